Background: an optimization exercise with open tools, aiming at small area, a short achievable clock period and few clock cycles per item. Do not read the settings as production practice.
Only simulation tests tie the RTL to the original design; equivalence was not proved.
Order is by start time. A run may have started before the one above it ended, and the first run may already hold edits.
Some runs may be left out. An edit can pass the tests and still lose a function that they never use.

--- flow/config.mk ---
export PLATFORM = sky130hd
export DESIGN_NAME = cipher
export DESIGN_NICKNAME = cipher
export VERILOG_FILES = /design/flow/design.v
export SDC_FILE = /design/flow/constraint.sdc
export NUM_CORES = 4
export LEC_CHECK = 0
export CAP_MARGIN = 30
export CORE_MARGIN = 2
export CORE_UTILIZATION = 40
export SLEW_MARGIN = 40
--- flow/constraint.sdc ---
create_clock -name core_clock -period 7.0 [get_ports {clk_in}]
set_input_delay 1.4000 -clock core_clock [delete_from_list [all_inputs] [get_ports {clk_in}]]
set_output_delay 1.4000 -clock core_clock [all_outputs]
set_load 0.01 [all_outputs]
--- flow/design.v ---
`timescale 1ns / 1ps
`default_nettype none
module aes_sbox(
    input wire [7:0] a,
    output wire [7:0] y
);
    wire x0 = a[7], x1 = a[6], x2 = a[5], x3 = a[4], x4 = a[3], x5 = a[2], x6 = a[1], x7 = a[0];
    wire y14;
    wire y13;
    wire y9;
    wire y8;
    wire t0;
    wire y1;
    wire y4;
    wire y12;
    wire y2;
    wire y5;
    wire y3;
    wire t1;
    wire y15;
    wire y20;
    wire y6;
    wire y10;
    wire y11;
    wire y7;
    wire y17;
    wire y19;
    wire y16;
    wire y21;
    wire y18;
    wire t2;
    wire t3;
    wire t4;
    wire t5;
    wire t6;
    wire t7;
    wire t8;
    wire t9;
    wire t10;
    wire t11;
    wire t12;
    wire t13;
    wire t14;
    wire t15;
    wire t16;
    wire t17;
    wire t18;
    wire t19;
    wire t20;
    wire t21;
    wire t22;
    wire t23;
    wire t24;
    wire t25;
    wire t26;
    wire t27;
    wire t28;
    wire t29;
    wire t30;
    wire t31;
    wire t32;
    wire t33;
    wire t34;
    wire t35;
    wire t36;
    wire t37;
    wire t38;
    wire t39;
    wire t40;
    wire t41;
    wire t42;
    wire t43;
    wire t44;
    wire t45;
    wire z0;
    wire z1;
    wire z2;
    wire z3;
    wire z4;
    wire z5;
    wire z6;
    wire z7;
    wire z8;
    wire z9;
    wire z10;
    wire z11;
    wire z12;
    wire z13;
    wire z14;
    wire z15;
    wire z16;
    wire z17;
    wire t46;
    wire t47;
    wire t48;
    wire t49;
    wire t50;
    wire t51;
    wire t52;
    wire t53;
    wire t54;
    wire t55;
    wire t56;
    wire t57;
    wire t58;
    wire t59;
    wire t60;
    wire t61;
    wire t62;
    wire t63;
    wire t64;
    wire t65;
    wire t66;
    wire s0;
    wire s6;
    wire s7;
    wire t67;
    wire s3;
    wire s4;
    wire s5;
    wire s1;
    wire s2;
    assign y14 = x3 ^ x5;
    assign y13 = x0 ^ x6;
    assign y9 = x0 ^ x3;
    assign y8 = x0 ^ x5;
    assign t0 = x1 ^ x2;
    assign y1 = t0 ^ x7;
    assign y4 = y1 ^ x3;
    assign y12 = y13 ^ y14;
    assign y2 = y1 ^ x0;
    assign y5 = y1 ^ x6;
    assign y3 = y5 ^ y8;
    assign t1 = x4 ^ y12;
    assign y15 = t1 ^ x5;
    assign y20 = t1 ^ x1;
    assign y6 = y15 ^ x7;
    assign y10 = y15 ^ t0;
    assign y11 = y20 ^ y9;
    assign y7 = x7 ^ y11;
    assign y17 = y10 ^ y11;
    assign y19 = y10 ^ y8;
    assign y16 = t0 ^ y11;
    assign y21 = y13 ^ y16;
    assign y18 = x0 ^ y16;
    assign t2 = y12 & y15;
    assign t3 = y3 & y6;
    assign t4 = t3 ^ t2;
    assign t5 = y4 & x7;
    assign t6 = t5 ^ t2;
    assign t7 = y13 & y16;
    assign t8 = y5 & y1;
    assign t9 = t8 ^ t7;
    assign t10 = y2 & y7;
    assign t11 = t10 ^ t7;
    assign t12 = y9 & y11;
    assign t13 = y14 & y17;
    assign t14 = t13 ^ t12;
    assign t15 = y8 & y10;
    assign t16 = t15 ^ t12;
    assign t17 = t4 ^ t14;
    assign t18 = t6 ^ t16;
    assign t19 = t9 ^ t14;
    assign t20 = t11 ^ t16;
    assign t21 = t17 ^ y20;
    assign t22 = t18 ^ y19;
    assign t23 = t19 ^ y21;
    assign t24 = t20 ^ y18;
    assign t25 = t21 ^ t22;
    assign t26 = t21 & t23;
    assign t27 = t24 ^ t26;
    assign t28 = t25 & t27;
    assign t29 = t28 ^ t22;
    assign t30 = t23 ^ t24;
    assign t31 = t22 ^ t26;
    assign t32 = t31 & t30;
    assign t33 = t32 ^ t24;
    assign t34 = t23 ^ t33;
    assign t35 = t27 ^ t33;
    assign t36 = t24 & t35;
    assign t37 = t36 ^ t34;
    assign t38 = t27 ^ t36;
    assign t39 = t29 & t38;
    assign t40 = t25 ^ t39;
    assign t41 = t40 ^ t37;
    assign t42 = t29 ^ t33;
    assign t43 = t29 ^ t40;
    assign t44 = t33 ^ t37;
    assign t45 = t42 ^ t41;
    assign z0 = t44 & y15;
    assign z1 = t37 & y6;
    assign z2 = t33 & x7;
    assign z3 = t43 & y16;
    assign z4 = t40 & y1;
    assign z5 = t29 & y7;
    assign z6 = t42 & y11;
    assign z7 = t45 & y17;
    assign z8 = t41 & y10;
    assign z9 = t44 & y12;
    assign z10 = t37 & y3;
    assign z11 = t33 & y4;
    assign z12 = t43 & y13;
    assign z13 = t40 & y5;
    assign z14 = t29 & y2;
    assign z15 = t42 & y9;
    assign z16 = t45 & y14;
    assign z17 = t41 & y8;
    assign t46 = z15 ^ z16;
    assign t47 = z10 ^ z11;
    assign t48 = z5 ^ z13;
    assign t49 = z9 ^ z10;
    assign t50 = z2 ^ z12;
    assign t51 = z2 ^ z5;
    assign t52 = z7 ^ z8;
    assign t53 = z0 ^ z3;
    assign t54 = z6 ^ z7;
    assign t55 = z16 ^ z17;
    assign t56 = z12 ^ t48;
    assign t57 = t50 ^ t53;
    assign t58 = z4 ^ t46;
    assign t59 = z3 ^ t54;
    assign t60 = t46 ^ t57;
    assign t61 = z14 ^ t57;
    assign t62 = t52 ^ t58;
    assign t63 = t49 ^ t58;
    assign t64 = z4 ^ t59;
    assign t65 = t61 ^ t62;
    assign t66 = z1 ^ t63;
    assign s0 = t59 ^ t63;
    assign s6 = t56 ^ ~t62;
    assign s7 = t48 ^ ~t60;
    assign t67 = t64 ^ t65;
    assign s3 = t53 ^ t66;
    assign s4 = t51 ^ t66;
    assign s5 = t47 ^ t65;
    assign s1 = t64 ^ ~s3;
    assign s2 = t55 ^ ~t67;
    assign y = {s0, s1, s2, s3, s4, s5, s6, s7};
endmodule
`default_nettype wire
`timescale 1ns / 1ps
`default_nettype none
module cipher(
    input wire clk_in,
    input wire rst_in,
    input wire start,
    input wire [127:0] block_in,
    input wire [127:0] key_in,
    output logic [127:0] result_out,
    output logic valid_out
);
    logic [127:0] state;
    logic [127:0] round_key;
    logic [3:0] round;   
    assign result_out = state;
    function automatic [7:0] byte_at(input [127:0] x, input integer r, input integer c);
        byte_at = x[127 - 8 * (4 * r + c) -: 8];
    endfunction
    function automatic [7:0] xtime(input [7:0] a);
        xtime = {a[6:0], 1'b0} ^ (a[7] ? 8'h1b : 8'h00);
    endfunction
    logic [7:0] rcon;
    always_comb begin
        case (round)
            4'd1: rcon = 8'h01;
            4'd2: rcon = 8'h02;
            4'd3: rcon = 8'h04;
            4'd4: rcon = 8'h08;
            4'd5: rcon = 8'h10;
            4'd6: rcon = 8'h20;
            4'd7: rcon = 8'h40;
            4'd8: rcon = 8'h80;
            4'd9: rcon = 8'h1b;
            default: rcon = 8'h36;
        endcase
    end
    wire last = (round == 4'd10);
    logic [127:0] next_key;
    genvar r, c;
    generate
        for (r = 0; r < 4; r = r + 1) begin : g_key
            wire [7:0] sub;
            aes_sbox ks(.a(byte_at(round_key, (r + 1) % 4, 3)), .y(sub));
            wire [7:0] t = (r == 0) ? (sub ^ rcon) : sub;
            wire [7:0] k0 = byte_at(round_key, r, 0);
            wire [7:0] k1 = byte_at(round_key, r, 1);
            wire [7:0] k2 = byte_at(round_key, r, 2);
            wire [7:0] k3 = byte_at(round_key, r, 3);
            assign next_key[127 - 8 * (4 * r + 0) -: 8] = k0 ^ t;
            assign next_key[127 - 8 * (4 * r + 1) -: 8] = (k0 ^ k1) ^ t;
            assign next_key[127 - 8 * (4 * r + 2) -: 8] = (k0 ^ k1 ^ k2) ^ t;
            assign next_key[127 - 8 * (4 * r + 3) -: 8] = (k0 ^ k1 ^ k2 ^ k3) ^ t;
        end
        logic [127:0] shifted;
        for (r = 0; r < 4; r = r + 1) begin : g_row
            for (c = 0; c < 4; c = c + 1) begin : g_col
                aes_sbox sb(.a(byte_at(state, r, (c + r) % 4)),
                            .y(shifted[127 - 8 * (4 * r + c) -: 8]));
            end
        end
        logic [127:0] next_state;
        for (c = 0; c < 4; c = c + 1) begin : g_mix
            wire [7:0] a0 = byte_at(shifted, 0, c);
            wire [7:0] a1 = byte_at(shifted, 1, c);
            wire [7:0] a2 = byte_at(shifted, 2, c);
            wire [7:0] a3 = byte_at(shifted, 3, c);
            wire [7:0] tot = a0 ^ a1 ^ a2 ^ a3;
            wire [7:0] m0 = tot ^ xtime(a0 ^ a1);
            wire [7:0] m1 = tot ^ xtime(a1 ^ a2);
            wire [7:0] m2 = tot ^ xtime(a2 ^ a3);
            wire [7:0] m3 = tot ^ xtime(a3 ^ a0);
            assign next_state[127 - 8 * (4 * 0 + c) -: 8] = a0 ^ byte_at(next_key, 0, c) ^ (last ? 8'h00 : m0);
            assign next_state[127 - 8 * (4 * 1 + c) -: 8] = a1 ^ byte_at(next_key, 1, c) ^ (last ? 8'h00 : m1);
            assign next_state[127 - 8 * (4 * 2 + c) -: 8] = a2 ^ byte_at(next_key, 2, c) ^ (last ? 8'h00 : m2);
            assign next_state[127 - 8 * (4 * 3 + c) -: 8] = a3 ^ byte_at(next_key, 3, c) ^ (last ? 8'h00 : m3);
        end
    endgenerate
    always_ff @(posedge clk_in) begin
        if (start) begin
            state <= block_in ^ key_in;
            round_key <= key_in;
        end else begin
            state <= next_state;
            round_key <= next_key;
        end
    end
    always_ff @(posedge clk_in) begin
        if (rst_in) begin
            round <= 4'd0;
            valid_out <= 1'b0;
        end else begin
            valid_out <= last;
            if (start) round <= 4'd1;
            else if (last) round <= 4'd0;
            else if (round != 4'd0) round <= round + 4'd1;
        end
    end
endmodule
`default_nettype wire
--- flow/run.sh ---
#!/bin/bash
# synth_recipe.tcl (not shown) runs the flow's synth.tcl, then flattens the netlist and writes it again
# the make line also repeats each setting of config.mk as NAME=value (left out here)
make -C /OpenROAD-flow-scripts/flow DESIGN_CONFIG=/design/flow/config.mk WORK_HOME=/design/flow/orfs CLKGATE_MAP_FILE= SYNTH_SCRIPT=/design/flow/synth_recipe.tcl finish
==> results.toml, run 1 <==
[worst_setup_path]
cp.required_ns = 7.44
crit_path_top_delay_cell = "sky130_fd_sc_hd__or4b_4"
cp_cell_sequence = "xor3_2 -> xnor2_2 -> xnor2_2 -> inv_1 -> ha_1 -> xnor3_1 -> and3_1 -> nor3_2 -> nor3_1 -> mux4_2 -> or4b_4 -> xnor2_4 -> xor2_2 -> xnor3_2 -> xor2_2 -> xnor3_1 -> buf_4 -> xnor2_1 -> nor2_1 -> xnor2_2 -> o21ai_1"
cp_max_fo = 6
critical_path.most_common_cell = "sky130_fd_sc_hd__xnor2_2"
worstSetupEndpointType = "register"
setup.worst_path.class = "reg2reg"
critPathArrivalTime_ns = 7.26
start_kind = "register"
critical_path.max_stage_delay_ns = 0.57

[cts]
cts_root_buffer = "sky130_fd_sc_hd__clkbuf_16"
cts-htree-levels = 2
path_clk_slew_ns = 0.06
cts_num_sinks = 261
clk-insertion-delay-late_ns = 0.62
max-clock-path-buffers = 3
total_cts_buffers = 38
cts_tree = "built"

[routing]
detail_route.wirelength_mm = 239
routed-wl-met2_mm = 103
dr.max_layer_used = "met5"
routed-via-count = 55200
detail_route.vias_per_cell = 5.91
drt-pass1-iter-count = 5
ant_nets = 0
detail_route.wirelength.met1_mm = 102
route.met3.wl_mm = 21.4
first_iter_violations = 6634
routedWlPerCell_um = 25.5
detail_route.drc_violations = 0

[placed_design]
place_worst_setup_slack_ns = -0.384
dp.final_hpwl_mm = 196
finalWeightedCongestion = 1.04
numPortBuffers = 387

[timing]
layout_min_cycle_time_ns = 6.82
worst_clock_skew_ns = 0.0314
maxClockFrequency_mhz = 147
timing.max_slew.rel_slack_pct = 34.6
worst_setup_slack_final_ns = 0.177
worstMarginPinSlew_ns = 0.973
grt_setup_unrepaired = "yes"
final_setup_violating_endpoints = 0
drv_slew = 0
final.period_utilization_pct = 97.5
timing_hold_violations_final = 0

[floorplan]
core-area_um2 = 135000
initial_utilization_pct = 40.1
num_rows = 135
die-width_um = 372
die_area_um2 = 138000
design.portCount = 388
dieHeight_um = 372

[synthesis]
synth_async_sr_flop_share_pct = 0
synthesis.instances = 6575
flop_and_latch_count_out_of_synthesis = 261
synth_sequential_area_ratio_pct = 9.65
postSynthAreaPerCell_um2 = 8.24
ys_top_cells_by_area = "sky130_fd_sc_hd__xnor2_1, sky130_fd_sc_hd__xnor3_1, sky130_fd_sc_hd__dfxtp_1"
post_syn_nets = 6920
synth.largest_area_cell = "sky130_fd_sc_hd__xnor2_1"
synth-edff-count = 0
syn-cell-area_um2 = 54100
synth.lib_cells_used.distinct = 129
ys_warn_count = 1
ys_dominant_reg_cell = "sky130_fd_sc_hd__dfxtp_1"
synth_top_cell_area_share_pct = 18.7

[hold_path]
holdCritPathClass = "reg2reg"

[global_routing]
grt_pass1_vias = 51400
largest_net_degree_at_the_start_of_global_routing = 135
grt_antenna_before_repair = 12
grt_pass1_wl_mm = 343
globalRoute.totalOverflow = 0
grtUsageTotal_pct = 33.0

[outcome]
outcome = "complete, no violations"

[run]
cap_viol_max_count = 0

[final_layout]
drive_gt1_share_pct = 18.6
final_net_count = 7873
syn2layout_area_growth_pct = 25.2
## cells in the final DEF, fill, tap and decap left out, types with 48 or more instances in the layout
cell type | Yosys | routed
sky130_fd_sc_hd__o22ai_1 | 61 | 61
sky130_fd_sc_hd__xor3_1 | 66 | 65
sky130_fd_sc_hd__nand2_1 | 548 | 547
sky130_fd_sc_hd__mux2i_1 | 166 | 163
sky130_fd_sc_hd__o211ai_1 | 72 | 72
sky130_fd_sc_hd__xnor3_1 | 255 | 245
sky130_fd_sc_hd__and3_1 | 48 | 48
sky130_fd_sc_hd__and2_1 | 49 | 48
sky130_fd_sc_hd__o21ai_0 | 367 | 362
sky130_fd_sc_hd__a21oi_1 | 324 | 322
sky130_fd_sc_hd__clkdlybuf4s50_1 | 0 | 386
sky130_fd_sc_hd__buf_4 | 22 | 925
sky130_fd_sc_hd__nand3_1 | 166 | 165
sky130_fd_sc_hd__nand4_1 | 48 | 48
sky130_fd_sc_hd__ha_1 | 86 | 85
sky130_fd_sc_hd__xnor2_2 | 41 | 92
sky130_fd_sc_hd__a31oi_1 | 83 | 82
sky130_fd_sc_hd__o221ai_1 | 52 | 52
sky130_fd_sc_hd__inv_1 | 140 | 140
sky130_fd_sc_hd__nor2_1 | 449 | 445
sky130_fd_sc_hd__xor2_1 | 557 | 545
sky130_fd_sc_hd__xnor2_1 | 1159 | 1099
sky130_fd_sc_hd__nor3_1 | 173 | 168
sky130_fd_sc_hd__dfxtp_1 | 261 | 252
sky130_fd_sc_hd__mux2_2 | 89 | 89
## cell type report
cell class / count / area [um2]
flip-flops and latches: 261 / 5240
clock buffers: 45 / 1040
diodes: 2 / 5.00
multi-input cells: 5764 / 47500
inverters: 145 / 544
repair buffers: 1318 / 10900
well taps: 1781 / 2230
clock inverters: 24 / 310
fillers: 13000 / 67200
## logic make-up (layout without fill, tap and decap cells)
logic type	count (synthesis)	count (layout)	share of synthesized area [%]
xor+xnor	2132	2132	44.7
simple gates	1738	1738	15.1
compound gates	1543	1543	19.3
buf+inv	550	1532	4.15
flops	261	261	9.65
mux	259	259	5.04
fa+ha+maj	92	92	2.10
other cells	0	2	0
## worst max-delay path, delay by kind of cell, from the launching register on
| family | cells | cell delay [ns] |
|---|---|---|
| DFF | 1 | 0.44 |
| AOI/OAI and AO/OA | 1 | 0.20 |
| and+or+nand+nor | 5 | 1.36 |
| xor gates and xnor gates | 11 | 3.61 |
| muxes | 1 | 0.51 |
| buffers and inverters | 2 | 0.28 |
| adders and majority gates | 1 | 0.23 |
## routing by layer
| metal | global-route usage, % | vias up |
|---|---|---|
| met2 | 51.0 | 2680 |
| met1 | 44.9 | 26700 |
| met4 | 14.0 | 10 |
| met5 | 0 | - |
| met3 | 5.89 | 473 |
| li1 | - | 25300 |
## stage by stage
stage | hold WS (ns) | setup TNS (ns) | utilization [%] | instances | area (um2)
floorplan | 0.553 | 0 | - | 6575 | 54100
global placement | 0.611 | -0.260 | 48.6 | 9263 | 65600
detailed placement | 0.607 | -0.490 | 48.6 | 9263 | 65600
CTS | 0.627 | 0 | 49.7 | 9332 | 67000
global route | 0.676 | -0.492 | 50.2 | 9339 | 67800
finish | 0.621 | 0 | 50.2 | 9340 | 67800
## synth_stat cells, types with 49 or more instances
cell type and instances:
sky130_fd_sc_hd__nand3_1 166, sky130_fd_sc_hd__xnor2_1 1159, sky130_fd_sc_hd__dfxtp_1 261, sky130_fd_sc_hd__buf_2 71, sky130_fd_sc_hd__nor2_1 449, sky130_fd_sc_hd__o211ai_1 72, sky130_fd_sc_hd__mux2i_1 166, sky130_fd_sc_hd__o221ai_1 52
sky130_fd_sc_hd__a31oi_1 83, sky130_fd_sc_hd__xor2_1 557, sky130_fd_sc_hd__clkbuf_1 287, sky130_fd_sc_hd__xnor3_1 255, sky130_fd_sc_hd__o21ai_0 367, sky130_fd_sc_hd__nor3_1 173, sky130_fd_sc_hd__o22ai_1 61, sky130_fd_sc_hd__nand2_1 548
sky130_fd_sc_hd__inv_1 140, sky130_fd_sc_hd__mux2_2 89, sky130_fd_sc_hd__ha_1 86, sky130_fd_sc_hd__and2_1 49, sky130_fd_sc_hd__xor3_1 66, sky130_fd_sc_hd__a21oi_1 324
## path summary, 6_finish.rpt
| path | slack (ns) | start | cells past startpoint | endpoint |
|---|---|---|---|---|
| worst min register to register | 0.62 | round_key[20]$_DFF_P_ | 2 | round_key[20]$_DFF_P_ |
| worst max-delay path | 0.18 | state[9]$_DFF_P_ | 21 | state[1]$_DFF_P_ |
| worst max register to register | 0.18 | state[9]$_DFF_P_ | 21 | state[1]$_DFF_P_ |
| worst min-delay path | 0.62 | round_key[20]$_DFF_P_ | 2 | round_key[20]$_DFF_P_ |
## what timing repair did
action                     4_1_cts  5_1_grt
setup buffers                    0        6
pin swaps                        1        7
gates resized for setup          9      120
hold buffers                     0        0
setup endpoints to repair        4      107
## flip-flops by register name, indices dropped and copies added (netlist names)
| register | cells |
|---|---|
| round | 4 |
| round_key | 128 |
| state | 128 |
| valid_out | 1 |
Testbench counts, summed over its fixed seeds: cycles 3,072, blocks 256.
Power of run 1 is left out: the tool's default activity adds up to more than one toggle a clock period on the data nets, which glitch-free logic cannot reach.
==> inputs of run 2 (changes only) <==
--- a/flow/design.v
+++ b/flow/design.v
@@ -298,7 +298,7 @@
                             .y(shifted[127 - 8 * (4 * r + c) -: 8]));
             end
         end
-        logic [127:0] next_state;
+        logic [127:0] mixed;
         for (c = 0; c < 4; c = c + 1) begin : g_mix
             wire [7:0] a0 = byte_at(shifted, 0, c);
             wire [7:0] a1 = byte_at(shifted, 1, c);
@@ -309,20 +309,17 @@
             wire [7:0] m1 = tot ^ xtime(a1 ^ a2);
             wire [7:0] m2 = tot ^ xtime(a2 ^ a3);
             wire [7:0] m3 = tot ^ xtime(a3 ^ a0);
-            assign next_state[127 - 8 * (4 * 0 + c) -: 8] = a0 ^ byte_at(next_key, 0, c) ^ (last ? 8'h00 : m0);
-            assign next_state[127 - 8 * (4 * 1 + c) -: 8] = a1 ^ byte_at(next_key, 1, c) ^ (last ? 8'h00 : m1);
-            assign next_state[127 - 8 * (4 * 2 + c) -: 8] = a2 ^ byte_at(next_key, 2, c) ^ (last ? 8'h00 : m2);
-            assign next_state[127 - 8 * (4 * 3 + c) -: 8] = a3 ^ byte_at(next_key, 3, c) ^ (last ? 8'h00 : m3);
+            assign mixed[127 - 8 * (4 * 0 + c) -: 8] = a0 ^ (last ? 8'h00 : m0);
+            assign mixed[127 - 8 * (4 * 1 + c) -: 8] = a1 ^ (last ? 8'h00 : m1);
+            assign mixed[127 - 8 * (4 * 2 + c) -: 8] = a2 ^ (last ? 8'h00 : m2);
+            assign mixed[127 - 8 * (4 * 3 + c) -: 8] = a3 ^ (last ? 8'h00 : m3);
         end
     endgenerate
+    wire [127:0] key_sel = start ? key_in : next_key;
+    wire [127:0] data_sel = start ? block_in : mixed;
     always_ff @(posedge clk_in) begin
-        if (start) begin
-            state <= block_in ^ key_in;
-            round_key <= key_in;
-        end else begin
-            state <= next_state;
-            round_key <= next_key;
-        end
+        state <= data_sel ^ key_sel;
+        round_key <= key_sel;
     end
     always_ff @(posedge clk_in) begin
         if (rst_in) begin
==> run 2 against run 1 <==
  * Clock skew rose by 0.0063 ns
  * Sequential cell count did not move
  * Non-clock buffer count rose by 122
  * Synthesized area fell by 2.0%
  * Maximum frequency barely moved
  * Cell count rose by 3.5%
  * Setup slack got worse by 0.0035 ns
==> results.toml, run 2 <==
[routing]
first_iter_violations = 6766
detail_route.vias_per_cell = 5.93
routedWlPerCell_um = 25.8
drt-pass1-iter-count = 6
ant_nets = 0
detail_route.drc_violations = 0
routed-via-count = 57300
detail_route.wirelength_mm = 249

[final_layout]
largest_registers = "round_key x128, state x128, round x4"
most-common-layout-cells = "sky130_fd_sc_hd__xnor2_1, sky130_fd_sc_hd__buf_4, sky130_fd_sc_hd__nand2_1"
mostFrequentLayoutCell = "sky130_fd_sc_hd__xnor2_1"
drive_gt1_share_pct = 19.1
syn2layout_area_growth_pct = 28.9
number_of_filler_cells_placed_in_the_layout = 12800
final_net_count = 8214
final_area_um2 = 68400

[synthesis]
post_syn_nets = 7131
syn-cell-area_um2 = 53100
synth_most_common_cell = "sky130_fd_sc_hd__xnor2_1"
flop_and_latch_count_out_of_synthesis = 261
synth_common_cells = "sky130_fd_sc_hd__xnor2_1, sky130_fd_sc_hd__nand2_1, sky130_fd_sc_hd__xor2_1, sky130_fd_sc_hd__nor2_1, sky130_fd_sc_hd__o21ai_0"
synth_top_cell_area_share_pct = 19.0
synth.lib_cells_used.distinct = 107
synth-edff-count = 0
ys_top_cells_by_area = "sky130_fd_sc_hd__xnor2_1, sky130_fd_sc_hd__dfxtp_1, sky130_fd_sc_hd__xor2_1"
ys_dominant_reg_cell = "sky130_fd_sc_hd__dfxtp_1"
synthesis.instances = 6786
postSynthAreaPerCell_um2 = 7.82
ys_warn_count = 1
synth.largest_area_cell = "sky130_fd_sc_hd__xnor2_1"
synth_async_sr_flop_share_pct = 0
synth_sequential_area_ratio_pct = 9.85

[global_routing]
grt_pass1_wl_mm = 362
gr-usage-met3_pct = 6.03
grtUsageMet1_pct = 47.9
grt_pass1_vias = 53900
groute.layer.met2.usage_pct = 55.7
grtUsageTotal_pct = 35.2
busiest_layer = "met2"
largest_net_degree_at_the_start_of_global_routing = 170
grt_antenna_before_repair = 46
globalRoute.totalOverflow = 0

[timing]
timing_hold_violations_final = 0
timing.max_slew.rel_slack_pct = 34.5
layout_min_cycle_time_ns = 6.83
worst_clock_skew_ns = 0.0377
grt_setup_unrepaired = "yes"
final.period_utilization_pct = 97.5
worst_setup_slack_final_ns = 0.173
maxClockFrequency_mhz = 146
final_setup_violating_endpoints = 0
drv_slew = 0
worstMarginPinSlew_ns = 0.972

[placed_design]
dp.final_hpwl_mm = 205
place_worst_setup_slack_ns = -0.643
finalWeightedCongestion = 1.03
detailed_place.area_um2 = 65500
numPortBuffers = 387

[hold_path]
holdCritPathClass = "reg2reg"
hold_path_cells = 3

[floorplan]
dieHeight_um = 368
initial_utilization_pct = 40.3
die-width_um = 368
design.portCount = 388
core-area_um2 = 132000
die_area_um2 = 136000
num_rows = 133

[cts]
clk-insertion-delay-late_ns = 0.60
cts_hold_buffers = 0
max-clock-path-buffers = 3
cts_root_buffer = "sky130_fd_sc_hd__clkbuf_16"
cts_num_sinks = 261
total_cts_buffers = 38
path_clk_slew_ns = 0.07
cts-htree-levels = 2
cts_tree = "built"

[worst_setup_path]
cpLargestDelayFamily = "XOR/XNOR gates"
critical_path.endpoint = "state[11]$_DFF_P_"
worst_r2r_startpoint = "state[57]$_DFF_P_"
critical_path.most_common_cell = "sky130_fd_sc_hd__xnor2_1"
cp_max_fo = 7
critical_path.max_stage_delay_ns = 0.56
setup.worst_path.class = "reg2reg"
worst_r2r_endpoint = "state[11]$_DFF_P_"
setup.worst_path.start = "state[57]$_DFF_P_"
critPathArrivalTime_ns = 7.37
crit_path_top_delay_cell = "sky130_fd_sc_hd__dfxtp_1"
worstSetupEndpointType = "register"
cp_num_cells = 28
r2r_cells = 28
reg2reg_slack_ns = 0.17
crit_buf_inv = 6
start_kind = "register"
cp.required_ns = 7.55

[outcome]
outcome = "complete, no violations"

[run]
cap_viol_max_count = 0
==> run 2: changes by cell type after synthesis, moves of 22 or more <==
cell | before | now
sky130_fd_sc_hd__clkbuf_1 | 287 | 316
sky130_fd_sc_hd__nor2_1 | 449 | 485
sky130_fd_sc_hd__a211oi_1 | 43 | 91
sky130_fd_sc_hd__buf_2 | 71 | 48
sky130_fd_sc_hd__o22ai_1 | 61 | 98
sky130_fd_sc_hd__nand2_1 | 548 | 697
sky130_fd_sc_hd__o21ai_0 | 367 | 485
sky130_fd_sc_hd__mux2_2 | 89 | 55
sky130_fd_sc_hd__a21oi_1 | 324 | 346
sky130_fd_sc_hd__xnor3_1 | 255 | 212
==> run 2: worst min path at each step <==
stage | to | from
after global routing | round_key[15]$_DFF_P_ | round_key[15]$_DFF_P_
after CTS | round_key[15]$_DFF_P_ | round_key[15]$_DFF_P_
after global placement | round_key[15]$_DFF_P_ | round_key[15]$_DFF_P_
after detailed placement | round_key[15]$_DFF_P_ | round_key[15]$_DFF_P_
final | round_key[15]$_DFF_P_ | round_key[15]$_DFF_P_
after floorplan | round[1]$_SDFFE_PP0P_ | round[1]$_SDFFE_PP0P_
==> run 2: worst min-delay path, cell delays in order, from the launching register on <==
cell                      delay [ns]
sky130_fd_sc_hd__dfxtp_1        0.32
sky130_fd_sc_hd__xor2_1         0.09
sky130_fd_sc_hd__nand2_1        0.07
sky130_fd_sc_hd__nand2_1        0.07
==> run 2: timing repair <==
| action | 4_1_cts | 5_1_grt |
|---|---|---|
| pin swaps | 1 | 35 |
| resized for setup | 37 | 202 |
| endpoints found under the setup margin | 42 | 118 |
| setup buffers | 0 | 27 |
==> run 2: per-stage QoR <==
| step | cells | setup TNS, ns | hold slack, ns | utilization [%] |
|---|---|---|---|---|
| floorplan | 6786 | -0.0116 | 0.555 | - |
| global placement | 9557 | -5.09 | 0.591 | 49.8 |
| detailed placement | 9557 | -3.67 | 0.600 | 49.8 |
| CTS | 9624 | -0.0824 | 0.611 | 50.9 |
| global route | 9657 | -0.258 | 0.656 | 52.0 |
| finish | 9663 | 0 | 0.608 | 52.0 |
==> run 2: per-layer routing <==
metal,routed length (um),vias to the layer above
met2,111000,2789
met3,22200,444
met5,229,-
met4,10400,38
li1,-,26400
met1,106000,27700
==> run 2: cells by family after synthesis <==
family                   share of synthesized area [%]
XOR/XNOR                                          42.2
adder cells (fa/ha/maj)                           2.12
flip-flops                                        9.85
AND/OR/NAND/NOR                                   16.4
AO/OA/AOI/OAI                                     21.3
buffers and inverters                             3.94
multiplexers                                      4.17
==> run 2: area by class of cell <==
type,count,area (um2),area share (%)
multi-input cells,5990,47100,68.8
diodes,12,30.0,0.0439
flip-flops and latches,261,5250,7.68
well taps,1755,2200,3.21
repair buffers,1440,12000,17.5
inverters,138,523,0.765
clock buffers,50,1110,1.62
clock inverters,17,210,0.307
Testbench counts for the RTL of run 2, summed over its fixed seeds: cycles 3,072, blocks 256.
Power of run 2 is left out for the same reason.
==> inputs of run 3 (changes only) <==
==> flow/design.v (replaced) <==
`timescale 1ns / 1ps
`default_nettype none
module aes_sbox(
    input wire [7:0] a,
    output wire [7:0] y
);
    localparam [255:0] T0 = 256'h4f1ead396f247a0410bdb210c006eab568ab4bfa8acb7a13b14ede67096c6eed;
    localparam [255:0] T1 = 256'hc870974094ead8a96a450b2ef33486b4e61a4c5e97816f7a7bae007d4c53fc7d;
    localparam [255:0] T2 = 256'hac39b6c0d6ce2efc577d64e03b0c3ffb23a869a2a428c424a16387fb3b48b4c6;
    localparam [255:0] T3 = 256'h4e9ddb76c892fb1be9da849cf6ac6c1b2568ea2effa8527d109020a2193d586a;
    localparam [255:0] T4 = 256'hf210a3aece472e532624b286bc48ecb4f7f17a494ce30f58c2b0f97752b8b11e;
    localparam [255:0] T5 = 256'h54b248130b4f256f7d8dcc4706319e086bc2aa4e0d787aa4f8045f7b6d98dd7f;
    localparam [255:0] T6 = 256'h21e0b833255917823f6bcb91b30db559e4851b3bf3ab2560980a3cc2c2fdb4ff;
    localparam [255:0] T7 = 256'h52379de7b844e3e14cb3770196ca0329e7bac28f866aac825caa2ec7bf977090;
    assign y[0] = T0[a];
    assign y[1] = T1[a];
    assign y[2] = T2[a];
    assign y[3] = T3[a];
    assign y[4] = T4[a];
    assign y[5] = T5[a];
    assign y[6] = T6[a];
    assign y[7] = T7[a];
endmodule
`default_nettype wire
`timescale 1ns / 1ps
`default_nettype none
module cipher(
    input wire clk_in,
    input wire rst_in,
    input wire start,
    input wire [127:0] block_in,
    input wire [127:0] key_in,
    output logic [127:0] result_out,
    output logic valid_out
);
    logic [127:0] state;
    logic [127:0] round_key;
    logic [3:0] round;   
    assign result_out = state;
    function automatic [7:0] byte_at(input [127:0] x, input integer r, input integer c);
        byte_at = x[127 - 8 * (4 * r + c) -: 8];
    endfunction
    function automatic [7:0] xtime(input [7:0] a);
        xtime = {a[6:0], 1'b0} ^ (a[7] ? 8'h1b : 8'h00);
    endfunction
    logic [7:0] rcon;
    always_comb begin
        case (round)
            4'd1: rcon = 8'h01;
            4'd2: rcon = 8'h02;
            4'd3: rcon = 8'h04;
            4'd4: rcon = 8'h08;
            4'd5: rcon = 8'h10;
            4'd6: rcon = 8'h20;
            4'd7: rcon = 8'h40;
            4'd8: rcon = 8'h80;
            4'd9: rcon = 8'h1b;
            default: rcon = 8'h36;
        endcase
    end
    wire last = (round == 4'd10);
    logic [127:0] next_key;
    genvar r, c;
    generate
        for (r = 0; r < 4; r = r + 1) begin : g_key
            wire [7:0] sub;
            aes_sbox ks(.a(byte_at(round_key, (r + 1) % 4, 3)), .y(sub));
            wire [7:0] t = (r == 0) ? (sub ^ rcon) : sub;
            wire [7:0] k0 = byte_at(round_key, r, 0);
            wire [7:0] k1 = byte_at(round_key, r, 1);
            wire [7:0] k2 = byte_at(round_key, r, 2);
            wire [7:0] k3 = byte_at(round_key, r, 3);
            assign next_key[127 - 8 * (4 * r + 0) -: 8] = k0 ^ t;
            assign next_key[127 - 8 * (4 * r + 1) -: 8] = (k0 ^ k1) ^ t;
            assign next_key[127 - 8 * (4 * r + 2) -: 8] = (k0 ^ k1 ^ k2) ^ t;
            assign next_key[127 - 8 * (4 * r + 3) -: 8] = (k0 ^ k1 ^ k2 ^ k3) ^ t;
        end
        logic [127:0] shifted;
        for (r = 0; r < 4; r = r + 1) begin : g_row
            for (c = 0; c < 4; c = c + 1) begin : g_col
                aes_sbox sb(.a(byte_at(state, r, (c + r) % 4)),
                            .y(shifted[127 - 8 * (4 * r + c) -: 8]));
            end
        end
        logic [127:0] mixed;
        for (c = 0; c < 4; c = c + 1) begin : g_mix
            wire [7:0] a0 = byte_at(shifted, 0, c);
            wire [7:0] a1 = byte_at(shifted, 1, c);
            wire [7:0] a2 = byte_at(shifted, 2, c);
            wire [7:0] a3 = byte_at(shifted, 3, c);
            wire [7:0] tot = a0 ^ a1 ^ a2 ^ a3;
            wire [7:0] m0 = tot ^ xtime(a0 ^ a1);
            wire [7:0] m1 = tot ^ xtime(a1 ^ a2);
            wire [7:0] m2 = tot ^ xtime(a2 ^ a3);
            wire [7:0] m3 = tot ^ xtime(a3 ^ a0);
            assign mixed[127 - 8 * (4 * 0 + c) -: 8] = a0 ^ (last ? 8'h00 : m0);
            assign mixed[127 - 8 * (4 * 1 + c) -: 8] = a1 ^ (last ? 8'h00 : m1);
            assign mixed[127 - 8 * (4 * 2 + c) -: 8] = a2 ^ (last ? 8'h00 : m2);
            assign mixed[127 - 8 * (4 * 3 + c) -: 8] = a3 ^ (last ? 8'h00 : m3);
        end
    endgenerate
    wire [127:0] key_sel = start ? key_in : next_key;
    wire [127:0] data_sel = start ? block_in : mixed;
    always_ff @(posedge clk_in) begin
        state <= data_sel ^ key_sel;
        round_key <= key_sel;
    end
    always_ff @(posedge clk_in) begin
        if (rst_in) begin
            round <= 4'd0;
            valid_out <= 1'b0;
        end else begin
            valid_out <= last;
            if (start) round <= 4'd1;
            else if (last) round <= 4'd0;
            else if (round != 4'd0) round <= round + 4'd1;
        end
    end
endmodule
`default_nettype wire
--- a/flow/config.mk
+++ b/flow/config.mk
@@ -5,6 +5,7 @@
 export SDC_FILE = /design/flow/constraint.sdc
 export NUM_CORES = 4
 export LEC_CHECK = 0
+export ABC_AREA = 1
 export CAP_MARGIN = 30
 export CORE_MARGIN = 2
 export CORE_UTILIZATION = 40
==> run 3 against run 2 <==
  * Still clean on timing, DRC and antenna
  * Count of clock-buffer cells in the layout is 3 higher
  * Synthesized area up 55%
  * Sequential cell count did not move
  * Via count is 110% higher
  * Cell count grew 95%
  * Register-to-register slack gained 1.6 ns
  * Largest cell class unchanged
  * Highest routed layer unchanged
==> results.toml, run 3 <==
[worst_setup_path]
critical_path.max_stage_delay_ns = 0.83
r2r_cells = 19
cp_cell_sequence = "inv_1 -> ha_1 -> nand2_1 -> nand3_1 -> nand3_1 -> nand3_1 -> nand3_1 -> nand3_1 -> nand2_1 -> inv_1 -> nand2_1 -> nand2_1 -> nand2_1 -> nand3_1 -> nand3_1 -> nand2_1 -> nand3_1 -> nand3_1 -> nand2_1"
critical_path.most_common_cell = "sky130_fd_sc_hd__nand3_1"
crit_path_top_delay_cell = "sky130_fd_sc_hd__dfxtp_1"
reg2reg_slack_ns = 1.76
worstSetupEndpointType = "register"
critPathArrivalTime_ns = 5.81
crit_buf_inv = 2
worst_r2r_endpoint = "state[106]$_DFF_P_"
worst_r2r_startpoint = "state[105]$_DFF_P_"
cp.required_ns = 7.57
setup.worst_path.class = "reg2reg"
cpLargestDelayFamily = "simple AND/OR/NAND/NOR gates"
start_kind = "register"
cp_max_fo = 16

[cts]
cts_root_buffer = "sky130_fd_sc_hd__clkbuf_16"
cts_num_sinks = 261
cts_hold_buffers = 0
path_clk_slew_ns = 0.07
clk-insertion-delay-late_ns = 0.71
total_cts_buffers = 45
max-clock-path-buffers = 3
cts-htree-levels = 2
cts_tree = "built"
cts-resized-gates = 0
postCtsSetupRepairBufs = 0

[synthesis]
post_synth_and_or_nand_nor_area_fraction_pct = 64.4
synth.largest_area_cell = "sky130_fd_sc_hd__nand3_1"
ys_top_cells_by_area = "sky130_fd_sc_hd__nand3_1, sky130_fd_sc_hd__nand2_1, sky130_fd_sc_hd__dfxtp_1"
post_synth_xor_area_fraction_pct = 2.21
synth_top_cell_area_share_pct = 28.2
combinational_family_with_the_most_area_after_synthesis = "simple AND/OR/NAND/NOR gates"
yosys.area_share.adder_pct = 4.76
synth.lib_cells_used.distinct = 57
flop_and_latch_count_out_of_synthesis = 261
muxShareOfSynthArea_pct = 0.0122
ys_warn_count = 1
syn-cell-area_um2 = 82000
synthesis.instances = 16500
synth_async_sr_flop_share_pct = 0
synth_most_common_cell = "sky130_fd_sc_hd__nand2_1"
synth-edff-count = 0
ys_dominant_reg_cell = "sky130_fd_sc_hd__dfxtp_1"
synth_common_cells = "sky130_fd_sc_hd__nand2_1, sky130_fd_sc_hd__nand3_1, sky130_fd_sc_hd__nor2_1, sky130_fd_sc_hd__inv_1, sky130_fd_sc_hd__o21ai_0"
synth_sequential_area_ratio_pct = 6.37
post_syn_nets = 17000
postSynthAreaPerCell_um2 = 4.98
synth_compound_gate_area_share_pct = 11.3

[placed_design]
detailed_place.area_um2 = 85900
place_worst_setup_slack_ns = 1.86
numPortBuffers = 387
finalWeightedCongestion = 1.09
dp.final_hpwl_mm = 397

[global_routing]
globalRoute.totalOverflow = 0
largest_net_degree_at_the_start_of_global_routing = 185
grt_antenna_before_repair = 84
grt_pass1_vias = 108000
grt_pass1_wl_mm = 754
grtUsageTotal_pct = 47.5

[floorplan]
design.portCount = 388
die_area_um2 = 209000
initial_utilization_pct = 40.2
core-area_um2 = 204000
dieHeight_um = 457
die-width_um = 457
num_rows = 166

[final_layout]
mostFrequentLayoutCell = "sky130_fd_sc_hd__nand2_1"
largest_registers = "round_key x128, state x128, round x4"
final_net_count = 16700
number_of_filler_cells_placed_in_the_layout = 23700
final_area_um2 = 87700
most-common-layout-cells = "sky130_fd_sc_hd__nand2_1, sky130_fd_sc_hd__nand3_1, sky130_fd_sc_hd__nor2_1"
syn2layout_area_growth_pct = 6.91
drive_gt1_share_pct = 5.35

[routing]
ant_nets = 0
drt-pass1-iter-count = 8
routedWlPerCell_um = 28.0
detail_route.vias_per_cell = 6.48
routed-via-count = 122000
first_iter_violations = 23600
detail_route.drc_violations = 0
detail_route.wirelength_mm = 528

[timing]
final.setup.tns_ns = 0
worst_clock_skew_ns = 0.0644
worst_setup_slack_final_ns = 1.76
final_setup_violating_endpoints = 0
maxClockFrequency_mhz = 191
drv_slew = 0
worstMarginPinSlew_ns = 0.934
layout_min_cycle_time_ns = 5.24
timing.max_slew.rel_slack_pct = 37.1
grt_setup_unrepaired = "no"
finalHoldWorstSlack_ns = 0.569
final.period_utilization_pct = 74.9
timing_hold_violations_final = 0

[hold_path]
holdCritPathClass = "reg2reg"
hold_path_cells = 2
terminating_pin_of_the_worst_hold_path = "round[1]$_SDFFE_PP0P_"
timing.hold.worst.start = "round[1]$_SDFFE_PP0P_"

[run]
cap_viol_max_count = 0

[outcome]
outcome = "complete, no violations"
run 3: cell count changes after synthesis, moves of 212 or more:
cell,previous run,this run
sky130_fd_sc_hd__xor2_1,569,109
sky130_fd_sc_hd__xnor3_1,212,0
sky130_fd_sc_hd__xnor2_1,1150,96
sky130_fd_sc_hd__nor2_1,485,893
sky130_fd_sc_hd__nand2_1,697,5874
sky130_fd_sc_hd__nand3_1,162,4615
sky130_fd_sc_hd__buf_2,48,410
sky130_fd_sc_hd__inv_1,136,850
sky130_fd_sc_hd__ha_1,86,312
run 3: worst max path at each step:
stage | from | endpoint | slack [ns] | depth (start not counted)
global route | state[105]$_DFF_P_ | state[42]$_DFF_P_ | 1.54 | 19
CTS | state[97]$_DFF_P_ | state[64]$_DFF_P_ | 1.91 | 21
global placement | state[65]$_DFF_P_ | state[106]$_DFF_P_ | 1.13 | 20
detailed placement | state[97]$_DFF_P_ | state[64]$_DFF_P_ | 1.86 | 21
finish | state[105]$_DFF_P_ | state[106]$_DFF_P_ | 1.76 | 19
floorplan | state[73]$_DFF_P_ | state[18]$_DFF_P_ | 3.95 | 21
run 3: worst min-delay path, stage by stage (launching register included):
cell                      delay [ns]
sky130_fd_sc_hd__dfxtp_1        0.37
sky130_fd_sc_hd__nand2_1        0.09
sky130_fd_sc_hd__a21oi_1        0.06
run 3: area by class of cell:
type | count | area, um2 | share of cell area, %
Clock inverter | 29 | 335 | 0.383
Antenna cell | 49 | 123 | 0.140
Tap cell | 2688 | 3360 | 3.84
Timing Repair Buffer | 622 | 5730 | 6.54
Clock buffer | 53 | 1220 | 1.39
Sequential cell | 261 | 5290 | 6.03
Inverter | 974 | 3700 | 4.23
Multi-Input combinational cell | 14200 | 67900 | 77.5
run 3: logic make-up (layout without fill, tap and decap cells):
family          count (synthesis)  after routing
buf+inv                      2010           1678
compound gates               1632           1632
fa+ha+maj                     312            312
flops                         261            261
xor+xnor                      206            206
mux                             1              1
simple gates                12100          12100
other cells                     0             49
run 3: per-layer routing:
layer	GRT usage [%]	routed length [um]	part of all wire, %
met5	0	371	0.070
met4	37.8	52100	9.9
met3	12.8	69100	13
met1	58.6	192000	36
met2	69.4	214000	41
run 3: metrics by stage:
step	util [%]	cells
floorplan	-	16500
global placement	42.0	18700
detailed placement	42.1	18800
CTS	42.9	18800
global route	42.9	18900
finish	42.9	18900
Testbench counts for the RTL of run 3, summed over its fixed seeds: cycles 3,072, blocks 256.
Power of run 3 is left out for the same reason.
==> inputs of run 4 (changes only) <==
==> flow/design.v (replaced) <==
`timescale 1ns / 1ps
`default_nettype none
module aes_sbox(
    input wire [7:0] a,
    output wire [7:0] y
);
    localparam [255:0] T0 = 256'h4f1ead396f247a0410bdb210c006eab568ab4bfa8acb7a13b14ede67096c6eed;
    localparam [255:0] T1 = 256'hc870974094ead8a96a450b2ef33486b4e61a4c5e97816f7a7bae007d4c53fc7d;
    localparam [255:0] T2 = 256'hac39b6c0d6ce2efc577d64e03b0c3ffb23a869a2a428c424a16387fb3b48b4c6;
    localparam [255:0] T3 = 256'h4e9ddb76c892fb1be9da849cf6ac6c1b2568ea2effa8527d109020a2193d586a;
    localparam [255:0] T4 = 256'hf210a3aece472e532624b286bc48ecb4f7f17a494ce30f58c2b0f97752b8b11e;
    localparam [255:0] T5 = 256'h54b248130b4f256f7d8dcc4706319e086bc2aa4e0d787aa4f8045f7b6d98dd7f;
    localparam [255:0] T6 = 256'h21e0b833255917823f6bcb91b30db559e4851b3bf3ab2560980a3cc2c2fdb4ff;
    localparam [255:0] T7 = 256'h52379de7b844e3e14cb3770196ca0329e7bac28f866aac825caa2ec7bf977090;
    assign y[0] = T0[a];
    assign y[1] = T1[a];
    assign y[2] = T2[a];
    assign y[3] = T3[a];
    assign y[4] = T4[a];
    assign y[5] = T5[a];
    assign y[6] = T6[a];
    assign y[7] = T7[a];
endmodule
`default_nettype wire
`timescale 1ns / 1ps
`default_nettype none
module cipher(
    input wire clk_in,
    input wire rst_in,
    input wire start,
    input wire [127:0] block_in,
    input wire [127:0] key_in,
    output logic [127:0] result_out,
    output logic valid_out
);
    logic [127:0] state;
    logic [127:0] round_key;
    logic [3:0] count;
    function automatic [7:0] byte_at(input [127:0] x, input integer r, input integer c);
        byte_at = x[127 - 8 * (4 * r + c) -: 8];
    endfunction
    function automatic [7:0] xtime(input [7:0] a);
        xtime = {a[6:0], 1'b0} ^ (a[7] ? 8'h1b : 8'h00);
    endfunction
    logic [7:0] rcon;
    always_comb begin
        case (count)
            4'd1: rcon = 8'h02;
            4'd2: rcon = 8'h04;
            4'd3: rcon = 8'h08;
            4'd4: rcon = 8'h10;
            4'd5: rcon = 8'h20;
            4'd6: rcon = 8'h40;
            4'd7: rcon = 8'h80;
            4'd8: rcon = 8'h1b;
            4'd9: rcon = 8'h36;
            default: rcon = 8'h01;
        endcase
    end
    logic load;
    logic [127:0] shifted;
    wire [127:0] key_sel = load ? key_in : round_key;
    logic [127:0] next_key;
    logic [127:0] mixed;
    logic [127:0] sbox_in;
    logic [127:0] next_state;
    genvar r, c;
    generate
        for (r = 0; r < 4; r = r + 1) begin : g_shift
            for (c = 0; c < 4; c = c + 1) begin : g_col
                assign shifted[127 - 8 * (4 * r + c) -: 8] = byte_at(state, r, (c + r) % 4);
            end
        end
        for (r = 0; r < 4; r = r + 1) begin : g_key
            wire [7:0] sub;
            aes_sbox ks(.a(byte_at(key_sel, (r + 1) % 4, 3)), .y(sub));
            wire [7:0] t = (r == 0) ? (sub ^ rcon) : sub;
            wire [7:0] k0 = byte_at(key_sel, r, 0);
            wire [7:0] k1 = byte_at(key_sel, r, 1);
            wire [7:0] k2 = byte_at(key_sel, r, 2);
            wire [7:0] k3 = byte_at(key_sel, r, 3);
            assign next_key[127 - 8 * (4 * r + 0) -: 8] = k0 ^ t;
            assign next_key[127 - 8 * (4 * r + 1) -: 8] = (k0 ^ k1) ^ t;
            assign next_key[127 - 8 * (4 * r + 2) -: 8] = (k0 ^ k1 ^ k2) ^ t;
            assign next_key[127 - 8 * (4 * r + 3) -: 8] = (k0 ^ k1 ^ k2 ^ k3) ^ t;
        end
        for (c = 0; c < 4; c = c + 1) begin : g_mix
            wire [7:0] a0 = byte_at(shifted, 0, c);
            wire [7:0] a1 = byte_at(shifted, 1, c);
            wire [7:0] a2 = byte_at(shifted, 2, c);
            wire [7:0] a3 = byte_at(shifted, 3, c);
            wire [7:0] tot = a0 ^ a1 ^ a2 ^ a3;
            assign mixed[127 - 8 * (4 * 0 + c) -: 8] = a0 ^ tot ^ xtime(a0 ^ a1);
            assign mixed[127 - 8 * (4 * 1 + c) -: 8] = a1 ^ tot ^ xtime(a1 ^ a2);
            assign mixed[127 - 8 * (4 * 2 + c) -: 8] = a2 ^ tot ^ xtime(a2 ^ a3);
            assign mixed[127 - 8 * (4 * 3 + c) -: 8] = a3 ^ tot ^ xtime(a3 ^ a0);
        end
        for (r = 0; r < 16; r = r + 1) begin : g_sub
            aes_sbox sb(.a(sbox_in[8 * r + 7 -: 8]), .y(next_state[8 * r + 7 -: 8]));
        end
    endgenerate
    assign sbox_in = (load ? block_in : mixed) ^ key_sel;
    assign result_out = shifted ^ round_key;
    always_ff @(posedge clk_in) begin
        state <= next_state;
        round_key <= next_key;
    end
    always_ff @(posedge clk_in) begin
        if (rst_in) begin
            count <= 4'd0;
            load <= 1'b1;
            valid_out <= 1'b0;
        end else begin
            if (count == 4'd0) count <= start ? 4'd1 : 4'd0;
            else if (count == 4'd10) count <= 4'd0;
            else count <= count + 4'd1;
            load <= !((count == 4'd0 && start) || (count != 4'd0 && count < 4'd9));
            valid_out <= (count == 4'd9);
        end
    end
endmodule
`default_nettype wire
==> flow/flow/run.sh (new file) <==
#!/bin/bash
# The standard layout (standard.sh), except that synthesis does not extract half and full
# adders (ADDER_MAP_FILE left empty): the design has no arithmetic, and the extracted
# ha/fa cells are larger and slower than the XOR/NAND logic ABC maps otherwise.
set -euo pipefail
cd "$(dirname "$0")/.."
W=$PWD
sed -e 's#^\(make .*\) "\${@:-finish}"$#\1 ADDER_MAP_FILE= "${@:-finish}"#' standard.sh > standard_noadders.sh
grep -q 'ADDER_MAP_FILE= ' standard_noadders.sh
bash standard_noadders.sh finish > "$W/flow_make.log" 2>&1
test -s out/final.def
==> flow/standard.sh (new file) <==
#!/bin/bash
# synth_recipe.tcl (not shown) runs the flow's synth.tcl, then flattens the netlist and writes it again
# the make line also repeats each setting of config.mk as NAME=value (left out here)
make -C /OpenROAD-flow-scripts/flow DESIGN_CONFIG=/design/flow/config.mk WORK_HOME=/design/flow/orfs CLKGATE_MAP_FILE= SYNTH_SCRIPT=/design/flow/synth_recipe.tcl "${@:-finish}"
--- a/flow/config.mk
+++ b/flow/config.mk
@@ -8,5 +8,6 @@
 export ABC_AREA = 1
 export CAP_MARGIN = 30
 export CORE_MARGIN = 2
-export CORE_UTILIZATION = 40
+export CORE_UTILIZATION = 65
+export SETUP_SLACK_MARGIN = 3.5
 export SLEW_MARGIN = 40
removed: flow/run.sh
==> run 4 against run 3 <==
  * The flow now stops in global routing
  * Synthesized cell count fell by 10%
  * Synthesized area down 11%
==> results.toml, run 4 <==
[synthesis]
synth_common_cells = "sky130_fd_sc_hd__nand2_1, sky130_fd_sc_hd__nand3_1, sky130_fd_sc_hd__nor2_1, sky130_fd_sc_hd__inv_1, sky130_fd_sc_hd__o21ai_0"
synth-edff-count = 0
ys_warn_count = 1
synth_most_common_cell = "sky130_fd_sc_hd__nand2_1"
synth.largest_area_cell = "sky130_fd_sc_hd__nand2_1"
synth_sequential_area_ratio_pct = 7.22
postSynthAreaPerCell_um2 = 4.90
syn-cell-area_um2 = 72600
ys_dominant_reg_cell = "sky130_fd_sc_hd__dfxtp_1"
ys_top_cells_by_area = "sky130_fd_sc_hd__nand2_1, sky130_fd_sc_hd__nand3_1, sky130_fd_sc_hd__dfxtp_1"
synth_top_cell_area_share_pct = 29.8
synth_async_sr_flop_share_pct = 0
flop_and_latch_count_out_of_synthesis = 262
post_syn_nets = 15100
synthesis.instances = 14800
synth.lib_cells_used.distinct = 64

[placed_design]
dp.final_hpwl_mm = 289
numPortBuffers = 387
finalWeightedCongestion = 1.46
placed_cells = 16000

[cts]
cts_root_buffer = "sky130_fd_sc_hd__clkbuf_16"
total_cts_buffers = 41
cts_hold_buffers = 0
cts-htree-levels = 2
cts_num_sinks = 262
max-clock-path-buffers = 3

[floorplan]
dieHeight_um = 338
design.portCount = 388
num_rows = 122
die-width_um = 338
initial_utilization_pct = 65.6

[timing]
worstEndpointGrtRepair = "round_key[71]$_DFF_P_/D"
timing.repair.worst_endpoint_type = "register data pin"

[outcome]
error = "[ERROR GRT-0232] Routing congestion too high. Check the congestion heatmap in the GUI."
outcome = "stopped before the end"
stop_stage = "global routing"

[global_routing]
largest_net_degree_at_the_start_of_global_routing = 82
grtUsageTotal_pct = 82.5
globalRoute.totalOverflow = 452
run 4: cell count changes after synthesis, moves of 49 or more:
cell,before,now
sky130_fd_sc_hd__xor2_1,109,424
sky130_fd_sc_hd__buf_4,124,35
sky130_fd_sc_hd__xnor2_1,96,145
sky130_fd_sc_hd__buf_2,410,494
sky130_fd_sc_hd__ha_1,312,0
sky130_fd_sc_hd__buf_1,155,65
sky130_fd_sc_hd__nand3_1,4615,3328
sky130_fd_sc_hd__nand4_1,225,85
sky130_fd_sc_hd__nand2_1,5874,5768
run 4: worst max-delay path by stage:
| stage | start | end | slack [ns] | cells past startpoint |
|---|---|---|---|---|
| after CTS | key_in[11] | state[9]$_DFF_P_ | 3.42 | 15 |
| after global placement | key_in[61] | state[61]$_DFF_P_ | 1.79 | 16 |
| after floorplan | key_in[56] | state[56]$_DFF_P_ | 3.74 | 14 |
| after detailed placement | key_in[100] | state[98]$_DFF_P_ | 1.82 | 15 |
run 4: logic make-up after synthesis:
| family | synth area share [%] |
|---|---|
| AO/OA/AOI/OAI | 13.3 |
| AND/OR/NAND/NOR | 61.9 |
| XOR/XNOR | 7.04 |
| flip-flops | 7.22 |
| multiplexers | 0.143 |
| buffers and inverters | 10.4 |
run 4: routing by layer:
layer	overflow	global-route usage (%)
met4	180	77.8
met5	12	52.3
met3	78	75.7
met2	148	92.4
met1	34	83.0
run 4: per-stage QoR:
step	setup slack [ns]	cell area, um2	util, %
2_1_floorplan	3.74	72600	-
3_3_place_gp	1.79	75400	68.1
3_5_place_dp	1.82	75600	68.3
4_1_cts	3.42	80600	72.9
run 4: what timing repair did:
| action | CTS |
|---|---|
| cloned | 15 |
| gates resized for setup | 759 |
| setup buffers | 72 |
| setup endpoints to repair | 343 |
| pin swaps | 31 |
Testbench counts for the RTL of run 4, summed over its fixed seeds: cycles 2,816, blocks 256.
==> inputs of run 5 (changes only) <==
==> flow/flow/run.sh (replaced) <==
#!/bin/bash
# The standard layout (standard.sh) with two changes to how it is made:
#  - synthesis does not extract half and full adders (ADDER_MAP_FILE left empty): the
#    design has no arithmetic, and the extracted ha/fa cells are larger and slower than
#    the XOR/NAND logic ABC maps otherwise;
#  - the port buffers that placement inserts on every input and output are buf_2 cells
#    instead of the slow delay buffers buffer_ports picks by default.
set -euo pipefail
cd "$(dirname "$0")/.."
W=$PWD
sed -e 's#^\(make .*\) "\${@:-finish}"$#\1 ADDER_MAP_FILE= "BUFFER_PORTS_ARGS=-buffer_cell sky130_fd_sc_hd__buf_2" "${@:-finish}"#' standard.sh > standard_custom.sh
grep -q 'ADDER_MAP_FILE= "BUFFER_PORTS_ARGS' standard_custom.sh
bash standard_custom.sh finish > "$W/flow_make.log" 2>&1
test -s out/final.def
--- a/flow/config.mk
+++ b/flow/config.mk
@@ -8,6 +8,6 @@
 export ABC_AREA = 1
 export CAP_MARGIN = 30
 export CORE_MARGIN = 2
-export CORE_UTILIZATION = 65
-export SETUP_SLACK_MARGIN = 3.5
+export CORE_UTILIZATION = 45
+export SETUP_SLACK_MARGIN = 3.6
 export SLEW_MARGIN = 40
==> run 5 against run 4 <==
  * Now clean on timing, DRC and antenna
  * Synthesized area unchanged
  * Synthesized cell count unchanged
==> results.toml, run 5 <==
[global_routing]
grt_antenna_before_repair = 46
grtUsageTotal_pct = 55.0
grt_pass1_wl_mm = 682
globalRoute.totalOverflow = 0
grt_pass1_vias = 101000
largest_net_degree_at_the_start_of_global_routing = 70

[synthesis]
post_syn_nets = 15100
synth_common_cells = "sky130_fd_sc_hd__nand2_1, sky130_fd_sc_hd__nand3_1, sky130_fd_sc_hd__nor2_1, sky130_fd_sc_hd__inv_1, sky130_fd_sc_hd__o21ai_0"
synth_most_common_cell = "sky130_fd_sc_hd__nand2_1"
flop_and_latch_count_out_of_synthesis = 262
ys_dominant_reg_cell = "sky130_fd_sc_hd__dfxtp_1"
synth.largest_area_cell = "sky130_fd_sc_hd__nand2_1"
postSynthAreaPerCell_um2 = 4.90
synth_async_sr_flop_share_pct = 0
syn-cell-area_um2 = 72600
synth_top_cell_area_share_pct = 29.8
ys_warn_count = 1
synth-edff-count = 0
ys_top_cells_by_area = "sky130_fd_sc_hd__nand2_1, sky130_fd_sc_hd__nand3_1, sky130_fd_sc_hd__dfxtp_1"
synthesis.instances = 14800
synth.lib_cells_used.distinct = 64
synth_sequential_area_ratio_pct = 7.22

[final_layout]
number_of_filler_cells_placed_in_the_layout = 17600
mostFrequentLayoutCell = "sky130_fd_sc_hd__nand2_1"
largest_registers = "round_key x128, state x128, count x4"
syn2layout_area_growth_pct = 19.1
layout.core_utilization_pct = 53.9
final_net_count = 15200
most-common-layout-cells = "sky130_fd_sc_hd__nand2_1, sky130_fd_sc_hd__nand3_1, sky130_fd_sc_hd__nor2_1"
drive_gt1_share_pct = 16.1

[hold_path]
hold_path_cells = 2
timing.hold.worst.start = "count[2]$_SDFF_PP0_"
holdCritPathClass = "reg2reg"
terminating_pin_of_the_worst_hold_path = "count[2]$_SDFF_PP0_"

[worst_setup_path]
worstSetupEndpointType = "register"
r2r_cells = 18
cpLargestDelayFamily = "simple AND/OR/NAND/NOR gates"
critical_path.max_stage_delay_ns = 0.37
cp_max_fo = 9
setup.worst_path.class = "reg2reg"
cp.required_ns = 7.54
setup.worst_path.start = "state[24]$_DFF_P_"
critical_path.most_common_cell = "sky130_fd_sc_hd__nand2_1"
worst_r2r_startpoint = "state[24]$_DFF_P_"
worst_r2r_endpoint = "state[118]$_DFF_P_"
crit_buf_inv = 2
critPathArrivalTime_ns = 4.22
crit_path_top_delay_cell = "sky130_fd_sc_hd__dfxtp_1"
reg2reg_slack_ns = 3.32
start_kind = "register"
cp_cell_sequence = "buf_4 -> inv_1 -> nand2_1 -> nand3_1 -> nand3_1 -> nand3_1 -> nand2_2 -> nand2_2 -> nand2_1 -> nand2_2 -> nand2_1 -> nand2_1 -> nand2_1 -> nand3_1 -> nand2_1 -> nand2_1 -> nand3_1 -> nand2_1"

[floorplan]
initial_utilization_pct = 45.3
die-width_um = 406
design.portCount = 388
die_area_um2 = 165000
dieHeight_um = 406
core-area_um2 = 160000
num_rows = 147

[cts]
path_clk_slew_ns = 0.06
cts-htree-levels = 2
clk-insertion-delay-late_ns = 0.70
total_cts_buffers = 43
max-clock-path-buffers = 3
cts_hold_buffers = 0
cts_num_sinks = 262
cts_tree = "built"
cts_root_buffer = "sky130_fd_sc_hd__clkbuf_16"

[timing]
worstMarginPinSlew_ns = 1.06
timing_hold_violations_final = 0
final.setup.tns_ns = 0
worst_setup_slack_final_ns = 3.32
final.period_utilization_pct = 52.6
worst_clock_skew_ns = 0.0584
maxClockFrequency_mhz = 271
grt_setup_unrepaired = "yes"
drv_slew = 0
finalHoldWorstSlack_ns = 0.541
timing.max_slew.rel_slack_pct = 28.5
layout_min_cycle_time_ns = 3.68
final_setup_violating_endpoints = 0

[placed_design]
place_worst_setup_slack_ns = 2.06
dp.final_hpwl_mm = 354
finalWeightedCongestion = 1.21
numPortBuffers = 387

[routing]
ant_nets = 0
detail_route.wirelength_mm = 496
detail_route.drc_violations = 0
routed-via-count = 117000
first_iter_violations = 26200
detail_route.vias_per_cell = 6.80
routedWlPerCell_um = 28.9
drt-pass1-iter-count = 17

[outcome]
outcome = "complete, no violations"

[run]
cap_viol_max_count = 0
## run 5: timing repair
action / in CTS / in global routing
setup buffers: 59 / 245
pin swaps: 22 / 139
setup endpoints to repair: 265 / 270
resized for setup: 651 / 1066
hold endpoints to repair: 0 / 0
cloned: 5 / 42
## run 5: worst max-delay path by stage
stage               slack [ns]                  to  depth (start not counted)
floorplan                 3.74   state[56]$_DFF_P_                         14
global placement          2.02   state[65]$_DFF_P_                         16
detailed placement        2.06   state[25]$_DFF_P_                         19
CTS                       3.43  state[118]$_DFF_P_                         21
global route              3.34   state[12]$_DFF_P_                         18
finish                    3.32  state[118]$_DFF_P_                         18
## run 5: layer usage
layer  share of wire (%)  wire [um]  global-route usage, %  up-vias
met5                0.33       1650                   5.38        -
met3                  19      96100                   30.5     3800
met1                  33     163000                   64.0    51200
li1                    -          -                      -    49300
met2                  37     182000                   73.5    12400
met4                  11      53800                   41.6       42
## run 5: worst min-delay path: cells and delay by family, from the launching register on
| kind | cells | cell delay (ns) |
|---|---|---|
| compound gates | 1 | 0.06 |
| flops | 1 | 0.35 |
| simple gates | 1 | 0.08 |
## run 5: area by class of cell
cell class | count | area (um2) | area share, %
diodes | 44 | 110 | 0.127
inverters | 914 | 3720 | 4.30
flip-flops and latches | 262 | 5400 | 6.24
multi-input cells | 12800 | 65800 | 76.0
well taps | 2160 | 2700 | 3.12
clock inverters | 25 | 337 | 0.389
repair buffers | 892 | 7240 | 8.37
repair inverters | 7 | 83.8 | 0.0969
clock buffers | 52 | 1150 | 1.33
## run 5: through the flow
step / instance area (um2) / instances
after floorplan: 72600 / 14800
after global placement: 74800 / 16700
after detailed placement: 75100 / 16700
after CTS: 79500 / 16800
after global routing: 86400 / 17100
final: 86500 / 17200
## run 5: cell families after synthesis
kind of cell / Yosys count / share of synthesized area, %
DFF: 262 / 7.22
AOI/OAI and AO/OA: 1695 / 13.3
muxes: 10 / 0.143
xor gates and xnor gates: 577 / 7.04
and+or+nand+nor: 10500 / 61.9
buffers and inverters: 1778 / 10.4
Power of run 5 is not shown: the default activity estimate is doubtful for this run.
==> inputs of run 6 (changes only) <==
--- a/flow/config.mk
+++ b/flow/config.mk
@@ -8,6 +8,6 @@
 export ABC_AREA = 1
 export CAP_MARGIN = 30
 export CORE_MARGIN = 2
-export CORE_UTILIZATION = 45
-export SETUP_SLACK_MARGIN = 3.6
+export CORE_UTILIZATION = 42
+export SETUP_SLACK_MARGIN = 3.8
 export SLEW_MARGIN = 40
==> run 6 against run 5 <==
  * Still clean
  * Worst hold slack worse by 0.028 ns
  * Die area increased by 7.1%
  * Cell count increased by 2.0%
  * Core utilization fell by 0.59 points
==> results.toml, run 6 <==
[outcome]
outcome = "complete, no violations"

[timing]
drv_slew = 0
grt_setup_unrepaired = "yes"
timing.max_slew.rel_slack_pct = 24.9
worst_setup_slack_final_ns = 3.49
maxClockFrequency_mhz = 285
worstMarginPinSlew_ns = 1.12
final.setup.tns_ns = 0
timing_hold_violations_final = 0
final.period_utilization_pct = 50.1
final_setup_violating_endpoints = 0
worst_clock_skew_ns = 0.0543
layout_min_cycle_time_ns = 3.51

[final_layout]
final_net_count = 15400
largest_registers = "round_key x128, state x128, count x4"
syn2layout_area_growth_pct = 26.2
multi_input_area_um2 = 68400
register_area_um2 = 5540
most-common-layout-cells = "sky130_fd_sc_hd__nand2_1, sky130_fd_sc_hd__nand3_1, sky130_fd_sc_hd__nor2_1"
mostFrequentLayoutCell = "sky130_fd_sc_hd__nand2_1"
drive_gt1_share_pct = 19.8
number_of_filler_cells_placed_in_the_layout = 18300

[worst_setup_path]
r2r_cells = 21
crit_path_top_delay_cell = "sky130_fd_sc_hd__dfxtp_4"
cp.required_ns = 7.56
worst_r2r_endpoint = "state[49]$_DFF_P_"
cp_max_fo = 11
critical_path.max_stage_delay_ns = 0.41
worst_r2r_startpoint = "state[24]$_DFF_P_"
critPathArrivalTime_ns = 4.07
critical_path.most_common_cell = "sky130_fd_sc_hd__nand2_1"
reg2reg_slack_ns = 3.49
cp_cell_sequence = "buf_4 -> inv_1 -> nand2_1 -> nand2_1 -> inv_1 -> nand2_1 -> nand2_1 -> nand2_1 -> nand3_2 -> nand3_1 -> nand2_4 -> nand2_4 -> nand2_4 -> nand2_4 -> nand3_1 -> nand3_2 -> nand2_1 -> nand2_1 -> nand2_1 -> nand3_1 -> nand2_2"
critical_path.endpoint = "state[49]$_DFF_P_"
worstSetupEndpointType = "register"
start_kind = "register"
setup.worst_path.class = "reg2reg"
setup.worst_path.start = "state[24]$_DFF_P_"

[cts]
total_cts_buffers = 45
cts_root_buffer = "sky130_fd_sc_hd__clkbuf_16"
cts-htree-levels = 2
cts_tree = "built"
cts_hold_buffers = 0
cts_num_sinks = 262
path_clk_slew_ns = 0.06
clk-insertion-delay-late_ns = 0.72
max-clock-path-buffers = 3

[synthesis]
synth_sequential_area_ratio_pct = 7.22
synth-edff-count = 0
syn-cell-area_um2 = 72600
synth_common_cells = "sky130_fd_sc_hd__nand2_1, sky130_fd_sc_hd__nand3_1, sky130_fd_sc_hd__nor2_1, sky130_fd_sc_hd__inv_1, sky130_fd_sc_hd__o21ai_0"
ys_dominant_reg_cell = "sky130_fd_sc_hd__dfxtp_1"
synth_most_common_cell = "sky130_fd_sc_hd__nand2_1"
synth_async_sr_flop_share_pct = 0
ys_warn_count = 1
ys_top_cells_by_area = "sky130_fd_sc_hd__nand2_1, sky130_fd_sc_hd__nand3_1, sky130_fd_sc_hd__dfxtp_1"
flop_and_latch_count_out_of_synthesis = 262
postSynthAreaPerCell_um2 = 4.90
synthesis.instances = 14800
synth.largest_area_cell = "sky130_fd_sc_hd__nand2_1"
synth_top_cell_area_share_pct = 29.8
post_syn_nets = 15100
synth.lib_cells_used.distinct = 64

[routing]
routed-via-count = 118000
detail_route.drc_violations = 0
routedWlPerCell_um = 29.7
ant_nets = 0
first_iter_violations = 27400
detail_route.wirelength_mm = 520
drt-pass1-iter-count = 23
detail_route.vias_per_cell = 6.75

[floorplan]
core-area_um2 = 172000
initial_utilization_pct = 42.3
dieHeight_um = 420
die_area_um2 = 176000
die-width_um = 420
num_rows = 152
design.portCount = 388

[global_routing]
grt_pass1_wl_mm = 709
grtUsageTotal_pct = 53.9
grt_antenna_before_repair = 37
globalRoute.totalOverflow = 0
grt_pass1_vias = 102000
largest_net_degree_at_the_start_of_global_routing = 68

[hold_path]
holdCritPathClass = "reg2reg"

[placed_design]
finalWeightedCongestion = 1.15
numPortBuffers = 387
dp.final_hpwl_mm = 360
place_worst_setup_slack_ns = 2.03

[run]
cap_viol_max_count = 0
-- run 6: cell types whose count changed in the layout (fill, tap and decap cells not counted), moves of 35 or more --
| cell | change |
|---|---|
| sky130_fd_sc_hd__buf_4 | +150 |
| sky130_fd_sc_hd__nor2_1 | -56 |
| sky130_fd_sc_hd__nand3_1 | -60 |
| sky130_fd_sc_hd__nand2_4 | +60 |
| sky130_fd_sc_hd__dfxtp_4 | +35 |
| sky130_fd_sc_hd__nand2_1 | -112 |
| sky130_fd_sc_hd__nand2_2 | +36 |
| sky130_fd_sc_hd__dfxtp_1 | -38 |
-- run 6: final cells by class --
type,instances,share of cell area (%)
sequential,262,6.04
clock buffer,56,1.34
multi-input combinational,12800,74.6
antenna,23,0.0628
inverter,914,4.18
tap,2310,3.15
clock inverter,27,0.427
timing repair buffer,1086,10.1
timing repair inverter,12,0.117
-- run 6: worst min path at each step --
stage                                    from                  end  slack (ns)  cells past startpoint
after floorplan           count[2]$_SDFF_PP0_  count[2]$_SDFF_PP0_        0.48                      2
after global placement    count[2]$_SDFF_PP0_  count[2]$_SDFF_PP0_        0.50                      2
after detailed placement  count[2]$_SDFF_PP0_  count[2]$_SDFF_PP0_        0.51                      2
after CTS                 count[2]$_SDFF_PP0_  count[2]$_SDFF_PP0_        0.52                      2
after global routing      count[2]$_SDFF_PP0_  count[2]$_SDFF_PP0_        0.54                      2
final                     count[2]$_SDFF_PP0_  count[2]$_SDFF_PP0_        0.51                      2
-- run 6: kinds of logic (layout without fill, tap and decap cells) --
kind of cell | Yosys count | in the layout | share of synthesized area, %
AND/OR/NAND/NOR | 10500 | 10500 | 61.9
buffers and inverters | 1778 | 2095 | 10.4
AO/OA/AOI/OAI | 1695 | 1695 | 13.3
XOR/XNOR | 577 | 577 | 7.04
flip-flops | 262 | 262 | 7.22
multiplexers | 10 | 10 | 0.143
other | 0 | 23 | 0
-- run 6: per-stage QoR --
step                      utilization [%]  cell area [um2]  instances  hold slack, ns
after floorplan                         -            72600      14800           0.484
after global placement               43.8            75200      16900           0.504
after detailed placement             43.9            75500      16900           0.506
after CTS                            48.1            82600      17100           0.518
after global routing                 53.3            91600      17500           0.541
final                                53.3            91600      17500           0.513
-- run 6: per-layer routing --
metal	up-vias	wire, um	share of wire (%)	GRT usage [%]
met5	-	425	0.082	0
met4	32	63700	12	47.3
met3	3952	87500	17	22.7
met2	12100	199000	38	74.8
met1	52300	170000	33	62.8
li1	49700	-	-	-
-- run 6: timing repair --
item	CTS	global route
setup buffers	121	345
endpoints found under the setup margin	331	267
resized for setup	1109	1313
pin swaps	52	163
gates cloned	19	50
-- run 6: critical path, delay by kind of cell (launching register included) --
family,cells,cell delay (ns)
flip-flops,1,0.41
AND/OR/NAND/NOR,18,2.56
buffers and inverters,3,0.38
Power of run 6 is not shown: the default activity estimate is doubtful for this run.

[port drivers added, routing unchanged]
In the flow no input, the clock included, has a driving cell. The finished layouts below were timed again as built, in two steps. Step 1 (the two cells are an assumption about what drives the block):
set clk [get_ports {clk_in}]
set_driving_cell -lib_cell sky130_fd_sc_hd__clkbuf_16 $clk
set_driving_cell -lib_cell sky130_fd_sc_hd__buf_2 [delete_from_list [all_inputs] $clk]
Step 2 times the ports against the registers' clock, not the clock port: input delays grow and output delays shrink by t, the midpoint of the rising clock arrivals with the driver on. Slacks: no drivers / after step 1 / after step 2; pairs: no drivers / after step 1.
| run | t (ns) | setup WS [ns] | worst setup path at the end | worst slew at a driven data input, ns |
|---|---|---|---|---|
| run 1 | 0.677 | 0.177 / 0.177 / 0.177 | register to register | 0.11 |
| run 2 | 0.667 | 0.173 / 0.173 / 0.173 | register to register | 0.16 |
| run 3 | 0.767 | 1.757 / 1.757 / 1.757 | register to register | 0.22 |
| run 5 | 0.766 | 3.316 / 3.316 / 2.796 | input to register | 0.36 |
| run 6 | 0.780 | 3.493 / 3.493 / 2.821 | input to register | 0.21 |
After both steps every run listed still meets setup and hold. For run 6, which loses most, drivers alone change the setup slack by 0.000 ns; drivers and shift together by -0.672 ns.
